Source: an optimization exercise on an open RTL-to-GDS flow (aim: small area). Production flows keep margins and buffers that such runs may drop. RTL that was checked went through simulation tests only; none was proved equivalent to the original. Order is by start time. A run may have started before the one above it ended, and the first run may already hold edits. The series may have gaps, and a smaller design here may also do less where the tests do not look. The RTL of runs 2, 3, 8 and 11 was laid out without a check of its function. The clock port is modelled as an ideal driver; clocking choices that lean on that would not hold on a real chip. Power is estimated from default activity; no workload was simulated.

--- design/flow/run.sh ---
#!/bin/bash
# synth_recipe.tcl (not shown) runs the flow's synth.tcl, then flattens the netlist and writes it again
# the make line also repeats each setting of config.mk as NAME=value (left out here)
make -C /OpenROAD-flow-scripts/flow DESIGN_CONFIG=/design/flow/config.mk WORK_HOME=/design/flow/orfs CLKGATE_MAP_FILE= SYNTH_SCRIPT=/design/flow/synth_recipe.tcl finish
--- design/flow/config.mk ---
export PLATFORM = sky130hd
export DESIGN_NAME = stereo_lepton_rx
export DESIGN_NICKNAME = stereo_lepton_rx
export VERILOG_FILES = /design/flow/design.v
export SDC_FILE = /design/flow/constraint.sdc
export NUM_CORES = 4
export LEC_CHECK = 0
export CAP_MARGIN = 20
export CORE_MARGIN = 2
export CORE_UTILIZATION = 40
export SLEW_MARGIN = 20
--- design/flow/constraint.sdc ---
create_clock -name core_clock -period 10.0 [get_ports {clk}]
set_input_delay 2.0000 -clock core_clock [delete_from_list [all_inputs] [get_ports {clk}]]
set_output_delay 2.0000 -clock core_clock [all_outputs]
set_load 0.01 [all_outputs]
--- design/flow/design.v ---
`timescale 1ns / 1ps
`default_nettype none
module lepton_channel (
	input  wire        clk,
	input  wire        reset,
	input  wire        fpixel,
	input  wire [1:0]  telemetry,
	output wire        ncs,
	output wire        sclk,
	input  wire        miso,
	output reg         n_locked,
	output wire        vsync,
	output wire        hsync,
	output wire        pvalid,
	output wire [23:0] pixel,
	output wire        tsync,
	output wire        tvalid,
	output wire [15:0] tdata
	);
	reg  [1:0]  ph;
	reg  [10:0] cnt;           
	reg         sd;            
	reg         rf;            
	reg  [23:0] shift;
	reg  [15:0] id;
	reg         wrong_id;
	wire nedg = ph[1] & ph[0];
	wire pedg = !ph[1] & ph[0];
	wire at_delay = cnt[10] & cnt[8] & cnt[7] & cnt[6] & cnt[4] & cnt[3] & cnt[2];        
	wire at_bmax  = cnt[10] & cnt[8] & cnt[4] & cnt[3] & cnt[2] & cnt[1] & cnt[0] &
	                (!fpixel | (cnt[9] & cnt[7]));                                         
	wire wrap     = sd ? at_bmax : at_delay;
	wire hi0      = cnt[10:6] == 5'd0;
	wire c15      = hi0 & cnt[5:0] == 6'd15;
	wire c31      = hi0 & cnt[5:0] == 6'd31;
	wire c32      = hi0 & cnt[5:0] == 6'd32;
	wire id_strobe  = sd & nedg & c15;
	wire crc_strobe = sd & nedg & c31;
	wire sync     = sd & ph == 2'd0 & c32;
	wire sync_q   = sd & ph == 2'd1 & c32;
	wire valid_q  = !n_locked & ph == 2'd1 & cnt[2:0] == 3'd0 &
	                !(hi0 & cnt[5:3] != 3'd0 & cnt[5:3] <= 3'd4);
	wire p2valid  = valid_q & !cnt[3];
	reg  [1:0]  m3;
	wire p3valid  = valid_q & m3 == 2'd2;
	wire [11:0] idn = id[11:0];
	wire discard = idn[11:8] == 4'hf;
	wire normal  = idn < 12'd63;
	wire special = !id[15] & id[14:12] < 3'd5 & idn == 12'd20;
	wire bad_id  = !(discard | normal | special);
	wire [5:0]  sh6 = shift[5:0];
	wire normal_next = shift[11:0] < 12'd63;
	wire wrapc  = discard | idn == ((telemetry == 2'b00) ? 12'd59 : 12'd60);
	wire wrong_next = normal_next &
	                  (n_locked ? sh6 != 6'd1 :
	                   wrapc    ? sh6 != 6'd0 :
	                              !(normal & sh6 == idn[5:0] + 6'd1));
	wire reset_int = !reset & sync & (bad_id | wrong_id);
	assign ncs  = !(sd | (at_delay & ph[1]));
	assign sclk = !sd | ph[1];
	always @(posedge clk) begin
		if (reset | (rf & ph == 2'd0)) begin
			ph  <= 2'd2;
			cnt <= 11'd0;
		end else begin
			ph <= ph + 2'd1;
			if (nedg) cnt <= wrap ? 11'd0 : cnt + 11'd1;
		end
		if (reset | rf) begin
			sd <= 1'b0;
			n_locked <= 1'b1;
		end else begin
			if (nedg & at_delay) sd <= 1'b1;
			if (crc_strobe) n_locked <= 1'b0;
		end
		if (reset) rf <= 1'b0;
		else       rf <= reset_int | (rf & ph != 2'd0);
		if (pedg) shift <= {shift[22:16], shift[15] & fpixel, shift[14:0], miso};
		if (id_strobe) begin
			id <= shift[15:0];
			wrong_id <= wrong_next;
		end
	end
	wire fr = reset | n_locked;
	reg        last_seg;
	reg [11:0] seg_sync;
	reg        blank_q;
	reg        hs_toggle;
	wire blank = (blank_q | seg_sync[3]) & !seg_sync[11];
	wire tel_f = telemetry == 2'b01;
	wire tel_h = telemetry == 2'b10;
	wire vdata = !discard & (tel_f ? (idn < 12'd57 | !seg_sync[2]) :
	                         tel_h ? (idn > 12'd3 | !seg_sync[11]) : 1'b1);
	wire tdat  = !vdata & !discard & !blank;
	wire hsync1 = sync_q & !blank & vdata & (!tel_h | idn > 12'd4 | !seg_sync[11]);
	assign pvalid = (fpixel ? p3valid : p2valid) & !blank & vdata;
	assign tvalid = tdat & p2valid;
	assign vsync  = sync_q & !blank & seg_sync[11] & (tel_h ? idn == 12'd4 : idn == 12'd0);
	assign hsync  = hsync1 & hs_toggle;
	assign tsync  = sync_q & tdat & (tel_f ? idn == 12'd57 & seg_sync[2] : idn == 12'd0 & seg_sync[11]);
	assign pixel  = shift;
	assign tdata  = shift[15:0];
	always @(posedge clk) begin
		if (sync) m3 <= 2'd0;
		else if (valid_q) m3 <= (m3 == 2'd2) ? 2'd0 : m3 + 2'd1;
		if (fr) begin
			last_seg  <= 1'b0;
			seg_sync  <= 12'd0;
			blank_q   <= 1'b1;
			hs_toggle <= 1'b0;
		end else begin
			if (sync_q & special & id[14:12] == 3'd1) last_seg <= 1'b1;
			else if (sync_q & special & id[14:12] != 3'd0) last_seg <= 1'b0;
			if (sync & !discard & idn == 12'd0) seg_sync <= {seg_sync[10:0], last_seg};
			if (seg_sync[11]) blank_q <= 1'b0;
			else if (seg_sync[3]) blank_q <= 1'b1;
			if (blank | vsync) hs_toggle <= 1'b0;
			else if (hsync1) hs_toggle <= !hs_toggle;
		end
	end
endmodule
`timescale 1ns / 1ps
`default_nettype none
module stereo_lepton_rx (
	input  wire        clk,
	input  wire        reset,         
	input  wire        fpixel,        
	input  wire [1:0]  telemetry,     
	output wire [1:0]  ncs,
	output wire [1:0]  sclk,
	input  wire [1:0]  miso,
	output wire [1:0]  n_locked,      
	output wire        vsync_a,
	output wire        hsync_a,
	output wire        pvalid_a,
	output wire [23:0] pixel_a,
	output wire        tsync_a,
	output wire        tvalid_a,
	output wire [15:0] tdata_a,
	output wire        vsync_b,
	output wire        hsync_b,
	output wire        pvalid_b,
	output wire [23:0] pixel_b,
	output wire        tsync_b,
	output wire        tvalid_b,
	output wire [15:0] tdata_b
	);
	lepton_channel CHA (
		.clk(clk), .reset(reset), .fpixel(fpixel), .telemetry(telemetry),
		.ncs(ncs[0]), .sclk(sclk[0]), .miso(miso[0]), .n_locked(n_locked[0]),
		.vsync(vsync_a), .hsync(hsync_a), .pvalid(pvalid_a), .pixel(pixel_a),
		.tsync(tsync_a), .tvalid(tvalid_a), .tdata(tdata_a)
	);
	lepton_channel CHB (
		.clk(clk), .reset(reset), .fpixel(fpixel), .telemetry(telemetry),
		.ncs(ncs[1]), .sclk(sclk[1]), .miso(miso[1]), .n_locked(n_locked[1]),
		.vsync(vsync_b), .hsync(hsync_b), .pvalid(pvalid_b), .pixel(pixel_b),
		.tsync(tsync_b), .tvalid(tvalid_b), .tdata(tdata_b)
	);
endmodule
==> impl_metrics.toml, run 1 <==
[outcome]
status = "no timing/DRC/antenna violations"

[sta]
period_needed_ns = 6.36
fmax_mhz = 157
setup_viol_count_final = 0
whs_ns = 0.449
hold_viol = 0
slew_violations = 0
worst-slew-pin-transition_ns = 0.858
worst_slack_ns = 3.64
clock_skew_ns = 0.00906
rsz0062_at_grt = "no"
min_period_over_period = 0.636
maxSlewHeadroom = 0.426
tns_ns = 0

[power_and_ir_drop]
power_frac_seq = 0.490
power.leakage_nw = 2.88
comb_power_share = 0.039
p_int_mw = 1.03
vdd_drop_max_uv = 121
cellPowerDensity_nw_per_um2 = 161
power_switching_mw = 0.316
swShare = 0.235
p_clk_frac = 0.471
power_mw = 1.35

[clocking]
cts.sinks = 148
holdBufCountCts = 0
cts_tree = "done"
insertion_delay_ns = 0.42
ctsResizeCount = 0
cts_buffer_depth = 2
clk_pin_slew_ns = 0.06
post-cts-setup-buffers = 0
cts_buffers = 17
cts_max_level = 4
cts-root-buf = "clkbuf_16"

[worst_setup_path]
critical_path_arrival_ns = 4.36
cp_num_buf_inv = 2
critPathMaxFanout = 6
startpoint_type = "input pin"
r2r_cells = 7
path_cells = "clkdlybuf4s50_1 > nor2b_1 > a32o_1 > nand3_1 > nor2_1 > clkdlybuf4s50_1"
slowest_delay_ns = 0.57
crit_top_cell = "clkdlybuf4s50_1"
slowest_stage = "clkdlybuf4s50_1"
crit_path_end_kind = "output pin"
cp.required_ns = 8.00
path_class = "in2out"
cp_top_family = "buffers and inverters"
crit_cells = 6

[finish]
layout.nets = 700
utilization = 0.504
antennaDiodeCount = 0
drive_above_1_share = 0.0828
fill_cells = 1482
areaGrowthSynthToFinish_pct = 22.9

[logic_synthesis]
synth_seq_cells = 148
yosysSeqAreaShare = 0.555
synth_cell_types = 56
postSynthNetCount = 635
avgSynthCellArea_um2 = 11.2
syn_area_um2 = 6820
netlist_instances = 610
synthArstFlopShare = 0
synth_ff_type = "edfxtp_1"
synth_edf_count = 82
synth_warnings = 1

[global_route]
grt_pass1_vias = 4480
antenna_found_initial = 0
grt_pass1_wl_um = 23100
grt-ovfl-total = 0
grt_max_degree = 27
track_usage = 0.162

[placement]
dp_hpwl_um = 10100
portBuffers = 102
place.gp.congestion = 0.847
dp_worst_setup_slack_ns = 3.66

[detailed_routing]
dr.first_iter.drc_count = 350
drc_errors = 0
vias_per_cell = 5.16
drt-total-wl_um = 14300
drtAntennaViolNets = 0
wl_per_cell_um = 15.8
firstDrtPassIters = 5
vias = 4685

[min_path]
hold_depth = 0
hold_path_class = "reg2reg"

[floorplan]
ios = 103
die_area_um2 = 18100
die_x_um = 135
fp.dieH_um = 135
rows = 47
start_util = 0.410
core_area_um2 = 16600

[job]
cap_violations = 0
power groups by stage:
stage	Combinational [mW]	Clock, mW	Sequential (mW)
floorplan	0.0275	0	0.673
global placement	0.0518	0	0.673
detailed placement	0.0526	0	0.673
CTS	0.0529	0.653	0.660
global route	0.0569	0.675	0.661
finish	0.0525	0.635	0.660
worst reg2reg max path, stage by stage, from the launching register on:
cell	delay (ns)
edfxtp_1	0.50
inv_1	0.13
ha_1	0.21
or3b_2	0.47
nor3_1	0.20
nand4_1	0.70
mux2i_1	0.40
nor2_1	0.06
synth_stat cells, drive strengths merged, types with 14 or more instances:
cell	n	area share
buf	42	0.045
clkbuf	17	0.0094
dfxtp	66	0.19
edfxtp	82	0.36
ha	18	0.033
inv	16	0.0088
mux2i	32	0.047
nand2	26	0.014
nand3	24	0.018
nor2	80	0.044
nor4	14	0.015
xnor2	21	0.027
xor2	18	0.023
through the flow:
stage / std cells / instance area, um2
after detailed placement: 876 / 7790
after floorplan: 610 / 6820
after global routing: 908 / 8390
after global placement: 876 / 7790
after CTS: 908 / 8380
final: 908 / 8390
sequential cells by signal (all words and copies together), names as in the netlist, 2 cells and up:
signal and count:
CHA.cnt 11, CHA.id 16, CHA.m3 2, CHA.ph 2, CHA.seg_sync 12, CHA.shift 24, CHB.cnt 11, CHB.id 16
CHB.m3 2, CHB.ph 2, CHB.seg_sync 12, CHB.shift 24
placed cells by master (no fill, tap or decap), drive strengths merged, types with 3 or more instances in the layout:
cell / n
nor3: 9
a32o: 3
or4: 9
and3: 9
nand3b: 6
nand4: 11
nand2: 26
buf: 3
mux2i: 32
clkdlybuf4s50: 102
dfxtp: 66
clkbuf: 17
nand3: 24
and3b: 5
inv: 25
xor2: 18
o21ai: 12
or2: 3
nor2: 80
clkinv: 5
ha: 18
nand2b: 7
and2: 6
nor3b: 5
a21oi: 13
edfxtp: 82
and4b: 4
o31ai: 5
nor2b: 9
xnor2: 21
o21a: 3
a31oi: 5
nor4: 14
nor4b: 6
cells by family (layout without fill, tap and decap cells):
family	count (synthesis)	after routing	synth area share
buffers and inverters	75	153	0.0636
flip-flops	148	148	0.555
AO/OA/AOI/OAI	56	56	0.0548
AND/OR/NAND/NOR	241	241	0.195
multiplexers	33	33	0.0486
adder cells (fa/ha/maj)	18	18	0.0330
XOR/XNOR	39	39	0.0501
path summary, 6_finish.rpt:
path | startpoint | slack, ns | end
max | telemetry[1] | 3.64 | tvalid_a
min | CHB.shift[22]$_DFFE_PP_ | 0.45 | CHB.shift[23]$_DFFE_PP_
min reg2reg | CHB.shift[22]$_DFFE_PP_ | 0.45 | CHB.shift[23]$_DFFE_PP_
max reg2reg | CHA.id[0]$_DFFE_PP_ | 7.21 | CHA.seg_sync[2]$_SDFFE_PP0P_
cell type report:
class | instances | area (um2) | area share
clock inverter | 15 | 164 | 0.0195
multi-input combinational | 387 | 2630 | 0.314
timing repair buffer | 105 | 1040 | 0.124
sequential | 148 | 3780 | 0.451
inverter | 16 | 60.1 | 0.00716
clock buffer | 17 | 425 | 0.0507
tap | 220 | 275 | 0.0328
metal layers:
metal  routed length [um]  vias to the layer above  track usage
li1                     -                     2301            -
met1                 6730                     2253        0.218
met2                 6780                      114        0.257
met3                  627                       17       0.0353
met4                  182                        0       0.0608
met5                    0                        -            0
==> run 2, diff against run 1 <==
--- a/design/flow/design.v
+++ b/design/flow/design.v
@@ -23,5 +23,6 @@
 	reg         rf;            
 	reg  [23:0] shift;
-	reg  [15:0] id;
+	reg  [5:0]  id6;           
+	reg         discard;       
 	reg         wrong_id;
 	wire nedg = ph[1] & ph[0];
@@ -44,16 +45,16 @@
 	reg  [1:0]  m3;
 	wire p3valid  = valid_q & m3 == 2'd2;
-	wire [11:0] idn = id[11:0];
-	wire discard = idn[11:8] == 4'hf;
-	wire normal  = idn < 12'd63;
-	wire special = !id[15] & id[14:12] < 3'd5 & idn == 12'd20;
-	wire bad_id  = !(discard | normal | special);
+	wire normal  = id6 != 6'd63;
+	wire bad_id  = !(discard | normal);
 	wire [5:0]  sh6 = shift[5:0];
-	wire normal_next = shift[11:0] < 12'd63;
-	wire wrapc  = discard | idn == ((telemetry == 2'b00) ? 12'd59 : 12'd60);
+	wire hi_nz  = |shift[11:6];
+	wire normal_next  = !hi_nz & sh6 != 6'd63;
+	wire discard_next = shift[11:8] == 4'hf;
+	wire special_next = !shift[15] & shift[14:12] < 3'd5 & !hi_nz & sh6 == 6'd20;
+	wire wrapc  = discard | id6 == ((telemetry == 2'b00) ? 6'd59 : 6'd60);
 	wire wrong_next = normal_next &
 	                  (n_locked ? sh6 != 6'd1 :
 	                   wrapc    ? sh6 != 6'd0 :
-	                              !(normal & sh6 == idn[5:0] + 6'd1));
+	                              !(normal & sh6 == id6 + 6'd1));
 	wire reset_int = !reset & sync & (bad_id | wrong_id);
 	assign ncs  = !(sd | (at_delay & ph[1]));
@@ -78,5 +79,6 @@
 		if (pedg) shift <= {shift[22:16], shift[15] & fpixel, shift[14:0], miso};
 		if (id_strobe) begin
-			id <= shift[15:0];
+			id6 <= sh6 | {6{hi_nz}};
+			discard <= discard_next;
 			wrong_id <= wrong_next;
 		end
@@ -87,16 +89,17 @@
 	reg        blank_q;
 	reg        hs_toggle;
+	wire [5:0] idn = id6;
 	wire blank = (blank_q | seg_sync[3]) & !seg_sync[11];
 	wire tel_f = telemetry == 2'b01;
 	wire tel_h = telemetry == 2'b10;
-	wire vdata = !discard & (tel_f ? (idn < 12'd57 | !seg_sync[2]) :
-	                         tel_h ? (idn > 12'd3 | !seg_sync[11]) : 1'b1);
+	wire vdata = !discard & (tel_f ? (idn < 6'd57 | !seg_sync[2]) :
+	                         tel_h ? (idn > 6'd3 | !seg_sync[11]) : 1'b1);
 	wire tdat  = !vdata & !discard & !blank;
-	wire hsync1 = sync_q & !blank & vdata & (!tel_h | idn > 12'd4 | !seg_sync[11]);
+	wire hsync1 = sync_q & !blank & vdata & (!tel_h | idn > 6'd4 | !seg_sync[11]);
 	assign pvalid = (fpixel ? p3valid : p2valid) & !blank & vdata;
 	assign tvalid = tdat & p2valid;
-	assign vsync  = sync_q & !blank & seg_sync[11] & (tel_h ? idn == 12'd4 : idn == 12'd0);
+	assign vsync  = sync_q & !blank & seg_sync[11] & (tel_h ? idn == 6'd4 : idn == 6'd0);
 	assign hsync  = hsync1 & hs_toggle;
-	assign tsync  = sync_q & tdat & (tel_f ? idn == 12'd57 & seg_sync[2] : idn == 12'd0 & seg_sync[11]);
+	assign tsync  = sync_q & tdat & (tel_f ? idn == 6'd57 & seg_sync[2] : idn == 6'd0 & seg_sync[11]);
 	assign pixel  = shift;
 	assign tdata  = shift[15:0];
@@ -106,11 +109,11 @@
 		if (fr) begin
 			last_seg  <= 1'b0;
-			seg_sync  <= 12'd0;
+			seg_sync  <= 6'd0;
 			blank_q   <= 1'b1;
 			hs_toggle <= 1'b0;
 		end else begin
-			if (sync_q & special & id[14:12] == 3'd1) last_seg <= 1'b1;
-			else if (sync_q & special & id[14:12] != 3'd0) last_seg <= 1'b0;
-			if (sync & !discard & idn == 12'd0) seg_sync <= {seg_sync[10:0], last_seg};
+			if (id_strobe & special_next & shift[14:12] == 3'd1) last_seg <= 1'b1;
+			else if (id_strobe & special_next & shift[14:12] != 3'd0) last_seg <= 1'b0;
+			if (sync & !discard & idn == 6'd0) seg_sync <= {seg_sync[10:0], last_seg};
 			if (seg_sync[11]) blank_q <= 1'b0;
 			else if (seg_sync[3]) blank_q <= 1'b1;
==> impl_metrics.toml, run 2 <==
[detailed_routing]
dr.first_iter.drc_count = 277
drc_errors = 0
vias = 4402
vias_per_cell = 4.96
wl_per_cell_um = 15.1
drtAntennaViolNets = 0
firstDrtPassIters = 4
drt-total-wl_um = 13400

[sta]
maxSlewHeadroom = 0.418
fmax_mhz = 156
slew_violations = 0
whs_ns = 0.449
min_period_over_period = 0.641
worst-slew-pin-transition_ns = 0.872
setup_viol_count_final = 0
tns_ns = 0
hold_viol = 0
worst_slack_ns = 3.59
rsz0062_at_grt = "no"
period_needed_ns = 6.41
clock_skew_ns = 0.00479

[job]
cap_violations = 0

[finish]
antennaDiodeCount = 0
fill_cells = 1359
utilization = 0.511
mostFrequentLayoutCell = "clkdlybuf4s50_1"
layout.nets = 689
fin_cells = 888
drive_above_1_share = 0.0871
reg_top3 = "CHA.shift: 24 flops, CHB.shift: 24 flops"
final_cell_mix = "102 x clkdlybuf4s50_1, 79 x nor2_1, 66 x dfxtp_1"
areaGrowthSynthToFinish_pct = 24.6

[logic_synthesis]
synthArstFlopShare = 0
avgSynthCellArea_um2 = 10.4
synth_edf_count = 64
synthTopCellsByArea = "edfxtp_1 31%, dfxtp_1 21%, buf_4 4.8%, mux2i_1 4.8%, nor2_1 4.7%"
synth_warnings = 1
syn_area_um2 = 6250
synth_seq_cells = 130
synth_cell_types = 57
netlist.area_leader.share = 0.307
yosysSeqAreaShare = 0.519
synth.most_common_cell = "nor2_1"
synth_common_cells = "79 x nor2_1, 66 x dfxtp_1, 64 x edfxtp_1, 40 x buf_4, 32 x nand2_1"
synth_ff_type = "dfxtp_1"
synth_area_leader_cell = "edfxtp_1"
postSynthNetCount = 624
netlist_instances = 599

[floorplan]
ios = 103
die_area_um2 = 16700
die_x_um = 129
fp.dieH_um = 129
rows = 45
core_area_um2 = 15300
start_util = 0.410

[power_and_ir_drop]
power.leakage_nw = 2.72
power_switching_mw = 0.287
comb_power_share = 0.041
p_clk_frac = 0.502
cellPowerDensity_nw_per_um2 = 162
power_frac_seq = 0.457
vdd_drop_max_uv = 112
swShare = 0.227
p_int_mw = 0.976

[worst_setup_path]
slowest_stage = "clkdlybuf4s50_1"
crit_path_end_kind = "output pin"
crit_top_cell = "clkdlybuf4s50_1"
path_class = "in2out"
slowest_delay_ns = 0.61
critPathMaxFanout = 4
r2r_cells = 6
startpoint_type = "input pin"
path_cells = "clkdlybuf4s50_1 > nor2b_1 > nand3_1 > o21ai_0 > nand2_1 > nor4_1 > clkdlybuf4s50_1"
critical_path_arrival_ns = 4.41
cp.required_ns = 8.00

[clocking]
cts_buffers = 17
cts.sinks = 130
cts_buffer_depth = 2
cts_tree = "done"
post-cts-setup-buffers = 0
insertion_delay_ns = 0.42
cts-root-buf = "clkbuf_16"
holdBufCountCts = 0
cts_max_level = 4
clk_pin_slew_ns = 0.06
ctsResizeCount = 0

[global_route]
grt_pass1_wl_um = 21500
antenna_found_initial = 0
grt-ovfl-total = 0
grt_pass1_vias = 4236
track_usage = 0.165
grt_max_degree = 26

[placement]
dp_hpwl_um = 9530
dp_worst_setup_slack_ns = 3.50
portBuffers = 102
dp.cells = 856
place.gp.congestion = 0.834

[min_path]
hold_path_class = "reg2reg"
hold_depth = 0

[outcome]
status = "no timing/DRC/antenna violations"
==> run 2: cell count changes after synthesis, sizes merged, moves of 5 or more <==
| cell | previous run | this run |
|---|---|---|
| edfxtp | 82 | 64 |
| or2 | 3 | 14 |
| nand3 | 24 | 15 |
| or4 | 9 | 0 |
| inv | 16 | 24 |
| nor3 | 9 | 17 |
| nand2 | 26 | 32 |
| a21oi | 13 | 18 |
| nor4 | 14 | 9 |
| xor2 | 18 | 13 |
==> run 2: logic make-up after synthesis <==
kind of cell	count (synthesis)	synth area share
AOI/OAI and AO/OA	58	0.0592
xor gates and xnor gates	38	0.0532
adders and majority gates	18	0.0360
buffers and inverters	80	0.0738
DFF	130	0.519
muxes	30	0.0480
and+or+nand+nor	245	0.211
==> run 2: through the flow <==
stage	power [mW]	cell area, um2
after floorplan	0.616	6250
after global placement	0.640	7170
after detailed placement	0.641	7170
after CTS	1.28	7780
after global routing	1.30	7790
final	1.26	7790
==> run 2: worst max-delay path, delay by kind of cell <==
| family | cells | cell delay [ns] |
|---|---|---|
| AO/OA/AOI/OAI | 1 | 0.25 |
| buffers and inverters | 2 | 1.11 |
| AND/OR/NAND/NOR | 4 | 1.05 |
==> run 2: layout make-up <==
cell class | instances | area (um2) | area share
tap | 211 | 264 | 0.0339
clock buffer | 18 | 439 | 0.0564
clock inverter | 14 | 169 | 0.0217
sequential | 130 | 3240 | 0.416
inverter | 24 | 90.1 | 0.0116
multi-input combinational | 389 | 2570 | 0.329
timing repair buffer | 102 | 1020 | 0.131
==> run 2: path summary, 6_finish.rpt <==
path	startpoint	endpoint	slack, ns
setup / recovery	telemetry[1]	tsync_b	3.59
hold / removal	CHA.shift[17]$_DFFE_PN_	CHA.shift[18]$_DFFE_PN_	0.45
setup reg to reg	CHB.ph[0]$_SDFF_PP0_	CHB.last_seg$_SDFFE_PP0P_	7.60
hold reg to reg	CHA.shift[17]$_DFFE_PN_	CHA.shift[18]$_DFFE_PN_	0.45
==> run 2: routing by layer <==
layer,global-route usage,vias to the layer above,routed length (um)
met3,0.0421,13,427
met2,0.255,80,6420
met1,0.225,2108,6390
met5,0,-,0
li1,-,2201,-
met4,0.0633,0,181
==> run 2: power by group through the flow <==
stage	registers (mW)	logic, mW	clock network (mW)
CTS	0.578	0.0522	0.646
detailed placement	0.589	0.0518	0
floorplan	0.589	0.0279	0
global route	0.579	0.0568	0.668
finish	0.577	0.0519	0.634
global placement	0.588	0.0513	0
==> run 3, diff against run 2 <==
==> design/flow/flow/run.sh (new file) <==
#!/bin/bash
# Standard ORFS layout (standard.sh) with two changes:
#  - port buffers use the smallest buffer cell, sky130_fd_sc_hd__buf_1
#  - clock tree: clkbuf_8, larger sink clusters, no dummy loads
export BUFFER_PORTS_ARGS="-buffer_cell sky130_fd_sc_hd__buf_1"
export CTS_ARGS="-sink_clustering_enable -repair_clock_nets -dont_use_dummy_load -buf_list sky130_fd_sc_hd__clkbuf_8 -root_buf sky130_fd_sc_hd__clkbuf_8 -sink_clustering_size 30 -sink_clustering_max_diameter 200"
bash standard.sh > standard.log 2>&1
==> design/flow/standard.sh (new file) <==
#!/bin/bash
# synth_recipe.tcl (not shown) runs the flow's synth.tcl, then flattens the netlist and writes it again
# the make line also repeats each setting of config.mk as NAME=value (left out here)
make -C /OpenROAD-flow-scripts/flow DESIGN_CONFIG=/design/flow/config.mk WORK_HOME=/design/flow/orfs CLKGATE_MAP_FILE= SYNTH_SCRIPT=/design/flow/synth_recipe.tcl "${@:-finish}"
removed: design/flow/run.sh
==> impl_metrics.toml, run 3 <==
[outcome]
status = "no timing/DRC/antenna violations"

[power_and_ir_drop]
comb_power_share = 0.042
p_int_mw = 0.730
power.leakage_nw = 2.27
cellPowerDensity_nw_per_um2 = 138
power_switching_mw = 0.205
power_frac_seq = 0.617
p_clk_frac = 0.340
swShare = 0.219
vdd_drop_max_uv = 72.6

[clocking]
ctsResizeCount = 0
cts_buffer_depth = 2
cts_buffers = 17
cts.sinks = 130
cts_max_level = 4
clk_pin_slew_ns = 0.07
holdBufCountCts = 0
cts-root-buf = "clkbuf_8"
post-cts-setup-buffers = 0
cts_tree = "done"
insertion_delay_ns = 0.44

[detailed_routing]
vias = 4335
wl_per_cell_um = 14.6
drt-total-wl_um = 12800
drtAntennaViolNets = 0
firstDrtPassIters = 6
vias_per_cell = 4.97
drc_errors = 0
dr.first_iter.drc_count = 278

[worst_setup_path]
cp.required_ns = 8.00
crit_path_end_kind = "output pin"
r2r_slack_ns = 7.62
path_class = "in2out"
critical_path_arrival_ns = 3.58
startpoint_type = "input pin"
critPathMaxFanout = 4

[placement]
dp_hpwl_um = 9210
place.gp.congestion = 0.867
dp_worst_setup_slack_ns = 4.36
post_dp_cell_area_um2 = 6540
portBuffers = 102

[logic_synthesis]
synth_edf_count = 64
netlist.area_leader.share = 0.307
syn_area_um2 = 6250
synth_common_cells = "79 x nor2_1, 66 x dfxtp_1, 64 x edfxtp_1, 40 x buf_4, 32 x nand2_1"
synth_area_leader_cell = "edfxtp_1"
postSynthNetCount = 624
synth.most_common_cell = "nor2_1"
synthArstFlopShare = 0
synthTopCellsByArea = "edfxtp_1 31%, dfxtp_1 21%, buf_4 4.8%, mux2i_1 4.8%, nor2_1 4.7%"
synth_seq_cells = 130
synth_cell_types = 57
synth_warnings = 1
yosysSeqAreaShare = 0.519
netlist_instances = 599
avgSynthCellArea_um2 = 10.4
synth_ff_type = "dfxtp_1"

[floorplan]
core_area_um2 = 15300
die_x_um = 129
start_util = 0.410
rows = 45
die_area_um2 = 16700
ios = 103
fp.dieH_um = 129

[finish]
final_area_um2 = 6780
areaGrowthSynthToFinish_pct = 8.40
reg_top3 = "CHA.shift: 24 flops, CHB.shift: 24 flops"
final_cell_mix = "102 x buf_1, 79 x nor2_1, 66 x dfxtp_1"
layout.nets = 689
antennaDiodeCount = 0
mostFrequentLayoutCell = "buf_1"
drive_above_1_share = 0.0665

[sta]
clock_skew_ns = 0.0323
worst-slew-pin-transition_ns = 0.845
period_needed_ns = 5.58
min_period_over_period = 0.558
slew_violations = 0
fmax_mhz = 179
maxSlewHeadroom = 0.435
rsz0062_at_grt = "no"
tns_ns = 0
setup_viol_count_final = 0
worst_slack_ns = 4.42
hold_viol = 0

[global_route]
antenna_found_initial = 0
track_usage = 0.157
grt_pass1_wl_um = 20500
grt_max_degree = 26
grt_pass1_vias = 4070
grt-ovfl-total = 0

[min_path]
hold_path_class = "reg2reg"

[job]
cap_violations = 0
-- run 3: final timing paths --
| path | depth (start not counted) | startpoint | endpoint |
|---|---|---|---|
| hold / removal | 0 | CHA.shift[17]$_DFFE_PN_ | CHA.shift[18]$_DFFE_PN_ |
| setup reg to reg | 7 | CHB.ph[1]$_SDFF_PP1_ | CHB.seg_sync[0]$_SDFFE_PP0P_ |
| setup / recovery | 7 | telemetry[1] | tsync_b |
| hold reg to reg | 0 | CHA.shift[17]$_DFFE_PN_ | CHA.shift[18]$_DFFE_PN_ |
-- run 3: cell families (layout without fill, tap and decap cells) --
family,Yosys count,count (layout),share of synthesized area
buffers and inverters,80,143,0.0738
multiplexers,30,30,0.0480
AND/OR/NAND/NOR,245,245,0.211
AO/OA/AOI/OAI,58,58,0.0592
flip-flops,130,130,0.519
adder cells (fa/ha/maj),18,18,0.0360
XOR/XNOR,38,38,0.0532
-- run 3: through the flow --
| stage | instances | utilization | hold WS, ns | power (mW) |
|---|---|---|---|---|
| finish | 873 | 0.444 | 0.444 | 0.935 |
| global route | 873 | 0.444 | 0.458 | 0.976 |
| CTS | 873 | 0.444 | 0.449 | 0.949 |
| detailed placement | 856 | 0.428 | 0.436 | 0.629 |
| global placement | 856 | 0.428 | 0.425 | 0.627 |
| floorplan | 599 | - | 0.434 | 0.616 |
-- run 3: critical path, cell delays in order --
cell     delay, ns
buf_1         0.12
nor2b_1       0.40
nand3_1       0.17
o21ai_0       0.26
nand2_1       0.11
nor4_1        0.34
buf_1         0.19
-- run 3: per-layer routing --
metal / wire length [um] / share of wire / track usage
met1: 6140 / 0.48 / 0.218
met5: 0 / 0 / 0
met3: 451 / 0.035 / 0.0454
met4: 112 / 0.0088 / 0.0428
met2: 6060 / 0.47 / 0.240
-- run 3: final cells by class --
| type | instances | area, um2 |
|---|---|---|
| fill | 1465 | 8480 |
| sequential | 130 | 3240 |
| clock buffer | 17 | 234 |
| inverter | 24 | 90.1 |
| tap | 211 | 264 |
| multi-input combinational | 389 | 2570 |
| timing repair buffer | 102 | 383 |
-- run 3: power by group through the flow --
stage	Clock, mW	Combinational [mW]	Sequential, mW
CTS	0.332	0.0400	0.577
global route	0.353	0.0447	0.579
detailed placement	0	0.0399	0.589
finish	0.318	0.0396	0.577
global placement	0	0.0387	0.588
floorplan	0	0.0279	0.589
==> run 4, diff against run 3 <==
--- a/design/flow/design.v
+++ b/design/flow/design.v
@@ -61,11 +61,7 @@
 	assign sclk = !sd | ph[1];
 	always @(posedge clk) begin
-		if (reset | (rf & ph == 2'd0)) begin
-			ph  <= 2'd2;
-			cnt <= 11'd0;
-		end else begin
-			ph <= ph + 2'd1;
-			if (nedg) cnt <= wrap ? 11'd0 : cnt + 11'd1;
-		end
+		if (reset | (rf & ph == 2'd0)) {cnt, ph} <= 13'd2;
+		else if (nedg & wrap)         {cnt, ph} <= 13'd0;
+		else                          {cnt, ph} <= {cnt, ph} + 13'd1;
 		if (reset | rf) begin
 			sd <= 1'b0;
==> design/flow/flow/run.sh (replaced) <==
#!/bin/bash
# Standard ORFS layout (standard.sh) with two changes:
#  - port buffers use the smallest buffer cell, sky130_fd_sc_hd__buf_1
#  - clock tree from clkbuf_8 leaf buffers under a clkbuf_8 root, without dummy loads
export BUFFER_PORTS_ARGS="-buffer_cell sky130_fd_sc_hd__buf_1"
export CTS_ARGS="-sink_clustering_enable -repair_clock_nets -dont_use_dummy_load -buf_list sky130_fd_sc_hd__clkbuf_8 -root_buf sky130_fd_sc_hd__clkbuf_8 -sink_clustering_size 30 -sink_clustering_max_diameter 200"
bash standard.sh > standard.log 2>&1
--- a/design/flow/config.mk
+++ b/design/flow/config.mk
@@ -8,4 +8,5 @@
 export CAP_MARGIN = 20
 export CORE_MARGIN = 2
-export CORE_UTILIZATION = 40
+export CORE_UTILIZATION = 65
+export PLACE_DENSITY = 0.75
 export SLEW_MARGIN = 20
==> impl_metrics.toml, run 4 <==
[sta]
rsz0062_at_grt = "no"
period_needed_ns = 5.70
setup_viol_count_final = 0
hold_viol = 0
tns_ns = 0
fmax_mhz = 176
worst_slack_ns = 4.30
worst-slew-pin-transition_ns = 0.968
slew_violations = 0
clock_skew_ns = 0.0293
maxSlewHeadroom = 0.349
min_period_over_period = 0.570

[power_and_ir_drop]
vdd_drop_max_uv = 101
power_switching_mw = 0.204
power_mw = 0.933
comb_power_share = 0.040
power.leakage_nw = 2.36
p_int_mw = 0.730
p_clk_frac = 0.340
power_frac_seq = 0.620
swShare = 0.218
cellPowerDensity_nw_per_um2 = 140

[logic_synthesis]
synth_common_cells = "72 x nor2_1, 66 x dfxtp_1, 64 x edfxtp_1, 38 x buf_4, 32 x nand2_1"
synthArstFlopShare = 0
avgSynthCellArea_um2 = 10.5
postSynthNetCount = 616
yosysSeqAreaShare = 0.521
netlist_instances = 595
synth_cell_types = 58
synth_area_leader_cell = "edfxtp_1"
synth_ff_type = "dfxtp_1"
syn_area_um2 = 6230
synth_seq_cells = 130
synthTopCellsByArea = "edfxtp_1 31%, dfxtp_1 21%, buf_4 4.6%, mux2i_1 4.3%, nor2_1 4.3%"
synth_warnings = 1
synth_edf_count = 64
netlist.area_leader.share = 0.309
synth.most_common_cell = "nor2_1"

[floorplan]
die_area_um2 = 10400
ios = 103
core_area_um2 = 9280
die_x_um = 102
fp.dieH_um = 102
start_util = 0.671
rows = 35

[detailed_routing]
drc_errors = 0
drt-total-wl_um = 12400
vias = 4469
vias_per_cell = 5.68
dr.first_iter.drc_count = 198
firstDrtPassIters = 4
wl_per_cell_um = 15.8
drtAntennaViolNets = 0

[clocking]
cts_max_level = 4
cts_buffer_depth = 2
insertion_delay_ns = 0.43
cts_buffers = 17
clk_pin_slew_ns = 0.07
cts-root-buf = "clkbuf_8"
cts_tree = "done"
holdBufCountCts = 0
ctsResizeCount = 0
post-cts-setup-buffers = 0
cts.sinks = 130

[placement]
post_dp_cell_area_um2 = 6420
place.gp.congestion = 0.840
dp_worst_setup_slack_ns = 4.34
portBuffers = 102
dp_hpwl_um = 9010

[worst_setup_path]
crit_path_start = "telemetry[1]"
critical_path_arrival_ns = 3.70
startpoint_type = "input pin"
path_class = "in2out"
slowest_delay_ns = 0.44
crit_top_cell = "buf_1"
cp.required_ns = 8.00
crit_path_end_kind = "output pin"
slowest_stage = "nor2b_1"
path_cells = "buf_1 > nor2b_1 > nand3_1 > o21a_1 > nand2b_1 > nor3b_1 > buf_1"
critPathMaxFanout = 6
timing.rr.start = "CHB.cnt[7]$_SDFF_PP0_"

[outcome]
status = "no timing/DRC/antenna violations"

[finish]
fill_cells = 756
areaGrowthSynthToFinish_pct = 6.99
final_area_um2 = 6660
drive_above_1_share = 0.0669
layout.nets = 681
antennaDiodeCount = 0
reg_top3 = "CHA.shift: 24 flops, CHB.shift: 24 flops"
mostFrequentLayoutCell = "buf_1"
final_cell_mix = "102 x buf_1, 72 x nor2_1, 66 x dfxtp_1"

[min_path]
hp-start = "CHA.shift[18]$_DFFE_PN_"
hold_path_class = "reg2reg"

[global_route]
grt_pass1_vias = 4087
grt_pass1_wl_um = 19600
grt_max_degree = 26
track_usage = 0.243
grt-ovfl-total = 0
antenna_found_initial = 0

[job]
cap_violations = 0
run 4: cell count changes in the layout (fill, tap and decap cells not counted), moves of 4 or more:
cell / previous run / this run
inv_1: 24 / 12
nand3_1: 15 / 19
a21oi_1: 18 / 14
or3_1: 3 / 8
nor2_1: 79 / 72
ha_1: 16 / 12
nor4_1: 8 / 3
and3_1: 6 / 13
run 4: final timing paths:
check                                      end  cells after the start  slack, ns
setup / recovery                      tvalid_b                      7       4.30
hold / removal         CHA.shift[19]$_DFFE_PN_                      0       0.44
hold reg to reg        CHA.shift[19]$_DFFE_PN_                      0       0.44
setup reg to reg  CHB.seg_sync[5]$_SDFFE_PP0P_                      5       7.32
run 4: worst max-delay path: cells and delay by family:
family                 cells  cell delay [ns]
buffers and inverters      2             0.37
AND/OR/NAND/NOR            4             1.12
AO/OA/AOI/OAI              1             0.21
run 4: kinds of logic after synthesis:
| kind of cell | synth area share |
|---|---|
| flops | 0.521 |
| buf+inv | 0.0655 |
| xor+xnor | 0.0520 |
| simple gates | 0.227 |
| fa+ha+maj | 0.0281 |
| mux | 0.0434 |
| compound gates | 0.0627 |
run 4: area by class of cell:
cell class / count / area [um2] / share of cell area
repair buffers: 104 / 398 / 0.0597
inverters: 12 / 45.0 / 0.00676
clock buffers: 17 / 234 / 0.0351
flip-flops and latches: 130 / 3240 / 0.487
multi-input cells: 395 / 2580 / 0.387
well taps: 129 / 161 / 0.0242
run 4: layer usage:
metal | part of all wire | track usage | routed length, um | vias to the layer above
met3 | 0.044 | 0.0479 | 549 | 11
met1 | 0.47 | 0.357 | 5770 | 2149
met2 | 0.48 | 0.365 | 5930 | 104
met4 | 0.012 | 0.0779 | 143 | 0
met5 | 0 | 0 | 0 | -
li1 | - | - | - | 2205
run 4: power by group through the flow:
stage / clock (mW) / sequential (mW) / combinational, mW
after floorplan: 0 / 0.588 / 0.0276
after global placement: 0 / 0.589 / 0.0356
after detailed placement: 0 / 0.590 / 0.0371
after CTS: 0.323 / 0.578 / 0.0373
after global routing: 0.341 / 0.580 / 0.0415
final: 0.318 / 0.578 / 0.0372
run 4: through the flow:
step	hold slack, ns	utilization	std cells
floorplan	0.438	-	595
global placement	0.426	0.692	770
detailed placement	0.433	0.692	770
CTS	0.448	0.717	787
global route	0.453	0.718	787
finish	0.440	0.718	787
==> run 5, diff against run 4 <==
==> design/flow/flow/run.sh (replaced) <==
#!/bin/bash
# Standard ORFS layout (standard.sh) with two changes:
#  - port buffers use the smallest buffer cell, sky130_fd_sc_hd__buf_1
#  - clock tree from clkbuf_4 leaf buffers under a clkbuf_8 root, without dummy loads
export BUFFER_PORTS_ARGS="-buffer_cell sky130_fd_sc_hd__buf_1"
export CTS_ARGS="-sink_clustering_enable -repair_clock_nets -dont_use_dummy_load -buf_list sky130_fd_sc_hd__clkbuf_4 -root_buf sky130_fd_sc_hd__clkbuf_8 -sink_clustering_size 30 -sink_clustering_max_diameter 200"
bash standard.sh > standard.log 2>&1
==> impl_metrics.toml, run 5 <==
[outcome]
status = "no timing/DRC/antenna violations"

[finish]
antennaDiodeCount = 0
reg_top3 = "CHA.shift: 24 flops, CHB.shift: 24 flops"
final_area_um2 = 6560
areaGrowthSynthToFinish_pct = 5.38
final_cell_mix = "102 x buf_1, 72 x nor2_1, 66 x dfxtp_1"
mostFrequentLayoutCell = "buf_1"
drive_above_1_share = 0.0669
layout.nets = 681
fill_cells = 770
fin_cells = 787

[logic_synthesis]
netlist.area_leader.share = 0.309
syn_area_um2 = 6230
synth_ff_type = "dfxtp_1"
synth_area_leader_cell = "edfxtp_1"
synthArstFlopShare = 0
synthTopCellsByArea = "edfxtp_1 31%, dfxtp_1 21%, buf_4 4.6%, mux2i_1 4.3%, nor2_1 4.3%"
postSynthNetCount = 616
synth_warnings = 1
synth_edf_count = 64
synth.most_common_cell = "nor2_1"
avgSynthCellArea_um2 = 10.5
netlist_instances = 595
synth_seq_cells = 130
synth_cell_types = 58
yosysSeqAreaShare = 0.521
synth_common_cells = "72 x nor2_1, 66 x dfxtp_1, 64 x edfxtp_1, 38 x buf_4, 32 x nand2_1"

[placement]
post_dp_cell_area_um2 = 6420
portBuffers = 102
place.gp.congestion = 0.840
dp.cells = 770
dp_hpwl_um = 9010

[global_route]
grt_pass1_wl_um = 19700
grt_max_degree = 26
grt_pass1_vias = 4105
grt-ovfl-total = 0
antenna_found_initial = 0
track_usage = 0.242

[worst_setup_path]
crit_path_end_kind = "output pin"
crit_path_start = "telemetry[1]"
cp.required_ns = 8.00
critical_path_arrival_ns = 3.70
startpoint_type = "input pin"
critPathMaxFanout = 6
timing.rr.start = "CHB.cnt[7]$_SDFF_PP0_"
path_class = "in2out"

[detailed_routing]
drc_errors = 0
firstDrtPassIters = 8
vias_per_cell = 5.71
vias = 4494
drtAntennaViolNets = 0
dr.first_iter.drc_count = 230
drt-total-wl_um = 12500
wl_per_cell_um = 15.8

[sta]
maxSlewHeadroom = 0.340
rsz0062_at_grt = "no"
setup_viol_count_final = 0
clock_skew_ns = 0.0442
period_needed_ns = 5.70
fmax_mhz = 175
worst-slew-pin-transition_ns = 0.982
slew_violations = 0
hold_viol = 0
tns_ns = 0
min_period_over_period = 0.570

[clocking]
cts-root-buf = "clkbuf_8"
insertion_delay_ns = 0.41
cts.sinks = 130
cts_max_level = 4
cts_tree = "done"
ctsResizeCount = 0
cts_buffers = 17
cts_buffer_depth = 2
post-cts-setup-buffers = 0
holdBufCountCts = 0
clk_pin_slew_ns = 0.11

[floorplan]
core_area_um2 = 9280
die_area_um2 = 10400
fp.dieH_um = 102
rows = 35
ios = 103
die_x_um = 102
start_util = 0.671

[min_path]
hp-start = "CHA.shift[18]$_DFFE_PN_"
hold_path_class = "reg2reg"

[power_and_ir_drop]
power.leakage_nw = 2.32
vdd_drop_max_uv = 84.2
cellPowerDensity_nw_per_um2 = 130

[job]
cap_violations = 0
==> run 5: cell count changes in the layout (fill, tap and decap cells not counted) <==
cell and delta:
clkbuf_4 +16, clkbuf_8 -16
==> run 5: worst paths after layout <==
| check | endpoint | depth (start not counted) | slack [ns] |
|---|---|---|---|
| max | tvalid_b | 7 | 4.30 |
| min | CHA.shift[19]$_DFFE_PN_ | 0 | 0.43 |
| max reg2reg | CHB.seg_sync[5]$_SDFFE_PP0P_ | 5 | 7.32 |
| min reg2reg | CHA.shift[19]$_DFFE_PN_ | 0 | 0.43 |
==> run 5: per-stage QoR <==
| step | util | power, mW | hold WS (ns) | setup slack [ns] |
|---|---|---|---|---|
| global placement | 0.692 | 0.625 | 0.426 | 4.40 |
| floorplan | - | 0.616 | 0.438 | 4.80 |
| global route | 0.707 | 0.885 | 0.445 | 4.11 |
| detailed placement | 0.692 | 0.627 | 0.433 | 4.34 |
| CTS | 0.706 | 0.859 | 0.440 | 4.32 |
| finish | 0.707 | 0.854 | 0.429 | 4.30 |
==> run 5: worst max-delay path, stage by stage <==
cell	delay [ns]
buf_1	0.18
nor2b_1	0.44
nand3_1	0.18
o21a_1	0.21
nand2b_1	0.19
nor3b_1	0.31
buf_1	0.19
==> run 5: kinds of logic after synthesis <==
kind of cell / synth area share
AOI/OAI and AO/OA: 0.0627
xor gates and xnor gates: 0.0520
adders and majority gates: 0.0281
buffers and inverters: 0.0655
DFF: 0.521
muxes: 0.0434
and+or+nand+nor: 0.227
==> run 5: cell type report <==
| type | count | area (um2) | share of cell area |
|---|---|---|---|
| sequential | 130 | 3240 | 0.494 |
| multi-input combinational | 395 | 2580 | 0.393 |
| timing repair buffer | 104 | 398 | 0.0606 |
| tap | 129 | 161 | 0.0246 |
| clock buffer | 17 | 134 | 0.0204 |
| inverter | 12 | 45.0 | 0.00686 |
==> run 5: report_power, final <==
| part | leakage, nW | switching [mW] | internal (mW) | total (mW) |
|---|---|---|---|---|
| combinational | 1.15 | 0.0243 | 0.0131 | 0.0374 |
| clock | 0.0808 | 0.155 | 0.0834 | 0.239 |
| sequential | 1.09 | 0.0115 | 0.566 | 0.578 |
==> run 5: routing by layer <==
| layer | track usage | vias up | wire, um |
|---|---|---|---|
| li1 | - | 2207 | - |
| met5 | 0 | - | 0 |
| met2 | 0.368 | 111 | 5920 |
| met1 | 0.356 | 2162 | 5880 |
| met3 | 0.0417 | 14 | 510 |
| met4 | 0.0810 | 0 | 163 |
==> run 6, diff against run 5 <==
--- a/design/flow/design.v
+++ b/design/flow/design.v
@@ -103,7 +103,7 @@
 		if (sync) m3 <= 2'd0;
 		else if (valid_q) m3 <= (m3 == 2'd2) ? 2'd0 : m3 + 2'd1;
+		if (fr | (sync & idn == 6'd0)) seg_sync <= {seg_sync[10:0], last_seg};
 		if (fr) begin
 			last_seg  <= 1'b0;
-			seg_sync  <= 6'd0;
 			blank_q   <= 1'b1;
 			hs_toggle <= 1'b0;
@@ -111,5 +111,4 @@
 			if (id_strobe & special_next & shift[14:12] == 3'd1) last_seg <= 1'b1;
 			else if (id_strobe & special_next & shift[14:12] != 3'd0) last_seg <= 1'b0;
-			if (sync & !discard & idn == 6'd0) seg_sync <= {seg_sync[10:0], last_seg};
 			if (seg_sync[11]) blank_q <= 1'b0;
 			else if (seg_sync[3]) blank_q <= 1'b1;
==> design/flow/flow/run.sh (replaced) <==
#!/bin/bash
# Layout flow: the standard ORFS flow (standard.sh) with these changes:
#  - synthesis: the standard script (synth_recipe.tcl) unchanged, except that ABC
#    maps the logic with an area-oriented script (flow/abc_area.script) and the
#    adders are left to ABC instead of being mapped to half/full-adder cells
#  - port buffers use the smallest buffer cell, sky130_fd_sc_hd__buf_1
#  - clock tree from clkbuf_4 leaf buffers under a clkbuf_8 root, no dummy
#    loads; leaf buffers whose flip-flops see a slow clock edge are then
#    upsized to clkbuf_8 (flow/post_cts.tcl)
# Each tool's output goes to its log under orfs/logs; make's output to flow.log.
set -e
W=$PWD
cat > $W/area_synth.tcl <<EOT
proc abc {args} {
  set i [lsearch \$args -script]
  if {\$i >= 0} { lset args [expr {\$i + 1}] $W/flow/abc_area.script }
  yosys abc {*}\$args
}
source $W/synth_recipe.tcl
EOT
export BUFFER_PORTS_ARGS="-buffer_cell sky130_fd_sc_hd__buf_1"
export CTS_ARGS="-sink_clustering_enable -repair_clock_nets -dont_use_dummy_load -buf_list sky130_fd_sc_hd__clkbuf_4 -root_buf sky130_fd_sc_hd__clkbuf_8"
export POST_CTS_TCL=$W/flow/post_cts.tcl
bash standard.sh SYNTH_SCRIPT=$W/area_synth.tcl ADDER_MAP_FILE= finish > flow.log 2>&1
==> design/flow/flow/abc_area.script (new file) <==
&get -n
&st
&deepsyn -T 60
&st
&dch
&nf -R 1000
&put
==> design/flow/flow/post_cts.tcl (new file) <==
# Upsize the clock-tree leaf buffers whose flip-flop clock pins see a slow edge.
estimate_parasitics -placement
set up [dict create]
foreach pin [get_pins -hierarchical */CLK] {
  if {[get_property $pin slew_max] > 0.100} {
    set net [get_nets -of_objects $pin]
    foreach drv [get_pins -of_objects $net -filter "direction==output"] {
      dict set up [get_full_name [get_cells -of_objects $drv]] 1
    }
  }
}
foreach name [dict keys $up] {
  set inst [get_cells $name]
  if {[string match *clkbuf_4 [get_property $inst ref_name]]} {
    puts "upsizing $name"
    replace_cell $inst sky130_fd_sc_hd__clkbuf_8
  }
}
detailed_placement
check_placement -verbose
==> impl_metrics.toml, run 6 <==
[worst_setup_path]
cp_top_family = "compound AO/OA/AOI/OAI gates"
r2r_cells = 9
slowest_stage = "o32ai_1"
path_cells = "buf_1 > nor2b_1 > nand2_1 > o32ai_1 > nand2_1 > a211oi_1 > buf_1"
critPathMaxFanout = 6
startpoint_type = "input pin"
critical_path_arrival_ns = 3.36
cp_num_buf_inv = 2
crit_path_end_kind = "output pin"
path_class = "in2out"
slowest_delay_ns = 0.32
cp.required_ns = 8.00
crit_cells = 7

[global_route]
grt_max_degree = 26
grt-ovfl-total = 0
antenna_found_initial = 0
grt_pass1_vias = 3627
grt_pass1_wl_um = 17400
track_usage = 0.253

[sta]
min_period_over_period = 0.536
slew_violations = 0
fmax_mhz = 186
setup_viol_count_final = 0
worst-slew-pin-transition_ns = 0.710
maxSlewHeadroom = 0.526
clock_skew_ns = 0.0289
period_needed_ns = 5.36
tns_ns = 0
rsz0062_at_grt = "no"
hold_viol = 0

[floorplan]
fp.dieH_um = 96.4
ios = 103
start_util = 0.671
rows = 33
die_area_um2 = 9280
core_area_um2 = 8260
die_x_um = 96.4

[power_and_ir_drop]
vdd_drop_max_uv = 105
power_mw = 0.867
power.leakage_nw = 1.95
cellPowerDensity_nw_per_um2 = 145

[logic_synthesis]
synthTopCellsByArea = "edfxtp_1 48%, dfxtp_1 15%, buf_4 5.1%, nor2_1 3.8%, nor3_1 3.1%"
avgSynthCellArea_um2 = 11.3
synth.most_common_cell = "edfxtp_1"
synth_area_leader_cell = "edfxtp_1"
synth_cell_types = 47
synthArstFlopShare = 0
synth_seq_cells = 130
netlist_instances = 490
yosysSeqAreaShare = 0.628
netlist.area_leader.share = 0.477
synth_warnings = 1
synth_edf_count = 88
synth_common_cells = "88 x edfxtp_1, 56 x nor2_1, 42 x dfxtp_1, 39 x nand2_1, 38 x buf_4"
postSynthNetCount = 497
synth_ff_type = "edfxtp_1"
syn_area_um2 = 5540

[min_path]
hold_path_class = "reg2reg"
hold_depth = 0

[detailed_routing]
drt-total-wl_um = 11400
firstDrtPassIters = 5
drc_errors = 0
dr.first_iter.drc_count = 252
vias_per_cell = 5.86
wl_per_cell_um = 16.7
vias = 3993
drtAntennaViolNets = 0

[clocking]
cts.sinks = 130
cts_tree = "done"
insertion_delay_ns = 0.42
clk_pin_slew_ns = 0.09

[finish]
reg_top3 = "CHA.shift: 24 flops, CHB.shift: 24 flops"
layout.nets = 585
areaGrowthSynthToFinish_pct = 7.85
final_cell_mix = "102 x buf_1, 88 x edfxtp_1, 56 x nor2_1"
drive_above_1_share = 0.0434
antennaDiodeCount = 0
mostFrequentLayoutCell = "buf_1"

[placement]
dp_hpwl_um = 8050
portBuffers = 102
place.gp.congestion = 0.919

[outcome]
status = "no timing/DRC/antenna violations"

[job]
cap_violations = 0
[run 6: final timing paths]
check        slack [ns]                        end                       from
max                4.64                    tsync_b               telemetry[0]
min                0.42  CHA.seg_sync[6]$_DFFE_PP_  CHA.seg_sync[5]$_DFFE_PP_
max reg2reg        7.26      CHB.cnt[8]$_SDFF_PP0_       CHB.ph[1]$_SDFF_PP1_
min reg2reg        0.42  CHA.seg_sync[6]$_DFFE_PP_  CHA.seg_sync[5]$_DFFE_PP_
[run 6: layer usage]
metal	part of all wire	vias up	GRT usage	routed length (um)
li1	-	1926	-	-
met1	0.44	1874	0.340	5050
met2	0.47	173	0.391	5350
met3	0.068	20	0.0713	769
met4	0.019	0	0.0986	220
met5	0	-	0	0
[run 6: layout make-up]
cell class	count	area (um2)
sequential	130	3480
multi-input combinational	315	1770
clock buffer	17	153
inverter	7	26.3
fill	614	2280
tap	105	131
timing repair buffer	107	420
[run 6: through the flow]
stage | setup slack [ns] | area, um2 | cells | utilization | hold WS, ns
floorplan | 5.07 | 5540 | 490 | - | 0.400
global placement | 4.69 | 5810 | 663 | 0.704 | 0.402
detailed placement | 4.65 | 5820 | 664 | 0.705 | 0.409
global route | 4.50 | 5980 | 681 | 0.724 | 0.423
finish | 4.64 | 5980 | 681 | 0.724 | 0.419
[run 6: kinds of logic (layout without fill, tap and decap cells)]
group	after synthesis	after routing	synth area share
flip-flops	130	130	0.628
buffers and inverters	45	131	0.0562
XOR/XNOR	11	11	0.0174
multiplexers	1	1	0.00181
AO/OA/AOI/OAI	75	75	0.0849
AND/OR/NAND/NOR	228	228	0.211
[run 6: power by group]
group | switching [mW] | internal, mW | total, mW
clock | 0.157 | 0.0959 | 0.253
combinational | 0.0189 | 0.00975 | 0.0287
sequential | 0.00833 | 0.577 | 0.585
total | 0.184 | 0.682 | 0.867
[run 6: worst reg2reg max path: stages (launching register included)]
cell	delay (ns)
dfxtp_1	0.45
and3_1	0.26
and2_0	0.27
and3_1	0.31
and2_0	0.30
a21boi_0	0.13
o21ai_0	0.54
buf_4	0.27
a21oi_1	0.05
o21a_1	0.10
==> run 7, diff against run 6 <==
--- a/design/flow/design.v
+++ b/design/flow/design.v
@@ -19,5 +19,7 @@
 	);
 	reg  [1:0]  ph;
-	reg  [10:0] cnt;           
+	reg  [2:0]  bb;
+	reg  [1:0]  bm;
+	reg  [6:0]  bt;
 	reg         sd;            
 	reg         rf;            
@@ -28,21 +30,21 @@
 	wire nedg = ph[1] & ph[0];
 	wire pedg = !ph[1] & ph[0];
-	wire at_delay = cnt[10] & cnt[8] & cnt[7] & cnt[6] & cnt[4] & cnt[3] & cnt[2];        
-	wire at_bmax  = cnt[10] & cnt[8] & cnt[4] & cnt[3] & cnt[2] & cnt[1] & cnt[0] &
-	                (!fpixel | (cnt[9] & cnt[7]));                                         
+	wire at_delay = &bt[5:1] & bm[0] & bb[2];                                 
+	wire at_bmax  = &bb & (fpixel ? bt[6] & bt[4] & bt[0] :                   
+	                                bt[5] & bt[4] & bt[2] & bt[1] & bm[0]);   
 	wire wrap     = sd ? at_bmax : at_delay;
-	wire hi0      = cnt[10:6] == 5'd0;
-	wire c15      = hi0 & cnt[5:0] == 6'd15;
-	wire c31      = hi0 & cnt[5:0] == 6'd31;
-	wire c32      = hi0 & cnt[5:0] == 6'd32;
+	wire t0       = bt == 7'd0;
+	wire t1       = bt == 7'd1;
+	wire c15      = t0 & bm == 2'd1 & bb == 3'd7;       
+	wire c31      = t1 & bm == 2'd0 & bb == 3'd7;       
+	wire c32      = t1 & bm == 2'd1 & bb == 3'd0;       
 	wire id_strobe  = sd & nedg & c15;
 	wire crc_strobe = sd & nedg & c31;
 	wire sync     = sd & ph == 2'd0 & c32;
 	wire sync_q   = sd & ph == 2'd1 & c32;
-	wire valid_q  = !n_locked & ph == 2'd1 & cnt[2:0] == 3'd0 &
-	                !(hi0 & cnt[5:3] != 3'd0 & cnt[5:3] <= 3'd4);
-	wire p2valid  = valid_q & !cnt[3];
-	reg  [1:0]  m3;
-	wire p3valid  = valid_q & m3 == 2'd2;
+	wire valid_q  = !n_locked & ph == 2'd1 & bb == 3'd0 &
+	                !((t0 & bm != 2'd0) | (t1 & bm != 2'd2));
+	wire p2valid  = valid_q & !(bt[0] ^ (bm == 2'd1));
+	wire p3valid  = valid_q & (bm == 2'd1 | (t0 & bm == 2'd0));
 	wire normal  = id6 != 6'd63;
 	wire bad_id  = !(discard | normal);
@@ -61,7 +63,18 @@
 	assign sclk = !sd | ph[1];
 	always @(posedge clk) begin
-		if (reset | (rf & ph == 2'd0)) {cnt, ph} <= 13'd2;
-		else if (nedg & wrap)         {cnt, ph} <= 13'd0;
-		else                          {cnt, ph} <= {cnt, ph} + 13'd1;
+		if (reset | (rf & ph == 2'd0)) begin
+			{bt, bm, bb, ph} <= 14'd2;
+		end else if (nedg & wrap) begin
+			{bt, bm, bb, ph} <= 14'd0;
+		end else begin
+			ph <= ph + 2'd1;
+			if (nedg) begin
+				bb <= bb + 3'd1;
+				if (bb == 3'd7) begin
+					bm <= (bm == 2'd2) ? 2'd0 : bm + 2'd1;
+					if (bm == 2'd2) bt <= bt + 7'd1;
+				end
+			end
+		end
 		if (reset | rf) begin
 			sd <= 1'b0;
@@ -101,6 +114,4 @@
 	assign tdata  = shift[15:0];
 	always @(posedge clk) begin
-		if (sync) m3 <= 2'd0;
-		else if (valid_q) m3 <= (m3 == 2'd2) ? 2'd0 : m3 + 2'd1;
 		if (fr | (sync & idn == 6'd0)) seg_sync <= {seg_sync[10:0], last_seg};
 		if (fr) begin
==> impl_metrics.toml, run 7 <==
[logic_synthesis]
synth_seq_cells = 128
synth_ff_type = "edfxtp_1"
synth.most_common_cell = "edfxtp_1"
synth_common_cells = "88 x edfxtp_1, 64 x nor2_1, 40 x dfxtp_1, 39 x nand2_1, 38 x buf_4"
synthArstFlopShare = 0
avgSynthCellArea_um2 = 11.3
netlist_instances = 487
yosysSeqAreaShare = 0.628
synth_warnings = 1
postSynthNetCount = 494
netlist.area_leader.share = 0.482
synthTopCellsByArea = "edfxtp_1 48%, dfxtp_1 15%, buf_4 5.2%, nor2_1 4.4%, nor3_1 2.8%"
synth_cell_types = 41
synth_area_leader_cell = "edfxtp_1"
synth_edf_count = 88
syn_area_um2 = 5480

[finish]
areaGrowthSynthToFinish_pct = 7.51
reg_top3 = "CHA.shift: 24 flops, CHB.shift: 24 flops"
fin_cells = 676
drive_above_1_share = 0.0368
final_cell_mix = "102 x buf_1, 88 x edfxtp_1, 64 x nor2_1"
mostFrequentLayoutCell = "buf_1"
layout.nets = 580
antennaDiodeCount = 0

[placement]
dp_hpwl_um = 7650
portBuffers = 102
dp.cells = 659
place.gp.congestion = 0.851

[floorplan]
die_x_um = 95.8
start_util = 0.670
rows = 33
fp.dieH_um = 95.8
die_area_um2 = 9180
ios = 103
core_area_um2 = 8180

[power_and_ir_drop]
power_switching_mw = 0.178
power.leakage_nw = 1.87
comb_power_share = 0.035
p_clk_frac = 0.287
power_mw = 0.852
power_frac_seq = 0.678
p_int_mw = 0.674
cellPowerDensity_nw_per_um2 = 145
vdd_drop_max_uv = 102
swShare = 0.209

[job]
cap_violations = 0

[worst_setup_path]
path_class = "in2out"
startpoint_type = "input pin"
crit_path_start = "telemetry[0]"
cp_top_family = "simple AND/OR/NAND/NOR gates"
cp.required_ns = 8.00
timing.rr.start = "CHA.bt[6]$_SDFFE_PP0P_"
crit_cells = 8
critPathMaxFanout = 7
critical_path_arrival_ns = 3.56
slowest_delay_ns = 0.29
crit_path_end_kind = "output pin"
path_cells = "buf_1 > nor2b_1 > nand2_1 > o32ai_1 > nand2_1 > a21oi_1 > and2_0 > buf_1"
cp_num_buf_inv = 2
r2r-end = "CHA.last_seg$_SDFFE_PP0P_"
slowest_stage = "nor2b_1"
endpoint = "tsync_a"
r2r_cells = 10
r2r_slack_ns = 7.37

[outcome]
status = "no timing/DRC/antenna violations"

[clocking]
insertion_delay_ns = 0.40
cts.sinks = 128
cts_tree = "done"
clk_pin_slew_ns = 0.07

[detailed_routing]
drc_errors = 0
wl_per_cell_um = 15.8
drt-total-wl_um = 10700
drtAntennaViolNets = 0
firstDrtPassIters = 5
vias_per_cell = 5.78
vias = 3909
dr.first_iter.drc_count = 206

[min_path]
hold_path_class = "reg2reg"

[sta]
fmax_mhz = 180
period_needed_ns = 5.56
worst-slew-pin-transition_ns = 0.844
whs_ns = 0.426
maxSlewHeadroom = 0.434
tns_ns = 0
clock_skew_ns = 0.0353
slew_violations = 0
setup_viol_count_final = 0
rsz0062_at_grt = "no"
min_period_over_period = 0.556
hold_viol = 0

[global_route]
top_usage_layer = "met2"
grt_max_degree = 27
gr-usage-met1 = 0.319
grt_pass1_vias = 3521
track_usage = 0.242
grt-ovfl-total = 0
grt_pass1_wl_um = 16600
use_met2 = 0.380
grt_util_met3 = 0.0744
antenna_found_initial = 0
## run 7: worst min-delay path by stage
stage | endpoint | startpoint | depth (start not counted)
2_1_floorplan | CHA.seg_sync[10]$_DFFE_PP_ | CHA.seg_sync[9]$_DFFE_PP_ | 0
3_3_place_gp | CHA.seg_sync[9]$_DFFE_PP_ | CHA.seg_sync[8]$_DFFE_PP_ | 0
3_5_place_dp | CHB.seg_sync[11]$_DFFE_PP_ | CHB.seg_sync[10]$_DFFE_PP_ | 0
5_1_grt | CHA.seg_sync[11]$_DFFE_PP_ | CHA.seg_sync[10]$_DFFE_PP_ | 0
6_report | CHA.seg_sync[9]$_DFFE_PP_ | CHA.seg_sync[8]$_DFFE_PP_ | 0
## run 7: area by class of cell
type                       count  area [um2]
timing repair buffer         105         405
sequential                   128        3440
tap                          105         131
clock buffer                  17         153
fill                         609        2280
inverter                      10        37.5
multi-input combinational    311        1720
## run 7: metrics by stage
step | cell area (um2) | util | setup WS [ns]
2_1_floorplan | 5480 | - | 4.94
3_3_place_gp | 5730 | 0.701 | 4.63
3_5_place_dp | 5730 | 0.701 | 4.53
5_1_grt | 5890 | 0.721 | 4.31
6_report | 5890 | 0.721 | 4.44
## run 7: metal layers
layer	wire, um	share of wire
met1	4750	0.45
met2	5130	0.48
met3	660	0.062
met4	131	0.012
met5	0	0
## run 7: cells by family after synthesis
family                    after synthesis  synth area share
and+or+nand+nor                       223             0.203
AOI/OAI and AO/OA                      73            0.0861
buffers and inverters                  48            0.0589
xor gates and xnor gates               15            0.0240
DFF                                   128             0.628
## run 7: power groups by stage
stage | combinational, mW | clock [mW] | sequential (mW)
after floorplan | 0.0194 | 0 | 0.589
after global placement | 0.0285 | 0 | 0.589
after detailed placement | 0.0293 | 0 | 0.590
after global routing | 0.0327 | 0.270 | 0.579
final | 0.0295 | 0.245 | 0.578
==> run 8, diff against run 7 <==
--- a/design/flow/design.v
+++ b/design/flow/design.v
@@ -26,6 +26,5 @@
 	reg  [23:0] shift;
 	reg  [5:0]  id6;           
-	reg         discard;       
-	reg         wrong_id;
+	reg         resync_id;     
 	wire nedg = ph[1] & ph[0];
 	wire pedg = !ph[1] & ph[0];
@@ -47,17 +46,13 @@
 	wire p2valid  = valid_q & !(bt[0] ^ (bm == 2'd1));
 	wire p3valid  = valid_q & (bm == 2'd1 | (t0 & bm == 2'd0));
-	wire normal  = id6 != 6'd63;
-	wire bad_id  = !(discard | normal);
 	wire [5:0]  sh6 = shift[5:0];
 	wire hi_nz  = |shift[11:6];
-	wire normal_next  = !hi_nz & sh6 != 6'd63;
 	wire discard_next = shift[11:8] == 4'hf;
 	wire special_next = !shift[15] & shift[14:12] < 3'd5 & !hi_nz & sh6 == 6'd20;
+	wire discard = id6 == 6'd63 & !resync_id;
 	wire wrapc  = discard | id6 == ((telemetry == 2'b00) ? 6'd59 : 6'd60);
-	wire wrong_next = normal_next &
-	                  (n_locked ? sh6 != 6'd1 :
-	                   wrapc    ? sh6 != 6'd0 :
-	                              !(normal & sh6 == id6 + 6'd1));
-	wire reset_int = !reset & sync & (bad_id | wrong_id);
+	wire [5:0] exp_id = n_locked ? 6'd1 : wrapc ? 6'd0 : id6 + 6'd1;
+	wire resync_next = !discard_next & (hi_nz | sh6 == 6'd63 | sh6 != exp_id);
+	wire reset_int = !reset & sync & resync_id;
 	assign ncs  = !(sd | (at_delay & ph[1]));
 	assign sclk = !sd | ph[1];
@@ -89,6 +84,5 @@
 		if (id_strobe) begin
 			id6 <= sh6 | {6{hi_nz}};
-			discard <= discard_next;
-			wrong_id <= wrong_next;
+			resync_id <= resync_next;
 		end
 	end
==> impl_metrics.toml, run 8 <==
[worst_setup_path]
critPathMaxFanout = 6
cp.required_ns = 8.00
r2r_cells = 8
r2r_slack_ns = 7.16
r2r-end = "CHB.hs_toggle$_SDFFE_PP0P_"
crit_path_end_kind = "output pin"
critical_path_arrival_ns = 3.59
startpoint_type = "input pin"
timing.rr.start = "CHB.bt[1]$_SDFFE_PP0P_"
path_class = "in2out"

[min_path]
hold_depth = 0
hold_path_class = "reg2reg"
worst_hold_path.endpoint = "CHA.seg_sync[1]$_DFFE_PP_"
hp-start = "CHA.seg_sync[0]$_DFFE_PP_"

[sta]
worst-slew-pin-transition_ns = 0.780
period_needed_ns = 5.59
slew_violations = 0
hold_viol = 0
rsz0062_at_grt = "no"
clock_skew_ns = 0.0316
min_period_over_period = 0.559
setup_viol_count_final = 0
tns_ns = 0
worst_slack_ns = 4.41
maxSlewHeadroom = 0.466
fmax_mhz = 179

[logic_synthesis]
synth_warnings = 1
synth_common_cells = "86 x edfxtp_1, 57 x nor2_1, 42 x nand2_1, 40 x dfxtp_1, 38 x buf_4"
synthTopCellsByArea = "edfxtp_1 48%, dfxtp_1 15%, buf_4 5.3%, nor2_1 3.9%, nor3_1 3.1%"
synthArstFlopShare = 0
netlist_instances = 486
synth_area_leader_cell = "edfxtp_1"
synth_compound_area_frac = 0.0857
synth_fa_ha_area_frac = 0
avgSynthCellArea_um2 = 11.2
synth_seq_cells = 126
synth_top_family_by_area = "simple AND/OR/NAND/NOR gates"
postSynthNetCount = 493
synth_edf_count = 86
synth_ff_type = "edfxtp_1"
syn_area_um2 = 5420
netlist.area_leader.share = 0.477
yosysSeqAreaShare = 0.624
synthSimpleGateAreaFrac = 0.216
synth_cell_types = 41
synth.most_common_cell = "edfxtp_1"
synth_mux_area_frac = 0
synth-xor-area-share = 0.0194

[floorplan]
start_util = 0.666
fp.dieH_um = 95.3
die_x_um = 95.3
rows = 33
die_area_um2 = 9080
core_area_um2 = 8130
ios = 103

[finish]
mostFrequentLayoutCell = "buf_1"
areaGrowthSynthToFinish_pct = 7.80
layout.nets = 581
reg_top3 = "CHA.shift: 24 flops, CHB.shift: 24 flops"
drive_above_1_share = 0.0437
final_cell_mix = "102 x buf_1, 86 x edfxtp_1, 57 x nor2_1"
antennaDiodeCount = 0

[detailed_routing]
drc_errors = 0
drtAntennaViolNets = 0
vias_per_cell = 5.83
wl_per_cell_um = 16.6
dr.first_iter.drc_count = 227
drt-total-wl_um = 11200
firstDrtPassIters = 5
vias = 3947

[placement]
portBuffers = 102
dp_hpwl_um = 8070
dp_worst_setup_slack_ns = 4.48
place.gp.congestion = 0.855

[outcome]
status = "no timing/DRC/antenna violations"

[clocking]
clk_pin_slew_ns = 0.10
cts_tree = "done"
insertion_delay_ns = 0.41
cts.sinks = 126

[global_route]
antenna_found_initial = 0
grt_pass1_wl_um = 17500
grt-ovfl-total = 0
track_usage = 0.255
grt_max_degree = 27
grt_pass1_vias = 3656

[job]
cap_violations = 0

[power_and_ir_drop]
power.leakage_nw = 1.89
power_mw = 0.837
cellPowerDensity_nw_per_um2 = 143
vdd_drop_max_uv = 95.0
run 8: changes by cell type after synthesis, sizes merged, moves of 4 or more:
| cell | change |
|---|---|
| a21oi | +15 |
| or2 | +8 |
| clkinv | -7 |
| nor2 | -7 |
| nor3b | -7 |
| and3 | +6 |
| xor2 | -5 |
| nor4b | +4 |
run 8: how the worst max path moves through the flow:
stage / to / startpoint / depth (start not counted) / slack, ns
final: tsync_a / telemetry[0] / 6 / 4.41
after global routing: tsync_a / telemetry[0] / 6 / 4.31
after detailed placement: tsync_a / telemetry[0] / 6 / 4.48
after global placement: tsync_a / telemetry[0] / 6 / 4.55
after floorplan: tsync_a / telemetry[0] / 4 / 4.79
run 8: worst max-delay path: stages:
cell and delay, ns:
buf_1 0.21, nor2b_1 0.28, nand2_1 0.11, o32a_1 0.38
a2111oi_0 0.39, buf_1 0.22
run 8: cells by family after synthesis:
| kind of cell | after synthesis |
|---|---|
| AO/OA/AOI/OAI | 77 |
| AND/OR/NAND/NOR | 230 |
| buffers and inverters | 41 |
| flip-flops | 126 |
| XOR/XNOR | 12 |
run 8: layout make-up:
class                      count  area, um2
clock buffer                  17        146
sequential                   126       3380
multi-input combinational    319       1750
inverter                       3       11.3
tap                          105        131
fill                         627       2290
timing repair buffer         107        420
run 8: stage by stage:
step	cell area, um2	utilization	cells	hold WS [ns]
after global placement	5690	0.700	660	0.404
after global routing	5840	0.718	677	0.409
after floorplan	5420	-	486	0.400
final	5840	0.718	677	0.395
after detailed placement	5690	0.700	660	0.406
run 8: report_power, final:
part	internal [mW]	switching, mW	leakage (nW)
clock	0.0917	0.150	0.0860
sequential	0.560	0.00760	1.15
combinational	0.00899	0.0185	0.652
total	0.660	0.176	1.89
run 8: per-layer routing:
metal  part of all wire  vias to the layer above  GRT usage
li1                   -                     1924          -
met1               0.43                     1864      0.337
met2               0.49                      139      0.413
met3              0.057                       20     0.0553
met4              0.016                        0     0.0990
met5                  0                        -          0
==> run 9, diff against run 8 <==
--- a/design/flow/design.v
+++ b/design/flow/design.v
@@ -23,5 +23,4 @@
 	reg  [6:0]  bt;
 	reg         sd;            
-	reg         rf;            
 	reg  [23:0] shift;
 	reg  [5:0]  id6;           
@@ -54,10 +53,12 @@
 	wire [5:0] exp_id = n_locked ? 6'd1 : wrapc ? 6'd0 : id6 + 6'd1;
 	wire resync_next = !discard_next & (hi_nz | sh6 == 6'd63 | sh6 != exp_id);
-	wire reset_int = !reset & sync & resync_id;
+	wire resync = sync_q & resync_id;
 	assign ncs  = !(sd | (at_delay & ph[1]));
 	assign sclk = !sd | ph[1];
 	always @(posedge clk) begin
-		if (reset | (rf & ph == 2'd0)) begin
+		if (reset) begin
 			{bt, bm, bb, ph} <= 14'd2;
+		end else if (resync) begin
+			{bt, bm, bb, ph} <= {7'd127, 2'd2, 3'd7, 2'd3};
 		end else if (nedg & wrap) begin
 			{bt, bm, bb, ph} <= 14'd0;
@@ -72,5 +73,5 @@
 			end
 		end
-		if (reset | rf) begin
+		if (reset | resync) begin
 			sd <= 1'b0;
 			n_locked <= 1'b1;
@@ -79,6 +80,4 @@
 			if (crc_strobe) n_locked <= 1'b0;
 		end
-		if (reset) rf <= 1'b0;
-		else       rf <= reset_int | (rf & ph != 2'd0);
 		if (pedg) shift <= {shift[22:16], shift[15] & fpixel, shift[14:0], miso};
 		if (id_strobe) begin
==> impl_metrics.toml, run 9 <==
[outcome]
status = "no timing/DRC/antenna violations"

[worst_setup_path]
timing.rr.start = "CHA.ph[1]$_SDFF_PP1_"
r2r_slack_ns = 7.44
r2r_cells = 11
startpoint_type = "input pin"
critical_path_arrival_ns = 3.55
path_class = "in2out"
crit_path_end_kind = "output pin"
critPathMaxFanout = 6
r2r-end = "CHA.bt[6]$_SDFFE_PP0P_"
cp.required_ns = 8.00

[job]
cap_violations = 0

[sta]
maxSlewHeadroom = 0.548
min_period_over_period = 0.555
rsz0062_at_grt = "no"
period_needed_ns = 5.55
hold_viol = 0
worst-slew-pin-transition_ns = 0.660
clock_skew_ns = 0.0273
setup_viol_count_final = 0
tns_ns = 0
fmax_mhz = 180
slew_violations = 0

[detailed_routing]
drtAntennaViolNets = 0
drc_errors = 0
drt-total-wl_um = 11200
dr.first_iter.drc_count = 304
vias = 3988
firstDrtPassIters = 6
vias_per_cell = 6.02
wl_per_cell_um = 17.0

[clocking]
insertion_delay_ns = 0.42
clk_pin_slew_ns = 0.09
cts.sinks = 124
cts_tree = "done"

[placement]
place.gp.congestion = 0.986
dp_hpwl_um = 8010
portBuffers = 102

[floorplan]
ios = 103
die_x_um = 95.1
fp.dieH_um = 95.1
start_util = 0.664
rows = 33
die_area_um2 = 9050
core_area_um2 = 8130

[finish]
seqCellArea_um2 = 3340
layout.nets = 567
mostFrequentLayoutCell = "buf_1"
antennaDiodeCount = 0
reg_top3 = "CHA.shift: 24 flops, CHB.shift: 24 flops"
final_cell_mix = "102 x buf_1, 86 x edfxtp_1, 41 x nand2_1"
fill_cells = 614
drive_above_1_share = 0.0376
multi_input_area_um2 = 1760
areaGrowthSynthToFinish_pct = 7.44

[logic_synthesis]
synth_area_leader_cell = "edfxtp_1"
syn_area_um2 = 5400
synth_warnings = 1
synth.most_common_cell = "edfxtp_1"
avgSynthCellArea_um2 = 11.4
synth_ff_type = "edfxtp_1"
netlist_instances = 475
synth_seq_cells = 124
yosysSeqAreaShare = 0.619
synth_edf_count = 86
netlist.area_leader.share = 0.478
synthArstFlopShare = 0
synthTopCellsByArea = "edfxtp_1 48%, dfxtp_1 14%, buf_4 5.3%, nand2_1 2.9%, nor2_1 2.8%"
synth_common_cells = "86 x edfxtp_1, 41 x nand2_1, 40 x nor2_1, 38 x buf_4, 38 x dfxtp_1"
synth_cell_types = 42
postSynthNetCount = 482

[global_route]
grt-ovfl-total = 0
grt_pass1_vias = 3577
antenna_found_initial = 0
track_usage = 0.259
grt_max_degree = 29
grt_pass1_wl_um = 17600

[power_and_ir_drop]
power_mw = 0.833
power.leakage_nw = 1.89
vdd_drop_max_uv = 144
cellPowerDensity_nw_per_um2 = 144

[min_path]
hp-start = "CHB.seg_sync[6]$_DFFE_PP_"
hold_depth = 0
worst_hold_path.endpoint = "CHB.seg_sync[7]$_DFFE_PP_"
hold_path_class = "reg2reg"
[run 9: report_power, final]
part           internal, mW  total [mW]  switching, mW
sequential            0.551       0.560        0.00819
clock                0.0958       0.246          0.151
combinational       0.00922      0.0274         0.0181
[run 9: metal layers]
layer | share of wire | global-route usage
met1 | 0.43 | 0.357
met2 | 0.47 | 0.377
met3 | 0.075 | 0.0846
met4 | 0.027 | 0.109
met5 | 0 | 0
[run 9: final cells by class]
class / count / area share
Sequential cell: 124 / 0.576
Multi-Input combinational cell: 309 / 0.303
Timing Repair Buffer: 104 / 0.0686
Clock buffer: 17 / 0.0263
Tap cell: 105 / 0.0226
Inverter: 4 / 0.00259
[run 9: per-stage QoR]
| stage | cell area (um2) | cells | hold WS, ns | utilization | worst slack [ns] |
|---|---|---|---|---|---|
| after global routing | 5800 | 663 | 0.425 | 0.713 | 4.27 |
| after global placement | 5650 | 646 | 0.403 | 0.694 | 4.56 |
| final | 5800 | 663 | 0.404 | 0.713 | 4.45 |
| after floorplan | 5400 | 475 | 0.400 | - | 5.04 |
| after detailed placement | 5650 | 646 | 0.407 | 0.694 | 4.51 |
[run 9: worst max path at each step]
stage                     endpoint  slack [ns]         start
after global placement     hsync_a        4.56  telemetry[0]
after floorplan            hsync_a        5.04  telemetry[0]
after detailed placement   hsync_a        4.51  telemetry[0]
after global routing       hsync_a        4.27  telemetry[0]
final                      hsync_a        4.45  telemetry[0]
[run 9: cells by family (layout without fill, tap and decap cells)]
kind of cell | Yosys count | in the layout | synth area share
AO/OA/AOI/OAI | 82 | 82 | 0.0966
XOR/XNOR | 14 | 14 | 0.0227
buffers and inverters | 42 | 125 | 0.0556
flip-flops | 124 | 124 | 0.619
multiplexers | 3 | 3 | 0.00556
AND/OR/NAND/NOR | 210 | 210 | 0.200
[run 9: worst max-delay path: stages]
cell	delay, ns
buf_1	0.10
clkinv_1	0.15
nand2_1	0.26
nor2_1	0.11
a31oi_1	0.29
nand2b_1	0.11
nor2_1	0.19
o211a_1	0.19
buf_1	0.15
==> run 10, diff against run 9 <==
--- a/design/flow/config.mk
+++ b/design/flow/config.mk
@@ -6,7 +6,7 @@
 export NUM_CORES = 4
 export LEC_CHECK = 0
-export CAP_MARGIN = 20
+export CAP_MARGIN = 0
 export CORE_MARGIN = 2
 export CORE_UTILIZATION = 65
 export PLACE_DENSITY = 0.75
-export SLEW_MARGIN = 20
+export SLEW_MARGIN = 0
==> impl_metrics.toml, run 10 <==
[logic_synthesis]
synth_area_leader_cell = "edfxtp_1"
synth_warnings = 1
postSynthNetCount = 482
synth_ff_type = "edfxtp_1"
synth_edf_count = 86
synth_common_cells = "86 x edfxtp_1, 41 x nand2_1, 40 x nor2_1, 38 x buf_4, 38 x dfxtp_1"
synth_cell_types = 42
synth.most_common_cell = "edfxtp_1"
syn_area_um2 = 5400
netlist_instances = 475
yosysSeqAreaShare = 0.619
synthTopCellsByArea = "edfxtp_1 48%, dfxtp_1 14%, buf_4 5.3%, nand2_1 2.9%, nor2_1 2.8%"
synthArstFlopShare = 0
avgSynthCellArea_um2 = 11.4
netlist.area_leader.share = 0.478
synth_seq_cells = 124

[finish]
final_area_um2 = 5800
fill_cells = 614
mostFrequentLayoutCell = "buf_1"
final_cell_mix = "102 x buf_1, 86 x edfxtp_1, 41 x nand2_1"
multi_input_area_um2 = 1760
reg_top3 = "CHA.shift: 24 flops, CHB.shift: 24 flops"
areaGrowthSynthToFinish_pct = 7.44
layout.nets = 567
antennaDiodeCount = 0
drive_above_1_share = 0.0376
seqCellArea_um2 = 3340

[clocking]
insertion_delay_ns = 0.42
cts.sinks = 124
cts_tree = "done"
clk_pin_slew_ns = 0.09

[floorplan]
die_area_um2 = 9050
fp.dieH_um = 95.1
core_area_um2 = 8130
ios = 103
die_x_um = 95.1
rows = 33
start_util = 0.664

[sta]
hold_viol = 0
rsz0062_at_grt = "no"
fmax_mhz = 180
min_period_over_period = 0.555
period_needed_ns = 5.55
maxSlewHeadroom = 0.548
worst-slew-pin-transition_ns = 0.660
tns_ns = 0
setup_viol_count_final = 0
clock_skew_ns = 0.0273
slew_violations = 0

[min_path]
hold_path_class = "reg2reg"

[detailed_routing]
drc_errors = 0
drtAntennaViolNets = 0
drt-total-wl_um = 11200
vias_per_cell = 6.02
firstDrtPassIters = 6
wl_per_cell_um = 17.0
dr.first_iter.drc_count = 304
vias = 3988

[placement]
post_dp_cell_area_um2 = 5650
dp_hpwl_um = 8010
portBuffers = 102
place.gp.congestion = 0.986

[outcome]
status = "no timing/DRC/antenna violations"

[job]
cap_violations = 0

[worst_setup_path]
critPathMaxFanout = 6
crit_path_end_kind = "output pin"
startpoint_type = "input pin"
critical_path_arrival_ns = 3.55
cp.required_ns = 8.00
path_class = "in2out"

[global_route]
grt_pass1_wl_um = 17600
track_usage = 0.259
grt_pass1_vias = 3577
antenna_found_initial = 0
grt-ovfl-total = 0
grt_max_degree = 29

[power_and_ir_drop]
power.leakage_nw = 1.89
vdd_drop_max_uv = 144
cellPowerDensity_nw_per_um2 = 144
[run 10: power by group]
group	switching, mW	total (mW)	internal [mW]
combinational	0.0181	0.0274	0.00922
clock	0.151	0.246	0.0958
sequential	0.00819	0.560	0.551
total	0.177	0.833	0.656
[run 10: cell families after synthesis]
group,Yosys count,share of synthesized area
AOI/OAI and AO/OA,82,0.0966
xor gates and xnor gates,14,0.0227
buffers and inverters,42,0.0556
DFF,124,0.619
muxes,3,0.00556
and+or+nand+nor,210,0.200
[run 10: layout make-up]
class	instances	share of cell area
flip-flops and latches	124	0.576
well taps	105	0.0226
inverters	4	0.00259
repair buffers	104	0.0686
clock buffers	17	0.0263
multi-input cells	309	0.303
[run 10: worst paths after layout]
kind                          endpoint  depth (start not counted)  slack, ns                 startpoint
min reg2reg  CHB.seg_sync[7]$_DFFE_PP_                          0       0.40  CHB.seg_sync[6]$_DFFE_PP_
max reg2reg     CHA.bt[6]$_SDFFE_PP0P_                         11       7.44       CHA.ph[1]$_SDFF_PP1_
max                            hsync_a                          9       4.45               telemetry[0]
min          CHB.seg_sync[7]$_DFFE_PP_                          0       0.40  CHB.seg_sync[6]$_DFFE_PP_
[run 10: worst max-delay path: stages]
cell	delay, ns
buf_1	0.10
clkinv_1	0.15
nand2_1	0.26
nor2_1	0.11
a31oi_1	0.29
nand2b_1	0.11
nor2_1	0.19
o211a_1	0.19
buf_1	0.15
[run 10: per-layer routing]
metal | GRT usage | vias up | wire length (um)
met1 | 0.357 | 1883 | 4840
met5 | 0 | - | 0
met3 | 0.0846 | 30 | 848
li1 | - | 1905 | -
met2 | 0.377 | 170 | 5250
met4 | 0.109 | 0 | 303
[run 10: through the flow]
step	total power, mW	utilization	setup slack [ns]	instances	hold WS (ns)
3_5_place_dp	0.599	0.694	4.51	646	0.407
2_1_floorplan	0.589	-	5.04	475	0.400
5_1_grt	0.863	0.713	4.27	663	0.425
3_3_place_gp	0.598	0.694	4.56	646	0.403
6_report	0.833	0.713	4.45	663	0.404
==> run 11, diff against run 10 <==
--- a/design/flow/design.v
+++ b/design/flow/design.v
@@ -37,7 +37,7 @@
 	wire c31      = t1 & bm == 2'd0 & bb == 3'd7;       
 	wire c32      = t1 & bm == 2'd1 & bb == 3'd0;       
-	wire id_strobe  = sd & nedg & c15;
+	wire id_strobe  = nedg & c15;         
 	wire crc_strobe = sd & nedg & c31;
-	wire sync     = sd & ph == 2'd0 & c32;
+	wire sync     = ph == 2'd0 & c32;      
 	wire sync_q   = sd & ph == 2'd1 & c32;
 	wire valid_q  = !n_locked & ph == 2'd1 & bb == 3'd0 &
--- a/design/flow/config.mk
+++ b/design/flow/config.mk
@@ -6,7 +6,7 @@
 export NUM_CORES = 4
 export LEC_CHECK = 0
-export CAP_MARGIN = 0
+export CAP_MARGIN = 20
 export CORE_MARGIN = 2
 export CORE_UTILIZATION = 65
 export PLACE_DENSITY = 0.75
-export SLEW_MARGIN = 0
+export SLEW_MARGIN = 20
==> impl_metrics.toml, run 11 <==
[placement]
portBuffers = 102
place.gp.congestion = 0.886
dp_worst_setup_slack_ns = 4.45
dp_hpwl_um = 7810

[logic_synthesis]
syn_area_um2 = 5410
synth_warnings = 1
postSynthNetCount = 487
synth_common_cells = "86 x edfxtp_1, 42 x nand2_1, 38 x buf_4, 38 x dfxtp_1, 38 x nor2_1"
synth_cell_types = 42
synth_ff_type = "edfxtp_1"
synth_area_leader_cell = "edfxtp_1"
synth_edf_count = 86
synth_seq_cells = 124
synth.most_common_cell = "edfxtp_1"
avgSynthCellArea_um2 = 11.3
netlist_instances = 480
synthTopCellsByArea = "edfxtp_1 48%, dfxtp_1 14%, buf_4 5.3%, nand2_1 2.9%, nor2_1 2.6%"
synthArstFlopShare = 0
yosysSeqAreaShare = 0.618
netlist.area_leader.share = 0.477

[power_and_ir_drop]
power_frac_seq = 0.671
comb_power_share = 0.032
vdd_drop_max_uv = 78.6
p_int_mw = 0.656
p_clk_frac = 0.297
power.leakage_nw = 1.86
swShare = 0.213
power_switching_mw = 0.177
cellPowerDensity_nw_per_um2 = 143

[global_route]
grt_max_degree = 27
grt_pass1_wl_um = 17700
antenna_found_initial = 0
track_usage = 0.260
grt-ovfl-total = 0
grt_pass1_vias = 3679

[detailed_routing]
drt-total-wl_um = 11200
dr.first_iter.drc_count = 296
wl_per_cell_um = 16.8
vias = 4010
vias_per_cell = 6.01
drtAntennaViolNets = 0
firstDrtPassIters = 5
drc_errors = 0

[worst_setup_path]
path_cells = "buf_1 > nor2b_1 > nand2b_1 > o32ai_1 > clkinv_1 > a2111oi_0 > buf_1"
startpoint_type = "input pin"
cp.required_ns = 8.00
critical_path_arrival_ns = 3.55
cp_num_buf_inv = 3
path_class = "in2out"
crit_top_cell = "buf_1"
slowest_stage = "nor2b_1"
cp_top_family = "simple AND/OR/NAND/NOR gates"
crit_path_end_kind = "output pin"
critPathMaxFanout = 6
slowest_delay_ns = 0.43

[min_path]
hold_path_class = "reg2reg"

[sta]
setup_viol_count_final = 0
tns_ns = 0
fmax_mhz = 180
slew_violations = 0
worst_slack_ns = 4.45
rsz0062_at_grt = "no"
min_period_over_period = 0.555
hold_viol = 0
period_needed_ns = 5.55
maxSlewHeadroom = 0.500
worst-slew-pin-transition_ns = 0.746
clock_skew_ns = 0.0338

[finish]
layout.nets = 571
reg_top3 = "CHA.shift: 24 flops, CHB.shift: 24 flops"
antennaDiodeCount = 0
fill_cells = 603
mostFrequentLayoutCell = "buf_1"
final_cell_mix = "102 x buf_1, 86 x edfxtp_1, 42 x nand2_1"
drive_above_1_share = 0.0391
areaGrowthSynthToFinish_pct = 7.66

[floorplan]
rows = 33
die_area_um2 = 9070
die_x_um = 95.2
ios = 103
start_util = 0.665
core_area_um2 = 8130
fp.dieH_um = 95.2

[clocking]
clk_pin_slew_ns = 0.08
insertion_delay_ns = 0.41
cts.sinks = 124
cts_tree = "done"

[job]
cap_violations = 0

[outcome]
status = "no timing/DRC/antenna violations"
[run 11: changes by cell type after synthesis, moves of 4 or more]
cell      previous run  this run
nand3_1             22        14
clkinv_1             4         8
o21ai_0             20        24
nor3_1              29        25
o31ai_1              5         9
or2_0               12        18
nor3b_1              7         3
nor4_1               8        13
[run 11: worst paths after layout]
kind / startpoint / to / slack (ns) / depth (start not counted)
max: telemetry[1] / tsync_a / 4.45 / 7
max reg2reg: CHB.id6[0]$_DFFE_PP_ / CHB.resync_id$_DFFE_PP_ / 7.34 / 9
min reg2reg: CHB.seg_sync[6]$_DFFE_PP_ / CHB.seg_sync[7]$_DFFE_PP_ / 0.41 / 0
min: CHB.seg_sync[6]$_DFFE_PP_ / CHB.seg_sync[7]$_DFFE_PP_ / 0.41 / 0
[run 11: metal layers]
metal / up-vias / GRT usage / part of all wire
li1: 1916 / - / -
met1: 1916 / 0.358 / 0.45
met2: 157 / 0.397 / 0.47
met3: 21 / 0.0759 / 0.062
met4: 0 / 0.0930 / 0.018
met5: - / 0 / 0
[run 11: metrics by stage]
stage	instance area [um2]	power (mW)	instances	util	hold slack, ns
2_1_floorplan	5410	0.588	480	-	0.400
3_3_place_gp	5650	0.596	650	0.695	0.403
3_5_place_dp	5660	0.598	650	0.696	0.406
5_1_grt	5820	0.864	667	0.716	0.416
6_report	5820	0.833	667	0.716	0.407
[run 11: logic make-up after synthesis]
logic type / count (synthesis) / share of synthesized area
buffers and inverters: 46 / 0.0583
flip-flops: 124 / 0.618
AO/OA/AOI/OAI: 89 / 0.103
AND/OR/NAND/NOR: 208 / 0.199
XOR/XNOR: 13 / 0.0210
[run 11: area by class of cell]
cell class              count  area (um2)  share of cell area
clock buffers              17         153              0.0262
inverters                   8        30.0             0.00516
multi-input cells         310        1780               0.305
well taps                 105         131              0.0226
repair buffers            103         390              0.0670
flip-flops and latches    124        3340               0.574
[run 11: power by group through the flow]
stage,clock (mW),combinational [mW],sequential [mW]
final,0.248,0.0264,0.559
after global routing,0.274,0.0299,0.561
after detailed placement,0,0.0266,0.571
after global placement,0,0.0257,0.570
after floorplan,0,0.0170,0.571
==> run 12, diff against run 11 <==
--- a/design/flow/design.v
+++ b/design/flow/design.v
@@ -37,7 +37,7 @@
 	wire c31      = t1 & bm == 2'd0 & bb == 3'd7;       
 	wire c32      = t1 & bm == 2'd1 & bb == 3'd0;       
-	wire id_strobe  = nedg & c15;         
+	wire id_strobe  = sd & nedg & c15;
 	wire crc_strobe = sd & nedg & c31;
-	wire sync     = ph == 2'd0 & c32;      
+	wire sync     = sd & ph == 2'd0 & c32;
 	wire sync_q   = sd & ph == 2'd1 & c32;
 	wire valid_q  = !n_locked & ph == 2'd1 & bb == 3'd0 &
--- a/design/flow/config.mk
+++ b/design/flow/config.mk
@@ -8,5 +8,5 @@
 export CAP_MARGIN = 20
 export CORE_MARGIN = 2
-export CORE_UTILIZATION = 65
-export PLACE_DENSITY = 0.75
+export CORE_UTILIZATION = 75
+export PLACE_DENSITY = 0.85
 export SLEW_MARGIN = 20
==> impl_metrics.toml, run 12 <==
[logic_synthesis]
synthArstFlopShare = 0
netlist_instances = 475
synth-xor-area-share = 0.0227
synth_cell_types = 42
avgSynthCellArea_um2 = 11.4
synth_fa_ha_area_frac = 0
synth_top_family_by_area = "simple AND/OR/NAND/NOR gates"
synthTopCellsByArea = "edfxtp_1 48%, dfxtp_1 14%, buf_4 5.3%, nand2_1 2.9%, nor2_1 2.8%"
synth_mux_area_frac = 0.00556
synth_warnings = 1
synthSimpleGateAreaFrac = 0.200
postSynthNetCount = 482
synth_ff_type = "edfxtp_1"
synth_common_cells = "86 x edfxtp_1, 41 x nand2_1, 40 x nor2_1, 38 x buf_4, 38 x dfxtp_1"
syn_area_um2 = 5400
synth_seq_cells = 124
synth.most_common_cell = "edfxtp_1"
synth_area_leader_cell = "edfxtp_1"
yosysSeqAreaShare = 0.619
synth_edf_count = 86
netlist.area_leader.share = 0.478
synth_compound_area_frac = 0.0966

[sta]
fmax_mhz = 179
maxSlewHeadroom = 0.556
period_needed_ns = 5.58
slew_violations = 0
hold_viol = 0
setup_viol_count_final = 0
worst-slew-pin-transition_ns = 0.666
tns_ns = 0
clock_skew_ns = 0.0364
rsz0062_at_grt = "no"
min_period_over_period = 0.558

[worst_setup_path]
slowest_delay_ns = 0.30
slowest_stage = "a31oi_1"
endpoint = "hsync_a"
r2r_slack_ns = 7.45
r2r_cells = 11
crit_cells = 9
critPathMaxFanout = 6
startpoint_type = "input pin"
critical_path_arrival_ns = 3.58
cp_num_buf_inv = 3
timing.rr.start = "CHA.ph[1]$_SDFF_PP1_"
crit_path_end_kind = "output pin"
path_cells = "buf_1 > clkinv_1 > nand2_1 > nor2_1 > a31oi_1 > nand2b_1 > nor2_1 > o211a_1 > buf_1"
path_class = "in2out"
r2r-end = "CHA.bt[6]$_SDFFE_PP0P_"
cp_top_family = "simple AND/OR/NAND/NOR gates"
cp.required_ns = 8.00
crit_path_start = "telemetry[0]"

[clocking]
insertion_delay_ns = 0.41
cts.sinks = 124
cts_tree = "done"
clk_pin_slew_ns = 0.07

[global_route]
grt_max_degree = 29
track_usage = 0.300
grt_pass1_wl_um = 17500
grt-ovfl-total = 0
antenna_found_initial = 0
grt_pass1_vias = 3736

[min_path]
hold_path_class = "reg2reg"

[power_and_ir_drop]
vdd_drop_max_uv = 97.9
power.leakage_nw = 1.88
power_switching_mw = 0.174
p_int_mw = 0.644
swShare = 0.213
power_frac_seq = 0.683
p_clk_frac = 0.282
cellPowerDensity_nw_per_um2 = 142
comb_power_share = 0.034

[detailed_routing]
met1Wirelength_um = 4590
wl_met2_um = 5430
vias = 4035
firstDrtPassIters = 5
highest_layer = "met4"
drc_errors = 0
drt-total-wl_um = 11200
wl_per_cell_um = 17.1
dr.first_iter.drc_count = 330
vias_per_cell = 6.17
drtAntennaViolNets = 0
dr_wl_met3_um = 879

[finish]
fill_cells = 388
drive_above_1_share = 0.0376
antennaDiodeCount = 0
mostFrequentLayoutCell = "buf_1"
multi_input_area_um2 = 1760
final_area_um2 = 5770
final_cell_mix = "102 x buf_1, 86 x edfxtp_1, 41 x nand2_1"
layout.nets = 567
reg_top3 = "CHA.shift: 24 flops, CHB.shift: 24 flops"
areaGrowthSynthToFinish_pct = 6.88
seqCellArea_um2 = 3340

[floorplan]
ios = 103
rows = 30
start_util = 0.786
fp.dieH_um = 88.8
die_x_um = 88.8
die_area_um2 = 7890
core_area_um2 = 6870

[placement]
place.gp.congestion = 0.910
dp_hpwl_um = 8020
post_dp_cell_area_um2 = 5640
portBuffers = 102

[job]
cap_violations = 0

[outcome]
status = "no timing/DRC/antenna violations"
## run 12: worst min-delay path by stage
stage / start / to / slack, ns / cells past startpoint
final: CHB.seg_sync[1]$_DFFE_PP_ / CHB.seg_sync[2]$_DFFE_PP_ / 0.42 / 0
after global routing: CHB.seg_sync[6]$_DFFE_PP_ / CHB.seg_sync[7]$_DFFE_PP_ / 0.42 / 0
after detailed placement: CHA.seg_sync[5]$_DFFE_PP_ / CHA.seg_sync[6]$_DFFE_PP_ / 0.41 / 0
after global placement: CHB.seg_sync[4]$_DFFE_PP_ / CHB.seg_sync[5]$_DFFE_PP_ / 0.40 / 0
after floorplan: CHA.seg_sync[9]$_DFFE_PP_ / CHA.seg_sync[10]$_DFFE_PP_ / 0.40 / 0
## run 12: logic make-up (layout without fill, tap and decap cells)
| family | Yosys count | count (layout) |
|---|---|---|
| xor gates and xnor gates | 14 | 14 |
| and+or+nand+nor | 210 | 210 |
| AOI/OAI and AO/OA | 82 | 82 |
| DFF | 124 | 124 |
| buffers and inverters | 42 | 125 |
| muxes | 3 | 3 |
## run 12: worst reg2reg max path, cell delays in order, from the launching register on
cell and delay (ns):
dfxtp_1 0.42, nand2_1 0.16, nor2_1 0.28, nand2_1 0.19, nor3b_1 0.31, and2_0 0.28
and3_1 0.26, and3_1 0.24, nand2_1 0.09, o21ai_0 0.15, a21oi_1 0.06, nor2_1 0.07
## run 12: power by group through the flow
stage / combinational, mW / sequential (mW) / clock (mW)
2_1_floorplan: 0.0178 / 0.571 / 0
6_report: 0.0280 / 0.559 / 0.231
5_1_grt: 0.0305 / 0.561 / 0.249
3_5_place_dp: 0.0276 / 0.571 / 0
3_3_place_gp: 0.0264 / 0.570 / 0
## run 12: area by class of cell
type	instances	share of cell area
inverters	4	0.00260
clock buffers	17	0.0232
flip-flops and latches	124	0.579
repair buffers	104	0.0690
well taps	96	0.0208
multi-input cells	309	0.305
## run 12: routing by layer
metal / up-vias / track usage
met5: - / 0
met4: 0 / 0.152
met3: 33 / 0.0774
met2: 196 / 0.470
met1: 1895 / 0.389
li1: 1911 / -
## run 12: per-stage QoR
| step | hold WS, ns | std cells | setup slack [ns] | power (mW) | util |
|---|---|---|---|---|---|
| 2_1_floorplan | 0.400 | 475 | 5.04 | 0.589 | - |
| 3_3_place_gp | 0.404 | 637 | 4.55 | 0.597 | 0.821 |
| 3_5_place_dp | 0.405 | 637 | 4.49 | 0.599 | 0.821 |
| 5_1_grt | 0.421 | 654 | 4.28 | 0.841 | 0.840 |
| 6_report | 0.416 | 654 | 4.42 | 0.818 | 0.840 |

[static timing again, ports no longer ideal]
Ports are ideal in the flow. The routed layouts listed here were re-timed in OpenROAD.
Step 1 (the two cells are an assumption about what drives the block):
set clk [get_ports {clk}]
set_driving_cell -lib_cell sky130_fd_sc_hd__clkbuf_16 $clk
set_driving_cell -lib_cell sky130_fd_sc_hd__buf_2 [delete_from_list [all_inputs] $clk]
Step 2 also shifts input and output timing later by t, the mid clock arrival at the registers, as if the neighbouring blocks saw the same clock.
Slacks: ideal ports / drivers / drivers and shift; pairs: ideal ports / drivers.
| run | t (ns) | setup slack, ns | cell pins on the clock port's net |
|---|---|---|---|
| run 1 | 0.465 | 3.636 / 3.611 / 3.612 | 1 |
| run 2 | 0.456 | 3.586 / 3.540 / 3.540 | 1 |
| run 3 | 0.460 | 4.419 / 4.375 / 4.375 | 1 |
| run 4 | 0.448 | 4.303 / 4.281 / 4.281 | 1 |
| run 5 | 0.422 | 4.295 / 4.273 / 4.273 | 1 |
| run 6 | 0.436 | 4.637 / 4.607 / 4.607 | 1 |
| run 7 | 0.419 | 4.442 / 4.420 / 4.420 | 1 |
| run 8 | 0.424 | 4.415 / 4.389 / 4.389 | 1 |
| run 9 | 0.435 | 4.447 / 4.417 / 4.417 | 1 |
| run 10 | 0.435 | 4.447 / 4.417 / 4.417 | 1 |
| run 11 | 0.424 | 4.446 / 4.396 / 4.396 | 1 |
| run 12 | 0.424 | 4.418 / 4.394 / 4.394 | 1 |
After both steps every run listed still meets setup and hold. For run 11, which loses most, drivers alone change the setup slack by -0.050 ns; drivers and shift together by -0.050 ns.
